This is an optimization exercise on Yosys and OpenROAD, whose aim is a short achievable clock period and few clock cycles per item, not a production implementation. RTL that was checked went through simulation tests only; none was proved equivalent to the original. Order is by start time. A run may have started before the one above it ended, and the first run may already hold edits. Not every run is shown, and edits may drop behaviour that the tests do not exercise. Only the layout flow was run in run 2; the RTL was not checked for function there. Power and IR drop assume default switching activity.

<file path="flow/design.v">
module adder(
  input     [31:0]    operand1,
  input     [31:0]    operand2,
  output    [31:0]    out_data
);
  assign  out_data = operand1 + operand2;
endmodule
module mux(
  input   [31:0]    input1,
  input   [31:0]    input2,
  input             sel,
  output  [31:0]    out_data
);
  assign  out_data = (sel == 0) ? input1 : input2;
endmodule
module alu(
  input           [3:0]     alu_opr,
  input           [31:0]    operand1,
  input           [31:0]    operand2,
  output   reg    [31:0]    result,
  output   reg    [3:0]     flag
);
  localparam      ADD     = 4'b0000;
  localparam      SUB     = 4'b0001;
  localparam      AND     = 4'b0010;
  localparam      OR      = 4'b0011;
  localparam      XOR     = 4'b0100;
  localparam      SLL     = 4'b0101;
  localparam      SLT     = 4'b0110;
  localparam      SLTU    = 4'b0111;
  localparam      SRL     = 4'b1000;
  localparam      SRA     = 4'b1001;
  localparam      SUBU    = 4'b1010;
  reg           c_out;
  reg   [31:0]  temp;
  always @(*) begin
    c_out = 1'b0;
    temp  = 32'd0;
    case(alu_opr)
      ADD: begin
        result = operand1 + operand2;
      end
      SUB: begin
        {c_out, result} = {1'b0, operand1} + ~{1'b0, operand2} + 1'b1;
      end
      AND: begin
        result = operand1 & operand2; 
      end
      OR: begin
        result = operand1 | operand2; 
      end
      XOR: begin
        result = operand1 ^ operand2; 
      end
      SLL: begin
        result = operand1 << operand2[4:0]; 
      end
      SLT: begin
        if($signed(operand1) < $signed(operand2))begin
          result = 32'd1; 
        end
        else begin
          result = 32'd0; 
        end        
      end
      SLTU: begin
        if (operand1 < operand2) begin
          result = 32'd1; 
        end
        else begin
          result = 32'd0; 
        end    
      end
      SRL: begin
        result = operand1 >> operand2[4:0]; 
      end
      SRA: begin
        result = $signed(operand1) >>> operand2[4:0]; 
      end
      SUBU: begin
        result = operand1 - operand2;
      end
      default: begin
        result = operand1;
      end
    endcase
    flag = {result==32'b0, result[31], result[31]^result[30:0] == 31'b0, 1'b1};   
  end
endmodule
module alu_control(
  input       [2:0] alu_op,
  input       [3:0] func,
  output reg  [3:0] alu_operation
);
  localparam      R_TYPE       = 3'b000;
  localparam      I_TYPE_L     = 3'b100;
  localparam      I_TYPE_A     = 3'b001;
  localparam      S_TYPE       = 3'b010;
  localparam      SB_TYPE      = 3'b011;
  always @(*) begin
    alu_operation = 4'b0000;
    case(alu_op)
      R_TYPE: begin
        case(func)
          4'b0000: begin  
            alu_operation = 4'b0000;
          end
          4'b1000: begin  
            alu_operation = 4'b0001;
          end
          4'b0001: begin  
            alu_operation = 4'b0101;
          end
          4'b0010: begin  
            alu_operation = 4'b0110;
          end
          4'b0011: begin  
            alu_operation = 4'b0111;
          end
          4'b0100: begin  
            alu_operation = 4'b0100;
          end
          4'b0101: begin  
            alu_operation = 4'b1000;
          end
          4'b1101: begin  
            alu_operation = 4'b1001;
          end
          4'b0110: begin  
            alu_operation = 4'b0011;
          end
          4'b0111: begin   
            alu_operation = 4'b0010;
          end
        endcase
      end
      I_TYPE_L: begin
        case(func[2:0])
          3'b000: begin  
            alu_operation = 4'b0000;
          end
          3'b001: begin  
            alu_operation = 4'b0000;
          end
          3'b010: begin  
            alu_operation = 4'b0000;
          end
          3'b100: begin  
            alu_operation = 4'b0000;
          end
          3'b101: begin  
            alu_operation = 4'b0000;
          end
        endcase
      end
      I_TYPE_A: begin
        case(func[2:0])
          3'b000: begin  
            alu_operation = 4'b0000;
          end
          3'b010: begin  
            alu_operation = 4'b0110;
          end
          3'b011: begin  
            alu_operation = 4'b0111;
          end
          3'b100: begin  
            alu_operation = 4'b0100;
          end
          3'b110: begin  
            alu_operation = 4'b0011;
          end
          3'b111: begin  
            alu_operation = 4'b0010;
          end
          3'b001: begin  
            alu_operation = 4'b0101;
          end
          3'b101: begin
            if(func[3]) begin  
              alu_operation = 4'b1001;
            end
            else begin         
              alu_operation = 4'b1000;
            end
          end
        endcase
      end
      S_TYPE: begin
        case(func[2:0])
          3'b000: begin  
            alu_operation = 4'b0000;
          end
          3'b001: begin  
            alu_operation = 4'b0000;
          end
          3'b010: begin  
            alu_operation = 4'b0000;
          end
        endcase
      end
      SB_TYPE: begin
        case(func[2:0])
          3'b000: begin  
            alu_operation = 4'b0001;
          end
          3'b001: begin  
            alu_operation = 4'b0001;
          end
          3'b100: begin  
            alu_operation = 4'b0001;
          end
          3'b101: begin  
            alu_operation = 4'b0001;
          end
          3'b110: begin  
            alu_operation = 4'b1010;
          end
          3'b111: begin  
            alu_operation = 4'b1010;
          end
        endcase
      end
    endcase
  end
endmodule
module controller(
  input              [6:0]      opcode,
  output      reg               mem_to_reg,
  output      reg               mem_write,
  output      reg               mem_read,
  output      reg               alu_src,
  output      reg    [2:0]      alu_op,
  output      reg               reg_write,
  output      reg               branch
);
  localparam      R_TYPE       = 5'b01100;
  localparam      I_TYPE_L     = 5'b00000;
  localparam      I_TYPE_A     = 5'b00100;
  localparam      S_TYPE       = 5'b01000;
  localparam      SB_TYPE      = 5'b11000;
  always @(*) begin
    case(opcode[6:2])
      R_TYPE: begin
        mem_to_reg =  1'b0;
        mem_write  =  1'b0;
        mem_read   =  1'b0;
        alu_src    =  1'b0;
        alu_op     =  3'b000;
        reg_write  =  1'b1;
        branch     =  1'b0;
      end 
      I_TYPE_L: begin
        mem_to_reg =  1'b1;
        mem_write  =  1'b0;
        mem_read   =  1'b1;
        alu_src    =  1'b1;
        alu_op     =  3'b100;
        reg_write  =  1'b1;
        branch     =  1'b0;
      end
      I_TYPE_A: begin
        mem_to_reg =  1'b0;
        mem_write  =  1'b0;
        mem_read   =  1'b0;
        alu_src    =  1'b1;
        alu_op     =  3'b001;
        reg_write  =  1'b1;
        branch     =  1'b0;
      end
      S_TYPE: begin
        mem_to_reg =  1'b0;
        mem_write  =  1'b1;
        mem_read   =  1'b0;
        alu_src    =  1'b1;
        alu_op     =  3'b010;
        reg_write  =  1'b0;
        branch     =  1'b0;
      end
      SB_TYPE: begin
        mem_to_reg =  1'b0;
        mem_write  =  1'b0;
        mem_read   =  1'b0;
        alu_src    =  1'b0;
        alu_op     =  3'b011;
        reg_write  =  1'b0;
        branch     =  1'b1;
      end
      default: begin
        mem_to_reg =  1'b0;
        mem_write  =  1'b0;
        mem_read   =  1'b0;
        alu_src    =  1'b0;
        alu_op     =  3'b000;
        reg_write  =  1'b0;
        branch     =  1'b0;
      end
    endcase
  end
endmodule
module immediate_generator(
  input           [31:0]    instruction,
  output   reg    [31:0]    immediate   
);
  localparam      I_TYPE_L     = 5'b00000;
  localparam      I_TYPE_A     = 5'b00100;
  localparam      S_TYPE       = 5'b01000;
  localparam      SB_TYPE      = 5'b11000;
  always @(*) begin
    case(instruction[6:2]) 
      I_TYPE_L: begin
        immediate = {{20{instruction[31]}}, instruction[31:20]};
      end
      I_TYPE_A: begin
        immediate = {{20{instruction[31]}}, instruction[31:20]};
      end
      S_TYPE: begin
        immediate = {{20{instruction[31]}}, instruction[31:25], instruction[11:7]};
      end
      SB_TYPE: begin
        immediate = {{20{instruction[31]}}, instruction[7], instruction[30:25], instruction[11:8], 1'b0};
      end
      default: begin
        immediate = 32'b0;
      end
    endcase
  end
endmodule 
module program_counter(
  input                    clk,
  input                    rst,
  input                    mem_out_ready,
  input           [31:0]   next_pc,
  output    reg   [31:0]   pc 
);
  always @(posedge clk) begin
    if (rst) begin
      pc <= 32'b0;
    end
    else if (~mem_out_ready) begin
      pc <= pc;
    end
    else begin
      pc <= next_pc;
    end 
  end
endmodule
module register_array(
  input                 clk,
  input                 rst,
  input         [4:0]   rs1_sel,
  input         [4:0]   rs2_sel,
  input         [31:0]  wr_data,
  input         [4:0]   rd_sel,
  input                 wr_en,
  output  reg   [31:0]  rs1_data,
  output  reg   [31:0]  rs2_data
);
  reg   [31:0]    reg_array   [31:0];
  integer         count;  
  always @(posedge clk) begin
    if(rst) begin
      for(count=0; count<32; count = count +1) begin
        reg_array[count] 	<= 	32'b0;
      end 
    end
    else if(wr_en && rd_sel != 5'd0) begin
        reg_array[rd_sel] <= wr_data;
    end
    else begin
        reg_array[rd_sel] <= reg_array[rd_sel];
    end   
	end
  always @(*) begin
    rs1_data  = reg_array[rs1_sel];
    rs2_data  = reg_array[rs2_sel];
  end
endmodule
module width_sel(
    input               [2:0]     func,
    input               [31:0]    inp_word,
    output      reg     [31:0]    out_word
  );
  localparam      BYTE         = 3'b000;
  localparam      HALFWORD     = 3'b001;
  localparam      WORD         = 3'b010;
  localparam      BYTE_U       = 3'b100;
  localparam      HALFWORD_U   = 3'b101;
  reg signed [31:0] singed_word;
  reg signed [31:0] singed_byte;
  reg signed [31:0] singed_halfword;
  always @(*) begin
    singed_word = inp_word;
    singed_byte = (singed_word << 24) >>> 24;
    singed_halfword = (singed_word << 16) >>> 16;
    case(func)
      BYTE: begin
        out_word = singed_byte;
      end
      HALFWORD: begin
        out_word = singed_halfword;
      end
      WORD: begin
        out_word = inp_word;
      end
      BYTE_U: begin
        out_word = {24'b0, inp_word[7:0]};
      end
      HALFWORD_U: begin
        out_word = {16'b0, inp_word[15:0]};
      end
      default: begin
        out_word = inp_word;
      end
    endcase
  end 
endmodule
module branch_sel(
  input             branch,
  input   [3:0]     flag,
  input   [2:0]     func,
  input   [31:0]    operand1,
  input   [31:0]    operand2,
  output  reg       en_branch
);
  localparam      BEQ     = 3'b000;
  localparam      BNE     = 3'b001;
  localparam      BLT     = 3'b100;
  localparam      BGE     = 3'b101;
  localparam      BLTU    = 3'b110;
  localparam      BGEU    = 3'b111;
  always @(*) begin
    en_branch = 1'b0;
    if (branch) begin
      case(func)
        BEQ:  en_branch = flag[3];
        BNE:  en_branch = ~flag[3];
        BLT:  en_branch = ($signed(operand1) <  $signed(operand2));
        BGE:  en_branch = ($signed(operand1) >= $signed(operand2));
        BLTU: en_branch = (operand1 <  operand2);
        BGEU: en_branch = (operand1 >= operand2);
        default: en_branch = 1'b0;
      endcase
    end
  end
endmodule
module top_cpu#(
  parameter ADDR_WIDTH       = 32,
  parameter DATA_WIDTH       = 32
)(
  input                   clk,
  input                   rst,
  output [ADDR_WIDTH-1:0] imem_addr,
  input  [DATA_WIDTH-1:0] imem_rdata,
  output [ADDR_WIDTH-1:0] dmem_addr,
  output                  dmem_re,
  output                  dmem_we,
  output [DATA_WIDTH-1:0] dmem_wdata,
  input  [DATA_WIDTH-1:0] dmem_rdata,
  output                  retire_valid,
  output [ADDR_WIDTH-1:0] retire_pc,
  output                  retire_rd_we,
  output [4:0]            retire_rd,
  output [DATA_WIDTH-1:0] retire_rd_wdata
);
  wire [ADDR_WIDTH-1:0] next_address;
  wire [ADDR_WIDTH-1:0] pc;
  wire [ADDR_WIDTH-1:0] next_pc;
  wire                  out_ready;
  wire                  en_branch;
  wire [ADDR_WIDTH-1:0] branch_address;
  wire [DATA_WIDTH-1:0] immediate;
  wire [DATA_WIDTH-1:0] instruction;
  wire [3:0]            flag; 
  wire [3:0]            alu_operation;
  wire [DATA_WIDTH-1:0] alu_operand2;
  wire [DATA_WIDTH-1:0] alu_result;
  wire                  mem_to_reg;
  wire                  mem_write;
  wire                  mem_read;
  wire                  alu_src;             
  wire [2:0]            alu_op;        
  wire                  reg_write;
  wire                  branch;
  wire [DATA_WIDTH-1:0] read_data1;
  wire [DATA_WIDTH-1:0] read_data2;
  wire [DATA_WIDTH-1:0] WriteData;
  wire [DATA_WIDTH-1:0] StoreData;
  wire [DATA_WIDTH-1:0] write_data;
  wire [DATA_WIDTH-1:0] mem_read_data;
  wire [DATA_WIDTH-1:0] mem_read_data_width;
  wire [DATA_WIDTH-1:0] write_data_width;
  adder pc_adder(
    .operand1         (pc), 
    .operand2         (32'd4), 
    .out_data         (next_address)
    );
  assign imem_addr   = pc;
  assign instruction = imem_rdata;
  immediate_generator immediate_gen(
    .instruction      (instruction), 
    .immediate        (immediate)
    );
  controller controller(
    .opcode           (instruction[6:0]), 
    .mem_to_reg       (mem_to_reg), 
    .mem_write        (mem_write), 
    .mem_read         (mem_read), 
    .alu_src          (alu_src), 
    .alu_op           (alu_op), 
    .reg_write        (reg_write), 
    .branch           (branch)
  );
  alu_control alu_control(
    .alu_op           (alu_op), 
    .func             ({instruction[30], instruction[14:12]}), 
    .alu_operation    (alu_operation)
  );
  mux alu_mux(
    .input1           (read_data2), 
    .input2           (immediate), 
    .sel              (alu_src), 
    .out_data         (alu_operand2)
    );
  alu alu(
    .alu_opr          (alu_operation),
    .operand1         (read_data1), 
    .operand2         (alu_operand2), 
    .result           (alu_result), 
    .flag             (flag)
  );
  mux reg_mux(
    .input1           (alu_result), 
    .input2           (mem_read_data_width), 
    .sel              (mem_to_reg), 
    .out_data         (write_data)
    );
  register_array register_array(
    .clk              (clk), 
    .rst              (rst),
    .rs1_sel          (instruction[19:15]), 
    .rs2_sel          (instruction[24:20]),
    .wr_data          (write_data), 
    .rd_sel           (instruction[11:7]), 
    .wr_en            (reg_write), 
    .rs1_data         (read_data1), 
    .rs2_data         (read_data2)
  );
  branch_sel branch_sel(
    .branch           (branch),
    .flag             (flag),
    .func             (instruction[14:12]),
    .operand1         (read_data1),
    .operand2         (read_data2),
    .en_branch        (en_branch)
  ); 
  adder branch_adder(
    .operand1         (pc), 
    .operand2         (immediate), 
    .out_data         (branch_address)
    );
  mux pc_mux(
    .input1           (next_address), 
    .input2           (branch_address), 
    .sel              (en_branch), 
    .out_data         (next_pc)
    );
  program_counter PC(
    .clk              (clk), 
    .rst              (rst),
    .mem_out_ready    (1'b1), 
    .next_pc          (next_pc), 
    .pc               (pc)
  );
  width_sel mem_store_width_sel(
    .func             (instruction[14:12]), 
    .inp_word         (read_data2), 
    .out_word         (write_data_width)
  );
  assign dmem_addr     = alu_result;
  assign dmem_re       = mem_read;
  assign dmem_we       = mem_write;
  assign dmem_wdata    = write_data_width;
  assign mem_read_data = dmem_rdata;
  assign retire_valid    = ~rst;
  assign retire_pc       = pc;
  assign retire_rd_we    = reg_write & (instruction[11:7] != 5'd0);
  assign retire_rd       = instruction[11:7];
  assign retire_rd_wdata = write_data;
  width_sel mem_load_width_sel(
    .func             (instruction[14:12]), 
    .inp_word         (mem_read_data), 
    .out_word         (mem_read_data_width)
  );
endmodule
</file>
<file path="flow/constraint.sdc">
create_clock -name core_clock -period 12.0 [get_ports {clk}]
set_input_delay 2.4000 -clock core_clock [delete_from_list [all_inputs] [get_ports {clk}]]
set_output_delay 2.4000 -clock core_clock [all_outputs]
set_load 0.01 [all_outputs]
</file>
<file path="flow/config.mk">
export PLATFORM = sky130hd
export DESIGN_NAME = top_cpu
export DESIGN_NICKNAME = top_cpu
export VERILOG_FILES = /design/flow/design.v
export SDC_FILE = /design/flow/constraint.sdc
export NUM_CORES = 4
export LEC_CHECK = 0
export CAP_MARGIN = 20
export CORE_MARGIN = 2
export CORE_UTILIZATION = 40
export SETUP_SLACK_MARGIN = 4
export SLEW_MARGIN = 20
</file>
<file path="flow/run.sh">
#!/bin/bash
# synth_recipe.tcl (not shown) runs the flow's synth.tcl, then flattens the netlist and writes it again
# the make line also repeats each setting of config.mk as NAME=value (left out here)
make -C /OpenROAD-flow-scripts/flow DESIGN_CONFIG=/design/flow/config.mk WORK_HOME=/design/flow/orfs CLKGATE_MAP_FILE= SYNTH_SCRIPT=/design/flow/synth_recipe.tcl finish
</file>
==> reports/metrics.yaml, run 1 <==
critical_path:
  reg2reg_to: "PC.pc[26]"
  crit_path_top_delay_cell: "or4_4"
  cp.arrival_ns: 8.05
  critPathKind: "in -> out"
  critPathLaunchType: "input port"
  r2r_cells: 40
  worstPathMaxFanout: 11
  cp_num_buf_inv: 9
  max_stage_delay_ns: 0.54
  cp.required_ns: 9.60
  endpoint_kind: "output pin"
  critical_path.top_delay_family: "compound AO/OA/AOI/OAI gates"
  r2r_setup_slack_ns: 3.99
  cp_num_cells: 26
  r2r_start: "register_array.reg_array[0][8]"
clock_tree:
  cts_max_path_buffers: 3
  clk_latency_ns: 0.76
  clk_pin_slew_worst_paths_ns: 0.06
  cts_max_level: 3
  cts_tree: "done"
  clock-sinks: 1056
  clockRootBuffer: "clkbuf_16"
  cts_buffers: 110
floorplanning:
  num_rows: 150
  initial_core_util_pct: 40.3
  die-area_sq_mm: 0.172
  die_w_microns: 414
  die_h_microns: 414
  core_area_sq_mm: 0.167
  ios: 235
routing:
  drtIter0Drc: 8716
  drc: 0
  via_per_inst: 6.58
  ant_nets: 0
  routedWlPerCell_microns: 34.6
  vias: 59700
  first_pass_iters: 6
  wl_mm: 314
power:
  switching_share_pct: 37.0
  ir_worst_vdd_mv: 0.120
  p_int_mw: 8.14
  power_density_mw_per_mm2: 151
  power_leakage_nw: 33.2
  clkPwrFrac_pct: 26.9
  pwr-share-comb_pct: 40.3
  p_seq_share_pct: 32.8
  power.total_mw: 12.9
  p_sw_mw: 4.78
sta:
  max_freq_ghz: 0.0957
  period_minus_slack_ns: 10.45
  finalSetupTns_ns: 0
  setup_viol: 0
  worst_pin_slew_ns: 1.17
  rsz0062_at_grt: "yes"
  period_share_pct: 87.1
  relSlewSlack_pct: 21.6
  worst_slack_ns: 1.55
  timing_hold_violations_final: 0
  skew_ns: 0.0694
  final_max_slew_viol_count: 0
yosys:
  synthArstFlopShare_pct: 0
  avgSynthCellArea_sq_um: 10.9
  synth_flop_cell: "edfxtp_1"
  synth.most_common_cell: "nor2_1"
  syn_area_sq_mm: 0.0674
  synth_top_area_cell: "edfxtp_1"
  ys_ff_latch: 1056
  synth_warnings: 8
  synth_edf_count: 1024
  yosys-top-cells-area: "edfxtp_1 46%, mux4_2 11%, mux2i_1 8.8%"
  yosysSeqAreaShare_pct: 46.6
  yosys-top-cells-count: "1226 x nor2_1, 1024 x edfxtp_1, 591 x mux2i_1"
  yosysTopAreaCellShare_pct: 45.6
  synth_cells: 6178
  synth_cell_types: 107
flow_run:
  drv_cap: 0
placed_design:
  place_congestion: 1.04
  place_ws_ns: 0.217
  dpl.hpwl_mm: 195
  portBuffers: 232
min_path:
  worstHoldPathType: "reg -> reg"
  hold_depth: 2
  hold_end: "PC.pc[0]"
  min_from: "PC.pc[0]"
finish:
  area_growth_pct: 27.3
  layout.nets: 6994
  drive_above_1_share_pct: 29.1
global_routing:
  grt_pass1_wl_mm: 433
  first_global_vias: 58000
  grt_use_total_pct: 35.2
  antenna_found_initial: 12
  grt_max_degree: 57
  gr-total-overflow: 0
outcome:
  status: "complete, no violations"
## how the worst max path moves through the flow
| stage | start | to | slack, ns |
|---|---|---|---|
| 5_1_grt | imem_rdata[21] | retire_rd_wdata[29] | 1.47 |
| 2_1_floorplan | imem_rdata[21] | retire_rd_wdata[31] | 1.91 |
| 3_5_place_dp | imem_rdata[15] | retire_rd_wdata[28] | 0.22 |
| 6_report | imem_rdata[19] | retire_rd_wdata[29] | 1.55 |
| 4_1_cts | imem_rdata[20] | retire_rd_wdata[30] | 1.68 |
| 3_3_place_gp | imem_rdata[15] | retire_rd_wdata[28] | 0.28 |
## layout by cell type (no fill, tap or decap), types with 34 or more instances in the layout
cell,Yosys,routed
nand2_2,0,72
a22oi_1,222,197
nand4_1,46,46
buf_6,18,230
ha_1,153,129
mux4_2,341,341
inv_1,157,111
a211oi_1,61,48
edfxtp_1,1024,1024
mux2i_1,591,547
clkdlybuf4s50_1,0,133
buf_16,0,34
buf_12,2,57
clkbuf_16,0,118
nand2_1,383,309
a21oi_2,0,48
nor3_1,78,65
nand3_1,150,140
nor2_1,1226,1197
a21o_1,51,46
o21ai_0,135,96
a21oi_1,293,225
buf_4,54,502
## cell families (layout without fill, tap and decap cells)
group / after synthesis / after routing / synth area share, %
simple gates: 2091 / 2094 / 13.2
compound gates: 1123 / 1124 / 11.2
flops: 1056 / 1056 / 46.6
mux: 958 / 958 / 20.6
buf+inv: 756 / 1411 / 4.98
fa+ha+maj: 155 / 155 / 2.89
xor+xnor: 38 / 38 / 0.494
other cells: 1 / 38 / 0.00557
## layout make-up
| cell class | instances | area [sq um] |
|---|---|---|
| fillers | 14500 | 81500 |
| multi-input cells | 4401 | 36200 |
| flip-flops and latches | 1056 | 31400 |
| repair buffers | 1044 | 11100 |
| clock buffers | 127 | 2860 |
| well taps | 2204 | 2760 |
| clock inverters | 79 | 756 |
| inverters | 161 | 673 |
| diodes | 6 | 15.0 |
## repair_timing
item                                    in CTS  in global routing
gates cloned                                39                  7
resized for setup                          996                225
pin swaps                                  127                119
endpoints found under the setup margin     871                171
hold buffers                                 0                  0
setup buffers                              316                 79
## layer usage
layer  global-route usage, %  wire length [microns]  up-vias
li1                        -                      -    24400
met3                    9.75                  38700     1203
met4                    24.1                  26900       14
met5                       0                     92        -
met1                    42.1                 108000    29800
met2                    55.2                 141000     4393
## flip-flops by register name, indices dropped and copies added, names as in the netlist
signal / flops
register_array.reg_array: 1024
PC.pc: 32
## worst reg2reg max path: cells and delay by family, from the launching register on
family / cells / cell delay [ns]
flops: 1 / 0.42
mux: 5 / 1.96
buf+inv: 18 / 2.07
fa+ha+maj: 1 / 0.30
xor+xnor: 1 / 0.17
compound gates: 9 / 2.18
simple gates: 6 / 0.84
## power groups by stage
stage,clock (mW),combinational [mW],sequential (mW)
5_1_grt,3.63,5.36,4.25
2_1_floorplan,0,2.25,4.28
3_5_place_dp,0,3.95,4.31
3_3_place_gp,0,3.94,4.30
4_1_cts,3.49,4.77,4.23
6_report,3.48,5.20,4.24
## metrics by stage
step	utilization (%)	instance area (sq um)	hold WS [ns]	cells
after floorplan	-	68800	0.504	6209
after global placement	44.2	73900	0.502	8423
after detailed placement	44.2	73900	0.518	8423
after CTS	50.3	84100	0.526	8984
after global routing	51.3	85700	0.557	9077
final	51.3	85700	0.527	9078
Testbench counts, summed over its fixed seeds: cycles 24,000, instrs 24,000.
==> inputs of run 2 (changes only) <==
==> flow/design.v (replaced) <==
module top_cpu#(
  parameter ADDR_WIDTH       = 32,
  parameter DATA_WIDTH       = 32
)(
  input                   clk,
  input                   rst,
  output [ADDR_WIDTH-1:0] imem_addr,
  input  [DATA_WIDTH-1:0] imem_rdata,
  output [ADDR_WIDTH-1:0] dmem_addr,
  output                  dmem_re,
  output                  dmem_we,
  output [DATA_WIDTH-1:0] dmem_wdata,
  input  [DATA_WIDTH-1:0] dmem_rdata,
  output                  retire_valid,
  output [ADDR_WIDTH-1:0] retire_pc,
  output                  retire_rd_we,
  output [4:0]            retire_rd,
  output [DATA_WIDTH-1:0] retire_rd_wdata
);
  localparam BI = 5;
  localparam BN = 1 << BI;
  reg  [31:0] pc_f;
  reg         bht_v   [0:BN-1];
  reg  [9-BI:0] bht_tag [0:BN-1];
  reg  [1:0]  bht_ctr [0:BN-1];
  reg         v_e;
  reg  [31:0] pc_e;
  reg  [31:0] a_e, b_e, s_e;           
  reg         fa_m_e, fb_m_e, fs_m_e;  
  reg  [4:0]  rd_e;
  reg         wr_e;                    
  reg         ld_e, st_e, br_e;        
  reg  [2:0]  f3_e;
  reg         sel_add_e, sel_slt_e, sel_sltu_e, sel_xor_e, sel_or_e, sel_and_e;
  reg         sel_sll_e, sel_srl_e, sel_sra_e;
  reg         sub_e;
  reg         bq_eq_e, bq_lt_e, bq_ltu_e, bq_inv_e;    
  reg         pred_e;
  reg         hit_e;
  reg  [1:0]  ctr_e;
  reg  [31:0] alt_e;                   
  reg         v_m;
  reg  [31:0] pc_m;
  reg  [31:0] res_m;
  reg  [4:0]  rd_m;
  reg         wr_m;
  reg         ld_m;
  reg  [2:0]  f3_m;
  reg  [31:0] daddr_q, dwdata_q;
  reg         dre_q, dwe_q;
  reg         bu_v, bu_t, bu_hit;      
  reg  [1:0]  bu_ctr;
  reg         v_w;
  reg  [31:0] pc_w;
  reg  [4:0]  rd_w;
  reg         wr_w;
  reg  [31:0] rwd_w;
  reg  [31:0] rf [1:31];
  wire [31:0] ld_x = (f3_m == 3'b000) ? {{24{dmem_rdata[7]}}, dmem_rdata[7:0]} :
                     (f3_m == 3'b001) ? {{16{dmem_rdata[15]}}, dmem_rdata[15:0]} :
                     (f3_m == 3'b100) ? {24'd0, dmem_rdata[7:0]} :
                     (f3_m == 3'b101) ? {16'd0, dmem_rdata[15:0]} : dmem_rdata;
  wire [31:0] wd_x = ld_m ? ld_x : res_m;
  wire [31:0] ir    = imem_rdata;
  wire [6:0]  opc_f = ir[6:0];
  wire [4:0]  rd_f  = ir[11:7];
  wire [2:0]  f3_f  = ir[14:12];
  wire [4:0]  rs1_f = ir[19:15];
  wire [4:0]  rs2_f = ir[24:20];
  wire        f7_f  = ir[30];
  wire is_r_f  = (opc_f[6:2] == 5'b01100);
  wire is_i_f  = (opc_f[6:2] == 5'b00100);
  wire is_ld_f = (opc_f[6:2] == 5'b00000);
  wire is_st_f = (opc_f[6:2] == 5'b01000);
  wire is_br_f = (opc_f[6:2] == 5'b11000);
  wire wr_f      = (is_r_f | is_i_f | is_ld_f) & (rd_f != 5'd0);
  wire use_rs2_f = is_r_f | is_st_f | is_br_f;
  wire use_imm_f = is_i_f | is_ld_f | is_st_f;
  wire [31:0] imm_i_f = {{20{ir[31]}}, ir[31:20]};
  wire [31:0] imm_s_f = {{20{ir[31]}}, ir[31:25], ir[11:7]};
  wire [31:0] imm_b_f = {{20{ir[31]}}, ir[7], ir[30:25], ir[11:8], 1'b0};
  wire [31:0] imm_f   = is_st_f ? imm_s_f : imm_i_f;
  wire [13:0] tlo_f   = {1'b0, pc_f[12:0]} + {1'b0, imm_b_f[12:0]};
  wire [18:0] hinc_f  = pc_f[31:13] + 19'd1;
  wire [18:0] hdec_f  = pc_f[31:13] - 19'd1;
  wire [18:0] thi_f   = (ir[31] == tlo_f[13]) ? pc_f[31:13] : (tlo_f[13] ? hinc_f : hdec_f);
  wire [31:0] tgt_f   = {thi_f, tlo_f[12:0]};
  wire [31:0] pcp4_f  = pc_f + 32'd4;
  wire [BI-1:0] fi    = pc_f[BI+1:2];
  wire          hit_f = bht_v[fi] & (bht_tag[fi] == pc_f[11:BI+2]);
  wire [1:0]    ctr_f = bht_ctr[fi];
  wire          pred_f = is_br_f & (hit_f ? ctr_f[1] : (ir[31] | f3_f == 3'b001));
  wire [31:0] rf1_f = (rs1_f == 5'd0) ? 32'd0 : rf[rs1_f];
  wire [31:0] rf2_f = (rs2_f == 5'd0) ? 32'd0 : rf[rs2_f];
  wire        m1_f  = wr_m & (rd_m == rs1_f);
  wire        m2_f  = wr_m & (rd_m == rs2_f);
  wire [31:0] r1_f  = m1_f ? wd_x : rf1_f;
  wire [31:0] r2_f  = m2_f ? wd_x : rf2_f;
  wire [31:0] b_f   = ({32{use_imm_f}} & imm_f) |
                      ({32{~use_imm_f & m2_f}} & wd_x) |
                      ({32{~use_imm_f & ~m2_f}} & rf2_f);
  wire stall_f = ld_e & wr_e & ((rs1_f == rd_e) | (use_rs2_f & (rs2_f == rd_e)));
  wire alu_any = is_r_f | is_i_f;
  wire f_add  = (alu_any & f3_f == 3'b000 & ~(is_r_f & f7_f)) | is_ld_f | is_st_f;
  wire f_sub  = is_r_f & f3_f == 3'b000 & f7_f;
  wire f_sll  = alu_any & f3_f == 3'b001;
  wire f_slt  = alu_any & f3_f == 3'b010;
  wire f_sltu = alu_any & f3_f == 3'b011;
  wire f_xor  = alu_any & f3_f == 3'b100;
  wire f_srl  = alu_any & f3_f == 3'b101 & ~f7_f;
  wire f_sra  = alu_any & f3_f == 3'b101 & f7_f;
  wire f_or   = alu_any & f3_f == 3'b110;
  wire f_and  = alu_any & f3_f == 3'b111;
  wire [31:0] a_x = fa_m_e ? res_m : a_e;
  wire [31:0] b_x = fb_m_e ? res_m : b_e;
  wire [31:0] s_x = fs_m_e ? res_m : s_e;
  wire [31:0] sum_x  = a_x + (sub_e ? ~b_x : b_x) + {31'd0, sub_e};
  wire        eq_ab  = (a_e == b_e);
  wire        lt_ab  = ($signed(a_e) < $signed(b_e));
  wire        ltu_ab = (a_e < b_e);
  wire        eq_mb  = (res_m == b_e);
  wire        lt_mb  = ($signed(res_m) < $signed(b_e));
  wire        ltu_mb = (res_m < b_e);
  wire        eq_am  = (a_e == res_m);
  wire        lt_am  = ($signed(a_e) < $signed(res_m));
  wire        ltu_am = (a_e < res_m);
  wire        eq_x   = fa_m_e ? (fb_m_e | eq_mb) : (fb_m_e ? eq_am : eq_ab);
  wire        lt_x   = fa_m_e ? (~fb_m_e & lt_mb) : (fb_m_e ? lt_am : lt_ab);
  wire        ltu_x  = fa_m_e ? (~fb_m_e & ltu_mb) : (fb_m_e ? ltu_am : ltu_ab);
  wire [31:0] sll_x  = a_x << b_x[4:0];
  wire [31:0] srl_x  = a_x >> b_x[4:0];
  wire [31:0] sra_x  = $signed(a_x) >>> b_x[4:0];
  wire [31:0] res_x =
      ({32{sel_add_e}}  & sum_x) |
      ({32{sel_slt_e}}  & {31'd0, lt_x}) |
      ({32{sel_sltu_e}} & {31'd0, ltu_x}) |
      ({32{sel_xor_e}}  & (a_x ^ b_x)) |
      ({32{sel_or_e}}   & (a_x | b_x)) |
      ({32{sel_and_e}}  & (a_x & b_x)) |
      ({32{sel_sll_e}}  & sll_x) |
      ({32{sel_srl_e}}  & srl_x) |
      ({32{sel_sra_e}}  & sra_x);
  wire [31:0] sd_x = (f3_e[1:0] == 2'b00) ? {{24{s_x[7]}}, s_x[7:0]} :
                     (f3_e[1:0] == 2'b01) ? {{16{s_x[15]}}, s_x[15:0]} : s_x;
  wire cmp_x = (bq_eq_e & eq_x) | (bq_lt_e & lt_x) | (bq_ltu_e & ltu_x);
  wire mis_e = br_e & (cmp_x ^ bq_inv_e);
  wire go_f = ~stall_f & ~mis_e;           
  always @(posedge clk) begin
    if (rst)            pc_f <= 32'd0;
    else if (mis_e)     pc_f <= alt_e;
    else if (stall_f)   pc_f <= pc_f;
    else if (pred_f)    pc_f <= tgt_f;
    else                pc_f <= pcp4_f;
    v_e  <= ~rst & go_f;
    wr_e <= ~rst & go_f & wr_f;
    ld_e <= ~rst & go_f & is_ld_f;
    st_e <= ~rst & go_f & is_st_f;
    br_e <= ~rst & go_f & is_br_f;
    pc_e <= pc_f;
    rd_e <= rd_f;
    f3_e <= f3_f;
    a_e  <= r1_f;
    b_e  <= b_f;
    s_e  <= r2_f;
    fa_m_e <= wr_e & (rd_e == rs1_f);
    fb_m_e <= ~use_imm_f & wr_e & (rd_e == rs2_f);
    fs_m_e <= wr_e & (rd_e == rs2_f);
    sel_add_e  <= f_add | f_sub;
    sub_e      <= f_sub;
    sel_slt_e  <= f_slt;
    sel_sltu_e <= f_sltu;
    sel_xor_e  <= f_xor;
    sel_or_e   <= f_or;
    sel_and_e  <= f_and;
    sel_sll_e  <= f_sll;
    sel_srl_e  <= f_srl;
    sel_sra_e  <= f_sra;
    bq_eq_e  <= (f3_f[2:1] == 2'b00);
    bq_lt_e  <= (f3_f[2:1] == 2'b10);
    bq_ltu_e <= (f3_f[2:1] == 2'b11);
    bq_inv_e <= f3_f[0] ^ pred_f;
    pred_e   <= pred_f;
    hit_e    <= hit_f;
    ctr_e    <= ctr_f;
    alt_e    <= pred_f ? pcp4_f : tgt_f;
    v_m  <= ~rst & v_e;
    wr_m <= ~rst & wr_e;
    ld_m <= ~rst & ld_e;
    pc_m <= pc_e;
    rd_m <= rd_e;
    f3_m <= f3_e;
    res_m <= res_x;
    dre_q <= ~rst & ld_e;
    dwe_q <= ~rst & st_e;
    if (ld_e | st_e) daddr_q  <= sum_x;
    if (st_e)        dwdata_q <= sd_x;
    bu_v   <= ~rst & br_e;
    bu_t   <= mis_e ^ pred_e;
    bu_hit <= hit_e;
    bu_ctr <= ctr_e;
    v_w  <= ~rst & v_m;
    wr_w <= ~rst & wr_m;
    pc_w <= pc_m;
    rd_w <= rd_m;
    if (wr_m) rwd_w <= wd_x;
  end
  wire [BI-1:0] ui = pc_m[BI+1:2];
  integer bj;
  always @(posedge clk) begin
    if (rst) begin
      for (bj = 0; bj < BN; bj = bj + 1) bht_v[bj] <= 1'b0;
    end else if (bu_v) begin
      bht_v[ui]   <= 1'b1;
      bht_tag[ui] <= pc_m[11:BI+2];
      if (!bu_hit)
        bht_ctr[ui] <= bu_t ? 2'b10 : 2'b01;
      else if (bu_t)
        bht_ctr[ui] <= (bu_ctr == 2'b11) ? 2'b11 : bu_ctr + 2'b01;
      else
        bht_ctr[ui] <= (bu_ctr == 2'b00) ? 2'b00 : bu_ctr - 2'b01;
    end
  end
  genvar gi;
  generate
    for (gi = 1; gi < 32; gi = gi + 1) begin : g_rf
      always @(posedge clk) begin
        if (rst)
          rf[gi] <= 32'd0;
        else if (wr_m && rd_m == gi)
          rf[gi] <= wd_x;
      end
    end
  endgenerate
  assign imem_addr       = pc_f;
  assign dmem_addr       = daddr_q;
  assign dmem_re         = dre_q;
  assign dmem_we         = dwe_q;
  assign dmem_wdata      = dwdata_q;
  assign retire_valid    = v_w;
  assign retire_pc       = pc_w;
  assign retire_rd_we    = wr_w;
  assign retire_rd       = rd_w;
  assign retire_rd_wdata = rwd_w;
endmodule
==> flow/flow/run.sh (new file) <==
#!/bin/bash
# The standard layout, with timing repair aimed well below the clock period:
# SETUP_SLACK_MARGIN asks repair_timing for that much slack at the design's
# 12 ns clock, so the achieved period is pushed toward 12 - margin.
set -euo pipefail
bash standard.sh SETUP_SLACK_MARGIN=8.5 finish > standard_make.log 2>&1
==> flow/standard.sh (new file) <==
#!/bin/bash
# synth_recipe.tcl (not shown) runs the flow's synth.tcl, then flattens the netlist and writes it again
# the make line also repeats each setting of config.mk as NAME=value (left out here)
make -C /OpenROAD-flow-scripts/flow DESIGN_CONFIG=/design/flow/config.mk WORK_HOME=/design/flow/orfs CLKGATE_MAP_FILE= SYNTH_SCRIPT=/design/flow/synth_recipe.tcl "${@:-finish}"
--- a/flow/config.mk
+++ b/flow/config.mk
@@ -9,4 +9,6 @@
 export CORE_MARGIN = 2
-export CORE_UTILIZATION = 40
-export SETUP_SLACK_MARGIN = 4
+export CORE_UTILIZATION = 60
+export CTS_CLUSTER_DIAMETER = 80
+export CTS_CLUSTER_SIZE = 30
+export PLACE_DENSITY = 0.7
 export SLEW_MARGIN = 20
removed: flow/run.sh
==> reports/metrics.yaml, run 2 <==
outcome:
  status: "aborted with a tool error"
  lastStage: "global routing"
  error_line: "[ERROR GRT-0232] Routing congestion too high. Check the congestion heatmap in the GUI."
clock_tree:
  clockRootBuffer: "clkbuf_16"
  hold_buffers: 0
  cts_buffers: 84
  cts_max_path_buffers: 3
  clock-sinks: 1694
  cts_max_level: 3
yosys:
  yosys-top-cells-area: "dfxtp_1 34%, edfxtp_1 12%, a21oi_1 7.0%"
  syn_area_sq_mm: 0.0815
  synth_cells: 9520
  synth_top_area_cell: "dfxtp_1"
  synth.most_common_cell: "nand2_1"
  avgSynthCellArea_sq_um: 8.56
  yosys-top-cells-count: "1388 x nand2_1, 1374 x dfxtp_1, 1196 x nor2_1"
  yosysTopAreaCellShare_pct: 33.8
  synth_cell_types: 82
  synth_warnings: 34
  yosysSeqAreaShare_pct: 45.5
  synthArstFlopShare_pct: 0
  synth_flop_cell: "dfxtp_1"
  synth_edf_count: 320
  ys_ff_latch: 1694
placed_design:
  dp_cells: 10900
  dpl.hpwl_mm: 226
  place_congestion: 1.03
  portBuffers: 232
global_routing:
  grt_use_total_pct: 65.6
  grt_max_degree: 108
  gr-total-overflow: 3
floorplanning:
  ios: 235
  initial_core_util_pct: 60.3
  num_rows: 135
  die_h_microns: 373
  die_w_microns: 373
==> run 2: logic make-up after synthesis <==
group / share of synthesized area [%]
xor gates and xnor gates: 1.39
buffers and inverters: 4.83
and+or+nand+nor: 16.9
muxes: 4.51
adders and majority gates: 3.47
AOI/OAI and AO/OA: 23.4
DFF: 45.5
==> run 2: repair_timing <==
item,4_1_cts
cloned,98
pin swaps,463
endpoints found under the setup margin,1479
gates resized for setup,2103
setup buffers,589
==> run 2: worst max-delay path by stage <==
stage                        startpoint        to  slack [ns]
after floorplan           imem_rdata[8]  pc_f[31]        5.62
after detailed placement  imem_rdata[8]  pc_f[31]        4.20
after CTS                 imem_rdata[8]  pc_f[31]        6.08
after global placement    imem_rdata[8]  pc_f[31]        4.25
==> run 2: through the flow <==
step	utilization [%]	cell area, sq um	power [mW]	setup WS [ns]
floorplan	-	85900	6.61	5.62
global placement	64.7	87400	6.91	4.25
detailed placement	64.7	87400	6.92	4.20
CTS	76.2	103000	10.8	6.08
==> run 2: per-layer routing <==
layer  GRT overflow  track usage [%]
met2              0             79.6
met3              0             48.1
met5              0             31.8
met4              0             51.8
met1              3             73.4
==> run 2: power groups by stage <==
stage | registers [mW] | logic (mW) | clock network [mW]
2_1_floorplan | 5.99 | 0.620 | 0
3_3_place_gp | 6.02 | 0.881 | 0
3_5_place_dp | 6.03 | 0.892 | 0
4_1_cts | 5.88 | 1.22 | 3.66
==> inputs of run 3 (changes only) <==
--- a/flow/design.v
+++ b/flow/design.v
@@ -1 +1,42 @@
+module adder(
+  input  [12:0] operand1,
+  input  [12:0] operand2,
+  output [13:0] out_data
+);
+  assign out_data = {1'b0, operand1} + {1'b0, operand2};
+endmodule
+module program_counter(
+  input  [31:0] pc,
+  output [31:0] pcp4,
+  output [18:0] hinc,
+  output [18:0] hdec
+);
+  assign pcp4 = pc + 32'd4;
+  assign hinc = pc[31:13] + 19'd1;
+  assign hdec = pc[31:13] - 19'd1;
+endmodule
+module register_array(
+  input      [991:0] regs,
+  input      [4:0]   sel,
+  output     [31:0]  q
+);
+  wire [1023:0] all = {regs, 32'd0};
+  wire [511:0] l1; wire [255:0] l2; wire [127:0] l3; wire [63:0] l4;
+  genvar i;
+  generate
+    for (i = 0; i < 16; i = i + 1) begin : g1
+      assign l1[i*32 +: 32] = sel[0] ? all[(2*i+1)*32 +: 32] : all[(2*i)*32 +: 32];
+    end
+    for (i = 0; i < 8; i = i + 1) begin : g2
+      assign l2[i*32 +: 32] = sel[1] ? l1[(2*i+1)*32 +: 32] : l1[(2*i)*32 +: 32];
+    end
+    for (i = 0; i < 4; i = i + 1) begin : g3
+      assign l3[i*32 +: 32] = sel[2] ? l2[(2*i+1)*32 +: 32] : l2[(2*i)*32 +: 32];
+    end
+    for (i = 0; i < 2; i = i + 1) begin : g4
+      assign l4[i*32 +: 32] = sel[3] ? l3[(2*i+1)*32 +: 32] : l3[(2*i)*32 +: 32];
+    end
+  endgenerate
+  assign q = sel[4] ? l4[63:32] : l4[31:0];
+endmodule
 module top_cpu#(
@@ -82,8 +123,9 @@
   wire [31:0] imm_f   = is_st_f ? imm_s_f : imm_i_f;
-  wire [13:0] tlo_f   = {1'b0, pc_f[12:0]} + {1'b0, imm_b_f[12:0]};
-  wire [18:0] hinc_f  = pc_f[31:13] + 19'd1;
-  wire [18:0] hdec_f  = pc_f[31:13] - 19'd1;
+  wire [13:0] tlo_f;
+  wire [18:0] hinc_f, hdec_f;
+  wire [31:0] pcp4_f;
+  adder           u_tlo (.operand1(pc_f[12:0]), .operand2(imm_b_f[12:0]), .out_data(tlo_f));
+  program_counter u_pcx (.pc(pc_f), .pcp4(pcp4_f), .hinc(hinc_f), .hdec(hdec_f));
   wire [18:0] thi_f   = (ir[31] == tlo_f[13]) ? pc_f[31:13] : (tlo_f[13] ? hinc_f : hdec_f);
   wire [31:0] tgt_f   = {thi_f, tlo_f[12:0]};
-  wire [31:0] pcp4_f  = pc_f + 32'd4;
   wire [BI-1:0] fi    = pc_f[BI+1:2];
@@ -92,4 +134,6 @@
   wire          pred_f = is_br_f & (hit_f ? ctr_f[1] : (ir[31] | f3_f == 3'b001));
-  wire [31:0] rf1_f = (rs1_f == 5'd0) ? 32'd0 : rf[rs1_f];
-  wire [31:0] rf2_f = (rs2_f == 5'd0) ? 32'd0 : rf[rs2_f];
+  wire [991:0] rf_flat;
+  wire [31:0]  rf1_f, rf2_f;
+  register_array u_rd1 (.regs(rf_flat), .sel(rs1_f), .q(rf1_f));
+  register_array u_rd2 (.regs(rf_flat), .sel(rs2_f), .q(rf2_f));
   wire        m1_f  = wr_m & (rd_m == rs1_f);
@@ -102,2 +146,3 @@
   wire stall_f = ld_e & wr_e & ((rs1_f == rd_e) | (use_rs2_f & (rs2_f == rd_e)));
+  reg  rp_f;                               
   wire alu_any = is_r_f | is_i_f;
@@ -146,3 +191,3 @@
   wire mis_e = br_e & (cmp_x ^ bq_inv_e);
-  wire go_f = ~stall_f & ~mis_e;           
+  wire go_f = ~stall_f & ~mis_e & ~rp_f;   
   always @(posedge clk) begin
@@ -150,5 +195,6 @@
     else if (mis_e)     pc_f <= alt_e;
-    else if (stall_f)   pc_f <= pc_f;
+    else if (rp_f)      pc_f <= pc_e;
     else if (pred_f)    pc_f <= tgt_f;
     else                pc_f <= pcp4_f;
+    rp_f <= ~rst & stall_f;
     v_e  <= ~rst & go_f;
@@ -225,2 +271,3 @@
     for (gi = 1; gi < 32; gi = gi + 1) begin : g_rf
+      assign rf_flat[(gi-1)*32 +: 32] = rf[gi];
       always @(posedge clk) begin
--- a/flow/config.mk
+++ b/flow/config.mk
@@ -9,6 +9,7 @@
 export CORE_MARGIN = 2
-export CORE_UTILIZATION = 60
+export CORE_UTILIZATION = 40
 export CTS_CLUSTER_DIAMETER = 80
 export CTS_CLUSTER_SIZE = 30
-export PLACE_DENSITY = 0.7
 export SLEW_MARGIN = 20
+export SYNTH_HIERARCHICAL = 1
+export SYNTH_MINIMUM_KEEP_SIZE = 0
==> reports/metrics.yaml, run 3 <==
global_routing:
  antenna_found_initial: 14
  grt_use_total_pct: 30.3
  met2_usage_pct: 46.8
  grt_max_degree: 224
  grt_use_met1_pct: 38.0
  top_usage_layer: "met2"
  first_global_vias: 73400
  grt_util_met3_pct: 5.90
  gr-total-overflow: 0
  grt_pass1_wl_mm: 502
yosys:
  yosys-top-cells-area: "dfxtp_1 31%, mux4_2 12%, edfxtp_1 11%"
  avgSynthCellArea_sq_um: 9.50
  yosysTopAreaCellShare_pct: 31.4
  yosys-top-cells-count: "1371 x dfxtp_1, 1321 x nand2_1, 1143 x nor2_1"
  synth_edf_count: 320
  synthArstFlopShare_pct: 0
  syn_area_sq_mm: 0.0875
  ys_ff_latch: 1691
  synth_cells: 9215
  synth_warnings: 8
  yosysSeqAreaShare_pct: 42.3
  synth_top_area_cell: "dfxtp_1"
  synth.most_common_cell: "dfxtp_1"
  synth_cell_types: 94
  synth_flop_cell: "dfxtp_1"
sta:
  final_max_slew_viol_count: 0
  max_freq_ghz: 0.246
  period_minus_slack_ns: 4.06
  finalSetupTns_ns: 0
  timing_hold_violations_final: 0
  relSlewSlack_pct: 17.2
  holdWs_ns: 0.331
  worst_pin_slew_ns: 1.24
  rsz0062_at_grt: "yes"
  setup_viol: 0
  skew_ns: 0.0734
  period_share_pct: 33.8
  worst_slack_ns: 7.94
critical_path:
  r2r_start: "fa_m_e"
  cp.arrival_ns: 4.81
  crit_path_top_delay_cell: "mux2_4"
  startpoint: "imem_rdata[25]"
  critical_path.endpoint: "pc_f[21]"
  path_cells: "buf_2 -> ha_4 -> a211oi_4 -> o21ai_1 -> o21a_1 -> a21oi_4 -> o21ai_4 -> buf_8 -> buf_16 -> nor2b_2 -> a211oi_1 -> a21oi_1 -> nor2_1 -> mux2_4 -> o32ai_2"
  endpoint_kind: "flip-flop"
  cp.required_ns: 12.75
  critPathKind: "in -> reg"
  reg2reg_to: "res_m[26]"
  r2r_setup_slack_ns: 8.13
  r2r_cells: 16
  max_stage_delay_ns: 0.31
  critPathLaunchType: "input port"
  worstPathMaxFanout: 7
finish:
  drive_above_1_share_pct: 25.4
  layout.nets: 9616
  nFillCells: 19200
  reg_top3: "rf x992, bht_tag x160, bht_ctr x64"
  fin_cells: 12300
  final_common_cell: "nand2_1"
  fin_util_pct: 49.6
  largest_reg_flops: 992
  final_cell_area_sq_mm: 0.108
  final_cell_mix: "1306 x nand2_1, 1261 x dfxtp_1, 1038 x nor2_1"
  regMostFlops: "rf"
  area_growth_pct: 23.2
min_path:
  hold_depth: 0
  worstHoldPathType: "reg -> reg"
routing:
  via_per_inst: 6.22
  drtIter0Drc: 9625
  wl_mm: 355
  drc: 0
  ant_nets: 0
  routedWlPerCell_microns: 28.9
  first_pass_iters: 7
  vias: 76400
flow_run:
  drv_cap: 0
power:
  power.total_mw: 11.8
  ir_worst_vdd_mv: 0.126
  power_density_mw_per_mm2: 109
  power_leakage_nw: 39.0
floorplanning:
  initial_core_util_pct: 40.3
  die_h_microns: 472
  num_rows: 171
  die-area_sq_mm: 0.223
  ios: 235
  core_area_sq_mm: 0.217
  die_w_microns: 472
clock_tree:
  clk_pin_slew_worst_paths_ns: 0.11
  clockRootBuffer: "clkbuf_16"
  cts_tree: "done"
  clock-sinks: 1691
  clk_latency_ns: 0.84
  cts_max_path_buffers: 3
  cts_max_level: 3
  cts_buffers: 99
placed_design:
  place_congestion: 0.981
  dpl.hpwl_mm: 196
  portBuffers: 232
  postPlaceCellArea_sq_mm: 0.0926
  dp_cells: 11700
  place_ws_ns: 5.51
outcome:
  status: "complete, no violations"
==> run 3: how the worst min path moves through the flow <==
| stage | start | to | slack, ns |
|---|---|---|---|
| floorplan | ctr_e[0] | bu_ctr[0] | 0.31 |
| global placement | ctr_e[1] | bu_ctr[1] | 0.31 |
| detailed placement | f3_e[2] | f3_m[2] | 0.31 |
| CTS | f3_e[2] | f3_m[2] | 0.33 |
| global route | f3_e[2] | f3_m[2] | 0.33 |
| finish | f3_e[2] | f3_m[2] | 0.33 |
==> run 3: cell type report <==
class	instances	area [sq um]	share of cell area [%]
diodes	6	15.0	0.0139
flip-flops and latches	1691	37300	34.6
inverters	225	888	0.824
clock buffers	107	2550	2.36
repair buffers	846	11000	10.2
well taps	2854	3570	3.31
clock inverters	81	1230	1.14
multi-input cells	6478	51200	47.5
==> run 3: worst max-delay path: cells and delay by family <==
kind                       cells  cell delay (ns)
AOI/OAI and AO/OA              8             1.25
buffers and inverters          3             0.45
muxes                          1             0.31
and+or+nand+nor                2             0.20
adders and majority gates      1             0.18
==> run 3: repair_timing <==
item,CTS,global route
hold buffers,0,0
cloned,115,16
setup buffers,206,100
endpoints found under the setup margin,1479,1057
pin swaps,164,152
gates resized for setup,1764,353
==> run 3: modules after synthesis (local to each module, per instance) <==
module	times used	flops+latches	area (sq um)
program_counter	1	0	1200
top_cpu	1	1691	69400
register_array	2	0	8130
adder	1	0	687
==> run 3: report_power, final <==
part | total [mW] | internal [mW] | switching [mW]
clock | 4.23 | 1.84 | 2.39
combinational | 1.67 | 0.677 | 0.991
sequential | 5.89 | 5.82 | 0.0719
total | 11.8 | 8.34 | 3.45
==> run 3: kinds of logic after synthesis <==
| logic type | count (synthesis) | synth area share [%] |
|---|---|---|
| AND/OR/NAND/NOR | 2882 | 13.5 |
| AO/OA/AOI/OAI | 2174 | 15.7 |
| flip-flops | 1691 | 42.3 |
| buffers and inverters | 1055 | 5.05 |
| multiplexers | 1049 | 18.8 |
| adder cells (fa/ha/maj) | 209 | 3.00 |
| XOR/XNOR | 154 | 1.55 |
| other | 1 | 0.00428 |
==> run 3: per-layer routing <==
metal | wire length [microns] | up-vias | part of all wire [%]
met5 | 21 | - | 0.0059
met4 | 30100 | 4 | 8.5
met3 | 34900 | 1168 | 9.8
met2 | 156000 | 4475 | 44
met1 | 134000 | 37500 | 38
li1 | - | 33300 | -
Testbench counts for the RTL of run 3, summed over its fixed seeds: cycles 24,956, instrs 24,000.
==> inputs of run 4 (changes only) <==
--- a/flow/design.v
+++ b/flow/design.v
@@ -1,5 +1,5 @@
 module adder(
-  input  [12:0] operand1,
-  input  [12:0] operand2,
-  output [13:0] out_data
+  input  [8:0]  operand1,
+  input  [8:0]  operand2,
+  output [9:0]  out_data
 );
@@ -7,2 +7,51 @@
 endmodule
+module mux(
+  input   [31:0]    input1,
+  input   [31:0]    input2,
+  input             sel,
+  output  [31:0]    out_data
+);
+  assign  out_data = ({32{sel}} & input1) | input2;
+endmodule
+module alu(
+  input  [31:0] operand1,
+  input  [31:0] operand2,
+  input         cin,
+  output [31:0] sum
+);
+  wire [31:0] p0 = operand1 ^ operand2;
+  wire [31:0] g0 = (operand1 & operand2) | {31'd0, p0[0] & cin};
+  wire [31:0] g1, p1, g2, p2, g3, p3, g4, p4, g5, p5;
+  width_sel l1 (.g(g0), .p(p0), .gs({g0[30:0], 1'b0}),  .ps({p0[30:0], 1'b1}),  .go(g1), .po(p1));
+  width_sel l2 (.g(g1), .p(p1), .gs({g1[29:0], 2'b0}),  .ps({p1[29:0], 2'b11}), .go(g2), .po(p2));
+  width_sel l3 (.g(g2), .p(p2), .gs({g2[27:0], 4'b0}),  .ps({p2[27:0], 4'hf}),  .go(g3), .po(p3));
+  width_sel l4 (.g(g3), .p(p3), .gs({g3[23:0], 8'b0}),  .ps({p3[23:0], 8'hff}), .go(g4), .po(p4));
+  width_sel l5 (.g(g4), .p(p4), .gs({g4[15:0], 16'b0}), .ps({p4[15:0], 16'hffff}), .go(g5), .po(p5));
+  assign sum = p0 ^ {g5[30:0], cin};
+endmodule
+module alu_control(
+  input   [31:0]    pc,
+  input   [12:0]    offset,
+  output  [31:0]    target
+);
+  assign  target = pc + {{19{offset[12]}}, offset};
+endmodule
+module controller(
+  input         sel_add, sel_slt, sel_sltu, sel_xor, sel_or, sel_and,
+  input         sel_sll, sel_srl, sel_sra,
+  input  [31:0] sum, x_xor, x_or, x_and, x_sll, x_srl, x_sra,
+  input         lt, ltu,
+  output [31:0] result
+);
+  assign result =
+      ({32{sel_add}}  & sum) |
+      ({32{sel_slt}}  & {31'd0, lt}) |
+      ({32{sel_sltu}} & {31'd0, ltu}) |
+      ({32{sel_xor}}  & x_xor) |
+      ({32{sel_or}}   & x_or) |
+      ({32{sel_and}}  & x_and) |
+      ({32{sel_sll}}  & x_sll) |
+      ({32{sel_srl}}  & x_srl) |
+      ({32{sel_sra}}  & x_sra);
+endmodule
 module program_counter(
@@ -10,8 +59,8 @@
   output [31:0] pcp4,
-  output [18:0] hinc,
-  output [18:0] hdec
+  output [22:0] hinc,
+  output [22:0] hdec
 );
   assign pcp4 = pc + 32'd4;
-  assign hinc = pc[31:13] + 19'd1;
-  assign hdec = pc[31:13] - 19'd1;
+  assign hinc = pc[31:9] + 23'd1;
+  assign hdec = pc[31:9] - 23'd1;
 endmodule
@@ -41,2 +90,21 @@
 endmodule
+module width_sel(
+  input  [31:0] g,
+  input  [31:0] p,
+  input  [31:0] gs,
+  input  [31:0] ps,
+  output [31:0] go,
+  output [31:0] po
+);
+  assign go = g | (p & gs);
+  assign po = p & ps;
+endmodule
+module branch_sel(
+  input   [22:0]    if_carry,
+  input   [22:0]    if_no_carry,
+  input             carry,
+  output  [22:0]    hi
+);
+  assign  hi = carry ? if_carry : if_no_carry;
+endmodule
 module top_cpu#(
@@ -81,3 +149,4 @@
   reg  [1:0]  ctr_e;
-  reg  [31:0] alt_e;                   
+  reg  [31:0] pcp4_e;
+  reg  [12:0] offb_e;                  
   reg         v_m;
@@ -123,9 +192,13 @@
   wire [31:0] imm_f   = is_st_f ? imm_s_f : imm_i_f;
-  wire [13:0] tlo_f;
-  wire [18:0] hinc_f, hdec_f;
+  wire [9:0]  tlo_f;
+  wire [22:0] hinc_f, hdec_f;
   wire [31:0] pcp4_f;
-  adder           u_tlo (.operand1(pc_f[12:0]), .operand2(imm_b_f[12:0]), .out_data(tlo_f));
+  adder           u_tlo (.operand1(pc_f[8:0]), .operand2(imm_b_f[8:0]), .out_data(tlo_f));
   program_counter u_pcx (.pc(pc_f), .pcp4(pcp4_f), .hinc(hinc_f), .hdec(hdec_f));
-  wire [18:0] thi_f   = (ir[31] == tlo_f[13]) ? pc_f[31:13] : (tlo_f[13] ? hinc_f : hdec_f);
-  wire [31:0] tgt_f   = {thi_f, tlo_f[12:0]};
+  wire        near_f = (ir[7] == ir[31]) & (ir[30] == ir[31]) & (ir[29] == ir[31]);
+  wire [22:0] thi_f;
+  branch_sel u_thi (.if_carry(ir[31] ? pc_f[31:9] : hinc_f),
+                    .if_no_carry(ir[31] ? hdec_f : pc_f[31:9]),
+                    .carry(tlo_f[9]), .hi(thi_f));
+  wire [31:0] tgt_f   = {thi_f, tlo_f[8:0]};
   wire [BI-1:0] fi    = pc_f[BI+1:2];
@@ -133,3 +206,3 @@
   wire [1:0]    ctr_f = bht_ctr[fi];
-  wire          pred_f = is_br_f & (hit_f ? ctr_f[1] : (ir[31] | f3_f == 3'b001));
+  wire          pred_f = is_br_f & near_f & (hit_f ? ctr_f[1] : (ir[31] | f3_f == 3'b001));
   wire [991:0] rf_flat;
@@ -140,7 +213,7 @@
   wire        m2_f  = wr_m & (rd_m == rs2_f);
-  wire [31:0] r1_f  = m1_f ? wd_x : rf1_f;
-  wire [31:0] r2_f  = m2_f ? wd_x : rf2_f;
-  wire [31:0] b_f   = ({32{use_imm_f}} & imm_f) |
-                      ({32{~use_imm_f & m2_f}} & wd_x) |
-                      ({32{~use_imm_f & ~m2_f}} & rf2_f);
+  wire [31:0] r1_f, r2_f, b_f;
+  mux u_r1 (.input1(rf1_f), .sel(~m1_f), .input2({32{m1_f}} & wd_x), .out_data(r1_f));
+  mux u_r2 (.input1(rf2_f), .sel(~m2_f), .input2({32{m2_f}} & wd_x), .out_data(r2_f));
+  mux u_b  (.input1(rf2_f), .sel(~use_imm_f & ~m2_f),
+            .input2(use_imm_f ? imm_f : ({32{m2_f}} & wd_x)), .out_data(b_f));
   wire stall_f = ld_e & wr_e & ((rs1_f == rd_e) | (use_rs2_f & (rs2_f == rd_e)));
@@ -161,3 +234,4 @@
   wire [31:0] s_x = fs_m_e ? res_m : s_e;
-  wire [31:0] sum_x  = a_x + (sub_e ? ~b_x : b_x) + {31'd0, sub_e};
+  wire [31:0] sum_x;
+  alu u_add (.operand1(a_x), .operand2(b_x ^ {32{sub_e}}), .cin(sub_e), .sum(sum_x));
   wire        eq_ab  = (a_e == b_e);
@@ -177,23 +251,23 @@
   wire [31:0] sra_x  = $signed(a_x) >>> b_x[4:0];
-  wire [31:0] res_x =
-      ({32{sel_add_e}}  & sum_x) |
-      ({32{sel_slt_e}}  & {31'd0, lt_x}) |
-      ({32{sel_sltu_e}} & {31'd0, ltu_x}) |
-      ({32{sel_xor_e}}  & (a_x ^ b_x)) |
-      ({32{sel_or_e}}   & (a_x | b_x)) |
-      ({32{sel_and_e}}  & (a_x & b_x)) |
-      ({32{sel_sll_e}}  & sll_x) |
-      ({32{sel_srl_e}}  & srl_x) |
-      ({32{sel_sra_e}}  & sra_x);
+  wire [31:0] res_x;
+  controller u_res (.sel_add(sel_add_e), .sel_slt(sel_slt_e), .sel_sltu(sel_sltu_e),
+                    .sel_xor(sel_xor_e), .sel_or(sel_or_e), .sel_and(sel_and_e),
+                    .sel_sll(sel_sll_e), .sel_srl(sel_srl_e), .sel_sra(sel_sra_e),
+                    .sum(sum_x), .x_xor(a_x ^ b_x), .x_or(a_x | b_x), .x_and(a_x & b_x),
+                    .x_sll(sll_x), .x_srl(srl_x), .x_sra(sra_x),
+                    .lt(lt_x), .ltu(ltu_x), .result(res_x));
   wire [31:0] sd_x = (f3_e[1:0] == 2'b00) ? {{24{s_x[7]}}, s_x[7:0]} :
                      (f3_e[1:0] == 2'b01) ? {{16{s_x[15]}}, s_x[15:0]} : s_x;
+  wire [31:0] tgt_x;
+  alu_control u_tgt (.pc(pc_e), .offset(offb_e), .target(tgt_x));
+  wire [31:0] alt_x = pred_e ? pcp4_e : tgt_x;
   wire cmp_x = (bq_eq_e & eq_x) | (bq_lt_e & lt_x) | (bq_ltu_e & ltu_x);
   wire mis_e = br_e & (cmp_x ^ bq_inv_e);
+  wire        tsel_f  = ~rst & ~mis_e & ~rp_f & pred_f;
+  wire [31:0] nother_f = rst ? 32'd0 : mis_e ? alt_x : rp_f ? pc_e : pcp4_f;
+  wire [31:0] npc_f;
+  mux u_npc (.input1(tgt_f), .sel(tsel_f), .input2({32{~tsel_f}} & nother_f), .out_data(npc_f));
   wire go_f = ~stall_f & ~mis_e & ~rp_f;   
   always @(posedge clk) begin
-    if (rst)            pc_f <= 32'd0;
-    else if (mis_e)     pc_f <= alt_e;
-    else if (rp_f)      pc_f <= pc_e;
-    else if (pred_f)    pc_f <= tgt_f;
-    else                pc_f <= pcp4_f;
+    pc_f <= npc_f;
     rp_f <= ~rst & stall_f;
@@ -230,3 +304,4 @@
     ctr_e    <= ctr_f;
-    alt_e    <= pred_f ? pcp4_f : tgt_f;
+    pcp4_e   <= pcp4_f;
+    offb_e   <= imm_b_f[12:0];
     v_m  <= ~rst & v_e;
@@ -240,4 +315,4 @@
     dwe_q <= ~rst & st_e;
-    if (ld_e | st_e) daddr_q  <= sum_x;
-    if (st_e)        dwdata_q <= sd_x;
+    daddr_q  <= sum_x;
+    dwdata_q <= sd_x;
     bu_v   <= ~rst & br_e;
@@ -250,3 +325,3 @@
     rd_w <= rd_m;
-    if (wr_m) rwd_w <= wd_x;
+    rwd_w <= wd_x;
   end
--- a/flow/config.mk
+++ b/flow/config.mk
@@ -10,4 +10,4 @@
 export CORE_UTILIZATION = 40
-export CTS_CLUSTER_DIAMETER = 80
-export CTS_CLUSTER_SIZE = 30
+export CTS_CLUSTER_DIAMETER = 60
+export CTS_CLUSTER_SIZE = 20
 export SLEW_MARGIN = 20
==> reports/metrics.yaml, run 4 <==
outcome:
  status: "complete, no violations"
yosys:
  syn_area_sq_mm: 0.0903
  synth_warnings: 8
  synth_cells: 9741
  avgSynthCellArea_sq_um: 9.27
placed_design:
  portBuffers: 232
  place_congestion: 0.965
  dpl.hpwl_mm: 209
  place_ws_ns: 5.37
  dp_cells: 12300
  postPlaceCellArea_sq_mm: 0.0950
finish:
  drive_above_1_share_pct: 24.7
  final_common_cell: "dfxtp_1"
  nFillCells: 20200
  final_cell_mix: "1281 x dfxtp_1, 1273 x nand2_1, 1034 x nor2_1"
  fin_cells: 13000
  reg_top3: "rf x992, bht_tag x160, bht_ctr x64"
  final_cell_area_sq_mm: 0.111
  area_growth_pct: 22.8
  layout.nets: 10200
  regMostFlops: "rf"
  largest_reg_flops: 992
critical_path:
  cp.required_ns: 12.78
  crit_path_top_delay_cell: "or4_4"
  path_common_cell: "buf_12"
  critPathLaunchType: "flip-flop"
  cp.arrival_ns: 4.84
  endpoint_kind: "flip-flop"
  cp_num_buf_inv: 5
  max_stage_delay_ns: 0.58
  worstPathMaxFanout: 8
  critical_path.top_delay_family: "compound AO/OA/AOI/OAI gates"
  path_cells: "buf_12 -> buf_16 -> buf_12 -> mux4_2 -> a22o_1 -> a221oi_4 -> nand3_2 -> xor2_2 -> or4_4 -> o311a_4 -> buf_12 -> buf_8 -> o31a_1 -> a221oi_2 -> a21o_1"
  critPathKind: "reg -> reg"
floorplanning:
  initial_core_util_pct: 40.2
  core_area_sq_mm: 0.225
  die_h_microns: 479
  num_rows: 174
  die_w_microns: 479
  die-area_sq_mm: 0.230
  ios: 235
sta:
  timing_hold_violations_final: 0
  relSlewSlack_pct: 21.5
  finalSetupTns_ns: 0
  period_minus_slack_ns: 4.06
  worst_slack_ns: 7.94
  period_share_pct: 33.8
  rsz0062_at_grt: "yes"
  worst_pin_slew_ns: 1.18
  final_max_slew_viol_count: 0
  skew_ns: 0.0486
  max_freq_ghz: 0.246
  setup_viol: 0
clock_tree:
  cts_tree: "done"
  clk_pin_slew_worst_paths_ns: 0.08
  cts_buffers: 145
  clock-sinks: 1698
  cts_max_path_buffers: 3
  clockRootBuffer: "clkbuf_16"
  cts_max_level: 4
  clk_latency_ns: 0.86
global_routing:
  gr-total-overflow: 0
  grt_max_degree: 107
  first_global_vias: 76400
  grt_pass1_wl_mm: 526
  antenna_found_initial: 21
  grt_use_total_pct: 30.7
min_path:
  worstHoldPathType: "reg -> reg"
power:
  p_int_mw: 9.13
  p_seq_share_pct: 46.0
  ir_worst_vdd_mv: 0.179
  pwr-share-comb_pct: 14.1
  power_density_mw_per_mm2: 115
  p_sw_mw: 3.63
  power_leakage_nw: 42.3
  clkPwrFrac_pct: 40.0
  power.total_mw: 12.8
  switching_share_pct: 28.5
flow_run:
  drv_cap: 0
routing:
  dr_wl_met2_mm: 163
  top_layer_used: "met5"
  wl_mm: 372
  met1_length_mm: 142
  first_pass_iters: 8
  routedWlPerCell_microns: 28.6
  via_per_inst: 6.19
  drtIter0Drc: 10700
  drc: 0
  ant_nets: 0
  vias: 80600
  met3WireLength_mm: 39.5
run 4: power groups by stage:
stage | combinational, mW | sequential [mW] | clock [mW]
finish | 1.80 | 5.87 | 5.10
global route | 1.86 | 5.87 | 5.38
CTS | 1.63 | 5.87 | 5.16
detailed placement | 1.30 | 6.01 | 0
global placement | 1.30 | 6.01 | 0
floorplan | 0.873 | 5.98 | 0
run 4: worst reg2reg max path, cell delays in order (launching register included):
cell	delay, ns
dfxtp_4	0.40
buf_12	0.14
buf_16	0.15
buf_12	0.12
mux4_2	0.50
a22o_1	0.26
a221oi_4	0.28
nand3_2	0.16
xor2_2	0.19
or4_4	0.58
o311a_4	0.22
buf_12	0.16
buf_8	0.12
o31a_1	0.24
a221oi_2	0.33
a21o_1	0.15
run 4: per-stage QoR:
stage / utilization, % / hold WS [ns]
finish: 49.4 / 0.325
global route: 49.3 / 0.332
CTS: 47.9 / 0.327
detailed placement: 42.3 / 0.312
global placement: 42.3 / 0.310
floorplan: - / 0.310
run 4: final cells by class:
cell class                      instances  area [sq um]  share of cell area, %
Clock buffer                          174          3890                   3.51
Timing Repair Buffer                  799         10700                   9.63
Antenna cell                           16          40.0                 0.0361
Multi-Input combinational cell       6948         53300                   48.1
Sequential cell                      1698         36600                   33.0
Inverter                              283          1340                   1.21
Timing Repair inverter                 12           109                 0.0982
Tap cell                             2992          3740                   3.38
Clock inverter                         94          1130                   1.02
run 4: path summary, 6_finish.rpt:
kind	from	to	slack, ns	depth (start not counted)
hold reg to reg	pc_m[26]	pc_w[26]	0.33	0
setup / recovery	pc_f[2]	pc_f[6]	7.94	15
hold / removal	pc_m[26]	pc_w[26]	0.33	0
setup reg to reg	pc_f[2]	pc_f[6]	7.94	15
run 4: timing repair:
action	4_1_cts	5_1_grt
endpoints found under the setup margin	1292	923
hold buffers	0	0
cloned	102	31
pin swaps	113	175
hold endpoints to repair	0	0
gates resized for setup	1702	373
buffers inserted	183	106
run 4: per-layer routing:
| metal | up-vias | GRT usage [%] |
|---|---|---|
| met5 | - | 0 |
| met4 | 8 | 19.6 |
| met3 | 1229 | 6.49 |
| met2 | 4906 | 47.2 |
| met1 | 39300 | 39.3 |
| li1 | 35100 | - |
Testbench counts for the RTL of run 4, summed over its fixed seeds: cycles 24,956, instrs 24,000.
==> inputs of run 5 (changes only) <==
--- a/flow/design.v
+++ b/flow/design.v
@@ -56,2 +56,43 @@
 endmodule
+module branch_check(
+  input  br, fa, fb, t_eq, t_lt, t_ltu, inv,
+  input  eq_ab, lt_ab, ltu_ab, eq_mb, lt_mb, ltu_mb, eq_am, lt_am, ltu_am,
+  output eq, lt, ltu, mis
+);
+  assign eq  = fa ? (fb | eq_mb) : (fb ? eq_am : eq_ab);
+  assign lt  = fa ? (~fb & lt_mb) : (fb ? lt_am : lt_ab);
+  assign ltu = fa ? (~fb & ltu_mb) : (fb ? ltu_am : ltu_ab);
+  assign mis = br & (((t_eq & eq) | (t_lt & lt) | (t_ltu & ltu)) ^ inv);
+endmodule
+module immediate_generator(
+  input  [31:0] a,
+  input  [31:0] b,
+  output        eq,
+  output        lt
+);
+  wire [31:0] g0 = a & ~b;
+  wire [31:0] e0 = ~(a ^ b);
+  wire [15:0] g1, e1, g2, e2, g3, e3, g4, e4, g5, e5;
+  cmp_step s1 (.g(g0), .e(e0), .go(g1), .eo(e1));
+  cmp_step s2 (.g({16'd0, g1}), .e({16'd0, e1}), .go(g2), .eo(e2));
+  cmp_step s3 (.g({24'd0, g2[7:0]}), .e({24'd0, e2[7:0]}), .go(g3), .eo(e3));
+  cmp_step s4 (.g({28'd0, g3[3:0]}), .e({28'd0, e3[3:0]}), .go(g4), .eo(e4));
+  cmp_step s5 (.g({30'd0, g4[1:0]}), .e({30'd0, e4[1:0]}), .go(g5), .eo(e5));
+  assign eq = e5[0];
+  assign lt = ~g5[0] & ~e5[0];
+endmodule
+module cmp_step(
+  input  [31:0] g,
+  input  [31:0] e,
+  output [15:0] go,
+  output [15:0] eo
+);
+  genvar i;
+  generate
+    for (i = 0; i < 16; i = i + 1) begin : g_pair
+      assign go[i] = g[2*i+1] | (e[2*i+1] & g[2*i]);
+      assign eo[i] = e[2*i+1] & e[2*i];
+    end
+  endgenerate
+endmodule
 module program_counter(
@@ -236,14 +277,11 @@
   alu u_add (.operand1(a_x), .operand2(b_x ^ {32{sub_e}}), .cin(sub_e), .sum(sum_x));
-  wire        eq_ab  = (a_e == b_e);
-  wire        lt_ab  = ($signed(a_e) < $signed(b_e));
-  wire        ltu_ab = (a_e < b_e);
-  wire        eq_mb  = (res_m == b_e);
-  wire        lt_mb  = ($signed(res_m) < $signed(b_e));
-  wire        ltu_mb = (res_m < b_e);
-  wire        eq_am  = (a_e == res_m);
-  wire        lt_am  = ($signed(a_e) < $signed(res_m));
-  wire        ltu_am = (a_e < res_m);
-  wire        eq_x   = fa_m_e ? (fb_m_e | eq_mb) : (fb_m_e ? eq_am : eq_ab);
-  wire        lt_x   = fa_m_e ? (~fb_m_e & lt_mb) : (fb_m_e ? lt_am : lt_ab);
-  wire        ltu_x  = fa_m_e ? (~fb_m_e & ltu_mb) : (fb_m_e ? ltu_am : ltu_ab);
+  wire        eq_ab, lt_ab, ltu_ab, eq_mb, lt_mb, ltu_mb, eq_am, lt_am, ltu_am;
+  wire        eq_x, lt_x, ltu_x, mis_e;
+  wire [31:0] sgn = 32'h8000_0000;
+  immediate_generator u_cab  (.a(a_e),         .b(b_e),         .eq(eq_ab), .lt(ltu_ab));
+  immediate_generator u_sab  (.a(a_e ^ sgn),   .b(b_e ^ sgn),   .eq(),      .lt(lt_ab));
+  immediate_generator u_cmb  (.a(res_m),       .b(b_e),         .eq(eq_mb), .lt(ltu_mb));
+  immediate_generator u_smb  (.a(res_m ^ sgn), .b(b_e ^ sgn),   .eq(),      .lt(lt_mb));
+  immediate_generator u_cam  (.a(a_e),         .b(res_m),       .eq(eq_am), .lt(ltu_am));
+  immediate_generator u_sam  (.a(a_e ^ sgn),   .b(res_m ^ sgn), .eq(),      .lt(lt_am));
   wire [31:0] sll_x  = a_x << b_x[4:0];
@@ -263,8 +301,13 @@
   wire [31:0] alt_x = pred_e ? pcp4_e : tgt_x;
-  wire cmp_x = (bq_eq_e & eq_x) | (bq_lt_e & lt_x) | (bq_ltu_e & ltu_x);
-  wire mis_e = br_e & (cmp_x ^ bq_inv_e);
-  wire        tsel_f  = ~rst & ~mis_e & ~rp_f & pred_f;
-  wire [31:0] nother_f = rst ? 32'd0 : mis_e ? alt_x : rp_f ? pc_e : pcp4_f;
-  wire [31:0] npc_f;
-  mux u_npc (.input1(tgt_f), .sel(tsel_f), .input2({32{~tsel_f}} & nother_f), .out_data(npc_f));
+  branch_check u_br (.br(br_e), .fa(fa_m_e), .fb(fb_m_e),
+                     .t_eq(bq_eq_e), .t_lt(bq_lt_e), .t_ltu(bq_ltu_e), .inv(bq_inv_e),
+                     .eq_ab(eq_ab), .lt_ab(lt_ab), .ltu_ab(ltu_ab),
+                     .eq_mb(eq_mb), .lt_mb(lt_mb), .ltu_mb(ltu_mb),
+                     .eq_am(eq_am), .lt_am(lt_am), .ltu_am(ltu_am),
+                     .eq(eq_x), .lt(lt_x), .ltu(ltu_x), .mis(mis_e));
+  wire        tsel_f  = ~rst & ~rp_f & pred_f;
+  wire [31:0] nother_f = rst ? 32'd0 : rp_f ? pc_e : pcp4_f;
+  wire [31:0] npc0_f, npc_f;
+  mux u_npc (.input1(tgt_f), .sel(tsel_f), .input2({32{~tsel_f}} & nother_f), .out_data(npc0_f));
+  mux u_mis (.input1(alt_x), .sel(mis_e & ~rst), .input2({32{~mis_e | rst}} & npc0_f), .out_data(npc_f));
   wire go_f = ~stall_f & ~mis_e & ~rp_f;   
==> reports/metrics.yaml, run 5 <==
finish:
  largest_reg_flops: 992
  multi_input_area_sq_mm: 0.0571
  drive_above_1_share_pct: 24.1
  reg_top3: "rf x992, bht_tag x160, bht_ctr x64"
  nFillCells: 20900
  area_growth_pct: 22.7
  final-seq-area_sq_mm: 0.0367
  regMostFlops: "rf"
  layout.nets: 10800
  final_common_cell: "dfxtp_1"
  final_cell_mix: "1261 x dfxtp_1, 1221 x nand2_1, 997 x nor2_1"
  fin_cells: 13600
power:
  ir_worst_vdd_mv: 0.125
  power_density_mw_per_mm2: 112
  power_leakage_nw: 45.8
floorplanning:
  core_area_sq_mm: 0.233
  initial_core_util_pct: 40.3
  die_w_microns: 489
  ios: 235
  num_rows: 177
  die-area_sq_mm: 0.239
  die_h_microns: 489
clock_tree:
  clock-sinks: 1698
  clk_latency_ns: 0.86
  cts_max_path_buffers: 3
  clockRootBuffer: "clkbuf_16"
  cts_buffers: 147
  cts_tree: "done"
  clk_pin_slew_worst_paths_ns: 0.07
  cts_max_level: 4
  hold_buffers: 0
critical_path:
  worstPathMaxFanout: 2
  critPathLaunchType: "flip-flop"
  critPathKind: "reg -> out"
  cp.arrival_ns: 1.46
  endpoint_kind: "output pin"
  r2r_setup_slack_ns: 8.27
  cp.required_ns: 9.60
flow_run:
  drv_cap: 0
placed_design:
  dpl.hpwl_mm: 222
  portBuffers: 232
  dp_cells: 12900
  place_congestion: 0.911
routing:
  vias: 83200
  ant_nets: 0
  wl_mm: 384
  routedWlPerCell_microns: 28.2
  drtIter0Drc: 10100
  first_pass_iters: 9
  drc: 0
  via_per_inst: 6.11
sta:
  finalSetupTns_ns: 0
  setup_viol: 0
  period_share_pct: 32.1
  skew_ns: 0.0443
  worst_pin_slew_ns: 1.28
  period_minus_slack_ns: 3.86
  timing_hold_violations_final: 0
  max_freq_ghz: 0.259
  relSlewSlack_pct: 14.7
  rsz0062_at_grt: "yes"
  final_max_slew_viol_count: 0
yosys:
  synth_warnings: 8
  syn_area_sq_mm: 0.0940
  synth_cells: 10200
  avgSynthCellArea_sq_um: 9.22
min_path:
  worstHoldPathType: "reg -> reg"
global_routing:
  grt_use_total_pct: 30.1
  antenna_found_initial: 25
  grt_pass1_wl_mm: 535
  grt_max_degree: 108
  gr-total-overflow: 0
  first_global_vias: 79700
outcome:
  status: "complete, no violations"
[run 5: changes by cell type in the layout (fill, tap and decap cells not counted), sizes merged, moves of 27 or more]
cell | previous run | this run
a21o | 330 | 538
and2 | 233 | 420
inv | 319 | 443
mux2i | 339 | 460
ha | 236 | 332
a21oi | 920 | 868
nor2 | 1131 | 1088
a221oi | 39 | 3
nand2 | 1294 | 1260
a211oi | 334 | 367
a22oi | 75 | 107
o31a | 33 | 2
mux4 | 440 | 412
nor3 | 55 | 28
[run 5: metrics by stage]
stage / total power, mW / cell area (sq um) / hold slack [ns] / utilization (%) / worst slack, ns
after floorplan: 6.93 / 96100 / 0.310 / - / 7.73
after global placement: 7.40 / 98800 / 0.310 / 42.4 / 5.37
after detailed placement: 7.42 / 98900 / 0.312 / 42.4 / 5.37
after CTS: 12.8 / 111000 / 0.318 / 47.7 / 8.10
after global routing: 13.3 / 115000 / 0.329 / 49.5 / 8.11
final: 12.9 / 115000 / 0.324 / 49.5 / 8.14
[run 5: final timing paths]
path                        to  cells past startpoint     from
hold reg to reg        pc_w[1]                      0  pc_m[1]
setup / recovery  imem_addr[2]                      2  pc_f[2]
hold / removal         pc_w[1]                      0  pc_m[1]
setup reg to reg      pc_f[22]                     16  pc_f[2]
[run 5: cell type report]
type	instances	share of cell area [%]
diodes	15	0.0326
well taps	3132	3.40
clock buffers	170	3.43
flip-flops and latches	1698	31.8
inverters	386	1.59
repair inverters	24	0.182
repair buffers	795	9.01
clock inverters	95	1.00
multi-input cells	7302	49.5
[run 5: critical path, cell delays in order, from the launching register on]
cell and delay [ns]:
dfxtp_4 0.36, buf_16 0.14, buf_6 0.12
[run 5: routing by layer]
layer / share of wire (%) / vias up / track usage (%) / routed length, microns
met5: 0.037 / - / 0 / 142
met4: 6.7 / 8 / 18.2 / 25900
met3: 10 / 1218 / 6.35 / 39600
met2: 45 / 4915 / 47.9 / 173000
met1: 38 / 40600 / 37.2 / 146000
li1: - / 36500 / - / -
[run 5: where the power goes]
part | internal (mW) | switching (mW)
combinational | 0.772 | 1.10
sequential | 5.79 | 0.0844
clock | 2.63 | 2.56
[run 5: repair_timing]
action                     in CTS  in global routing
gates cloned                   85                 45
pin swaps                      74                122
buffers inserted              169                142
setup endpoints to repair    1452               1078
resized for setup            1704                428
Testbench counts for the RTL of run 5, summed over its fixed seeds: cycles 24,956, instrs 24,000.
==> inputs of run 6 (changes only) <==
--- a/flow/design.v
+++ b/flow/design.v
@@ -260,3 +260,2 @@
   wire stall_f = ld_e & wr_e & ((rs1_f == rd_e) | (use_rs2_f & (rs2_f == rd_e)));
-  reg  rp_f;                               
   wire alu_any = is_r_f | is_i_f;
@@ -307,4 +306,4 @@
                      .eq(eq_x), .lt(lt_x), .ltu(ltu_x), .mis(mis_e));
-  wire        tsel_f  = ~rst & ~rp_f & pred_f;
-  wire [31:0] nother_f = rst ? 32'd0 : rp_f ? pc_e : pcp4_f;
+  wire        tsel_f  = ~rst & ~stall_f & pred_f;
+  wire [31:0] nother_f = rst ? 32'd0 : stall_f ? pc_f : pcp4_f;
   wire [31:0] npc0_f, npc_f;
@@ -312,6 +311,5 @@
   mux u_mis (.input1(alt_x), .sel(mis_e & ~rst), .input2({32{~mis_e | rst}} & npc0_f), .out_data(npc_f));
-  wire go_f = ~stall_f & ~mis_e & ~rp_f;   
+  wire go_f = ~stall_f & ~mis_e;           
   always @(posedge clk) begin
     pc_f <= npc_f;
-    rp_f <= ~rst & stall_f;
     v_e  <= ~rst & go_f;
==> reports/metrics.yaml, run 6 <==
floorplanning:
  core_area_sq_mm: 0.233
  ios: 235
  die_h_microns: 489
  die-area_sq_mm: 0.239
  initial_core_util_pct: 40.3
  num_rows: 177
  die_w_microns: 489
routing:
  met1_length_mm: 147
  top_layer_used: "met5"
  drtIter0Drc: 9853
  routedWlPerCell_microns: 27.9
  met3WireLength_mm: 36.7
  vias: 82500
  dr_wl_met2_mm: 171
  first_pass_iters: 9
  ant_nets: 0
  wl_mm: 378
  drc: 0
  via_per_inst: 6.08
clock_tree:
  cts_tree: "done"
  clk_latency_ns: 0.87
  clockRootBuffer: "clkbuf_16"
  clock-sinks: 1697
  hold_buffers: 0
  cts_buffers: 147
  cts_max_path_buffers: 3
  clk_pin_slew_worst_paths_ns: 0.07
  cts_max_level: 4
min_path:
  worstHoldPathType: "reg -> reg"
yosys:
  synth_warnings: 8
  syn_area_sq_mm: 0.0940
  synth_cells: 10200
  avgSynthCellArea_sq_um: 9.23
critical_path:
  endpoint_kind: "flip-flop"
  max_stage_delay_ns: 0.29
  critPathLaunchType: "input port"
  path_common_cell: "a21o_1"
  critPathKind: "in -> reg"
  cp.arrival_ns: 4.71
  crit_path_top_delay_cell: "nor4_1"
  cp.required_ns: 12.75
  path_cells: "buf_12 -> buf_16 -> xor2_2 -> nor4_1 -> and3_2 -> a41o_4 -> nand2_8 -> nor2b_4 -> and4_4 -> clkbuf_16 -> a21o_1 -> and2_1 -> a21o_1"
  worstPathMaxFanout: 7
finish:
  fin_cells: 13600
  drive_above_1_share_pct: 22.9
  regMostFlops: "rf"
  area_growth_pct: 21.4
  final_cell_mix: "1317 x dfxtp_1, 1232 x nand2_1, 1005 x nor2_1"
  layout.nets: 10700
  final_cell_area_sq_mm: 0.114
  largest_reg_flops: 992
  fin_util_pct: 49.0
  reg_top3: "rf x992, bht_tag x160, bht_ctr x64"
  final_common_cell: "dfxtp_1"
sta:
  period_share_pct: 33.0
  final_max_slew_viol_count: 0
  setup_viol: 0
  relSlewSlack_pct: 23.5
  max_freq_ghz: 0.252
  period_minus_slack_ns: 3.97
  finalSetupTns_ns: 0
  skew_ns: 0.0485
  timing_hold_violations_final: 0
  worst_pin_slew_ns: 1.14
  rsz0062_at_grt: "yes"
placed_design:
  postPlaceCellArea_sq_mm: 0.0988
  dpl.hpwl_mm: 218
  place_congestion: 0.968
  portBuffers: 232
  dp_cells: 12900
global_routing:
  grt_max_degree: 165
  grt_use_total_pct: 30.0
  antenna_found_initial: 13
  first_global_vias: 78800
  grt_pass1_wl_mm: 532
  gr-total-overflow: 0
flow_run:
  drv_cap: 0
power:
  power_leakage_nw: 45.7
  power_density_mw_per_mm2: 114
  ir_worst_vdd_mv: 0.144
outcome:
  status: "complete, no violations"
-- run 6: timing repair --
action / in CTS / in global routing
endpoints found under the setup margin: 1328 / 1294
pin swaps: 90 / 85
gates resized for setup: 1580 / 318
setup buffers: 178 / 94
gates cloned: 97 / 23
-- run 6: area by class of cell --
cell class	instances	area (sq um)
Multi-Input combinational cell	7300	56600
Sequential cell	1697	36500
Clock buffer	163	3850
Fill cell	21100	119000
Clock inverter	106	1440
Inverter	387	1640
Tap cell	3132	3920
Timing Repair Buffer	767	10100
Antenna cell	4	10.0
Timing Repair inverter	6	52.6
-- run 6: critical path, delay by kind of cell --
| family | cells | cell delay, ns |
|---|---|---|
| xor+xnor | 1 | 0.17 |
| simple gates | 6 | 1.27 |
| compound gates | 3 | 0.47 |
| buf+inv | 3 | 0.40 |
-- run 6: metal layers --
layer / vias to the layer above / GRT usage (%)
li1: 36400 / -
met1: 40200 / 38.0
met2: 4630 / 47.7
met3: 1209 / 6.27
met4: 6 / 16.6
met5: - / 0
-- run 6: where the power goes --
| part | internal, mW | switching, mW | leakage [nW] |
|---|---|---|---|
| Combinational | 0.743 | 1.08 | 29.0 |
| Sequential | 5.79 | 0.0765 | 14.2 |
| Clock | 2.67 | 2.62 | 2.56 |
| Total | 9.21 | 3.77 | 45.7 |
-- run 6: worst paths after layout --
path,to,slack (ns),cells past startpoint,start
max,pc_f[20],8.03,13,imem_rdata[19]
min,pc_w[18],0.33,0,pc_m[18]
max reg2reg,pc_f[20],8.11,16,pc_f[3]
min reg2reg,pc_w[18],0.33,0,pc_m[18]
-- run 6: per-stage QoR --
step	power [mW]	hold slack (ns)	worst slack, ns
6_report	13.0	0.326	8.03
5_1_grt	13.3	0.331	8.02
4_1_cts	12.9	0.326	8.07
3_5_place_dp	7.41	0.312	5.52
3_3_place_gp	7.39	0.312	5.51
2_1_floorplan	6.93	0.310	7.75
Testbench counts for the RTL of run 6, summed over its fixed seeds: cycles 24,810, instrs 24,000.
==> inputs of run 7 (changes only) <==
--- a/flow/design.v
+++ b/flow/design.v
@@ -306,7 +306,7 @@
                      .eq(eq_x), .lt(lt_x), .ltu(ltu_x), .mis(mis_e));
-  wire        tsel_f  = ~rst & ~stall_f & pred_f;
-  wire [31:0] nother_f = rst ? 32'd0 : stall_f ? pc_f : pcp4_f;
-  wire [31:0] npc0_f, npc_f;
-  mux u_npc (.input1(tgt_f), .sel(tsel_f), .input2({32{~tsel_f}} & nother_f), .out_data(npc0_f));
-  mux u_mis (.input1(alt_x), .sel(mis_e & ~rst), .input2({32{~mis_e | rst}} & npc0_f), .out_data(npc_f));
+  wire        tsel_f  = ~rst & ~mis_e & ~stall_f & pred_f;
+  wire [31:0] nother_f = rst ? 32'd0 : mis_e ? alt_x : stall_f ? pc_f :
+                         pred_f ? 32'd0 : pcp4_f;
+  wire [31:0] npc_f;
+  mux u_npc (.input1(tgt_f), .sel(tsel_f), .input2(nother_f), .out_data(npc_f));
   wire go_f = ~stall_f & ~mis_e;           
==> reports/metrics.yaml, run 7 <==
routing:
  routedWlPerCell_microns: 27.6
  wl_mm: 375
  met1_length_mm: 146
  dr_wl_met2_mm: 170
  vias: 83100
  drc: 0
  via_per_inst: 6.11
  top_layer_used: "met5"
  met3WireLength_mm: 36.8
  first_pass_iters: 10
  ant_nets: 0
  drtIter0Drc: 9865
min_path:
  worstHoldPathType: "reg -> reg"
  hold_depth: 0
  hold_end: "f3_m[2]"
  min_from: "f3_e[2]"
critical_path:
  reg2reg_to: "pc_f[29]"
  max_stage_delay_ns: 0.51
  cp.arrival_ns: 4.66
  path_common_cell: "buf_16"
  r2r_cells: 21
  critPathLaunchType: "input port"
  endpoint_kind: "flip-flop"
  path_cells: "buf_16 -> buf_16 -> buf_12 -> buf_16 -> buf_12 -> buf_16 -> mux4_2 -> a22o_4 -> o21ai_4 -> o31ai_4 -> a21o_1"
  critPathKind: "in -> reg"
  r2r_setup_slack_ns: 8.14
  crit_path_top_delay_cell: "mux4_2"
  cp.required_ns: 12.75
  cp_num_buf_inv: 6
  r2r_start: "b_e[29]"
  critical_path.top_delay_family: "compound AO/OA/AOI/OAI gates"
  worstPathMaxFanout: 6
sta:
  relSlewSlack_pct: 25.6
  finalSetupTns_ns: 0
  skew_ns: 0.0621
  worst_pin_slew_ns: 1.11
  max_freq_ghz: 0.256
  setup_viol: 0
  period_share_pct: 32.6
  final_max_slew_viol_count: 0
  period_minus_slack_ns: 3.91
  timing_hold_violations_final: 0
  rsz0062_at_grt: "yes"
finish:
  largest_reg_flops: 992
  final_cell_area_sq_mm: 0.115
  drive_above_1_share_pct: 25.3
  layout.nets: 10800
  area_growth_pct: 23.2
  nFillCells: 20900
  final_common_cell: "nand2_1"
  final_cell_mix: "1232 x nand2_1, 1231 x dfxtp_1, 1050 x nor2_1"
  regMostFlops: "rf"
  reg_top3: "rf x992, bht_tag x160, bht_ctr x64"
outcome:
  status: "complete, no violations"
floorplanning:
  num_rows: 177
  ios: 235
  core_area_sq_mm: 0.233
  die_h_microns: 488
  die-area_sq_mm: 0.238
  initial_core_util_pct: 40.2
  die_w_microns: 488
clock_tree:
  cts_max_level: 4
  cts_tree: "done"
  clk_latency_ns: 0.88
  clock-sinks: 1697
  cts_buffers: 147
  clk_pin_slew_worst_paths_ns: 0.07
  hold_buffers: 0
  clockRootBuffer: "clkbuf_16"
  cts_max_path_buffers: 3
global_routing:
  grt_pass1_wl_mm: 525
  grt_use_total_pct: 29.5
  gr-total-overflow: 0
  first_global_vias: 78700
  grt_max_degree: 126
  antenna_found_initial: 17
power:
  power.total_mw: 13.0
  power_leakage_nw: 45.4
  power_density_mw_per_mm2: 113
  ir_worst_vdd_mv: 0.155
yosys:
  syn_area_sq_mm: 0.0935
  synth_warnings: 8
  synth_cells: 10200
  avgSynthCellArea_sq_um: 9.14
placed_design:
  place_congestion: 0.980
  dpl.hpwl_mm: 216
  postPlaceCellArea_sq_mm: 0.0982
  portBuffers: 232
flow_run:
  drv_cap: 0
## run 7: area by class of cell
class	instances	area (sq um)	area share, %
well taps	3043	3810	3.30
repair buffers	815	10300	8.96
flip-flops and latches	1697	36800	32.0
multi-input cells	7352	57100	49.6
inverters	383	1800	1.56
repair inverters	17	149	0.129
clock buffers	170	3920	3.40
diodes	11	27.5	0.0239
clock inverters	98	1260	1.10
## run 7: metrics by stage
stage	hold slack, ns	worst slack [ns]	utilization [%]	std cells
6_report	0.326	8.09	49.6	13600
5_1_grt	0.332	8.07	49.6	13600
4_1_cts	0.326	8.10	47.9	13400
3_5_place_dp	0.312	5.36	42.2	12900
3_3_place_gp	0.311	5.35	42.2	12900
2_1_floorplan	0.310	8.01	-	10300
## run 7: worst register-to-register path, cell delays in order, from the launching register on
cell      delay (ns)
dfxtp_4         0.41
inv_2           0.06
ha_4            0.26
and2_1          0.13
and2_4          0.15
and2_4          0.15
and2_4          0.18
and2_4          0.15
nor2_2          0.03
mux2i_2         0.22
o21ai_4         0.15
a221oi_4        0.37
mux2i_4         0.31
buf_6           0.13
buf_8           0.12
buf_6           0.12
buf_16          0.15
a21oi_1         0.11
and3_1          0.17
a21oi_1         0.11
o21ai_1         0.08
a21o_1          0.15
## run 7: what timing repair did
item,CTS,global route
endpoints found under the setup margin,1258,1057
pin swaps,165,155
setup buffers,203,129
gates resized for setup,1930,435
cloned,83,32
## run 7: how the worst max path moves through the flow
stage	from	endpoint	slack, ns	depth (start not counted)
6_report	imem_rdata[20]	s_e[18]	8.09	11
4_1_cts	pc_f[2]	imem_addr[2]	8.10	2
3_3_place_gp	imem_rdata[20]	s_e[24]	5.35	8
3_5_place_dp	imem_rdata[20]	s_e[24]	5.36	8
2_1_floorplan	imem_rdata[20]	b_e[13]	8.01	8
5_1_grt	res_m[30]	pc_f[29]	8.07	22
## run 7: power by group
group	internal (mW)	switching, mW	total (mW)
combinational	0.807	1.11	1.92
clock	2.69	2.56	5.25
sequential	5.79	0.0841	5.87
## run 7: layer usage
layer  global-route usage [%]  vias to the layer above
li1                         -                    36700
met4                     16.7                        6
met5                        0                        -
met1                     37.9                    40700
met2                     46.9                     4628
met3                     5.09                     1023
Testbench counts for the RTL of run 7, summed over its fixed seeds: cycles 24,810, instrs 24,000.
==> inputs of run 8 (changes only) <==
--- a/flow/config.mk
+++ b/flow/config.mk
@@ -9,3 +9,3 @@
 export CORE_MARGIN = 2
-export CORE_UTILIZATION = 40
+export CORE_UTILIZATION = 50
 export CTS_CLUSTER_DIAMETER = 60
==> reports/metrics.yaml, run 8 <==
floorplanning:
  die_w_microns: 436
  ios: 235
  initial_core_util_pct: 50.4
  num_rows: 158
  core_area_sq_mm: 0.186
  die_h_microns: 436
  die-area_sq_mm: 0.191
clock_tree:
  cts_max_level: 4
  cts_tree: "done"
  clk_pin_slew_worst_paths_ns: 0.08
  clk_latency_ns: 0.85
  hold_buffers: 0
  cts_max_path_buffers: 3
  clock-sinks: 1697
  cts_buffers: 144
  clockRootBuffer: "clkbuf_16"
critical_path:
  critPathLaunchType: "flip-flop"
  critPathKind: "reg -> reg"
  cp.required_ns: 12.73
  endpoint_kind: "flip-flop"
  worstPathMaxFanout: 8
  cp.arrival_ns: 4.64
global_routing:
  antenna_found_initial: 17
  grt_use_total_pct: 37.8
  grt_pass1_wl_mm: 536
  grt_max_degree: 113
  first_global_vias: 79400
  gr-total-overflow: 0
finish:
  layout.nets: 10900
  fin_cells: 13100
  multi_input_area_sq_mm: 0.0570
  regMostFlops: "rf"
  area_growth_pct: 23.2
  final-seq-area_sq_mm: 0.0368
  final_common_cell: "dfxtp_1"
  reg_top3: "rf x992, bht_tag x160, bht_ctr x64"
  largest_reg_flops: 992
  nFillCells: 15200
  final_cell_mix: "1249 x dfxtp_1, 1230 x nand2_1, 1047 x nor2_1"
  drive_above_1_share_pct: 25.4
sta:
  worst_pin_slew_ns: 1.22
  relSlewSlack_pct: 18.7
  period_minus_slack_ns: 3.91
  timing_hold_violations_final: 0
  setup_viol: 0
  rsz0062_at_grt: "yes"
  finalSetupTns_ns: 0
  period_share_pct: 32.6
  max_freq_ghz: 0.256
  final_max_slew_viol_count: 0
  worst_slack_ns: 8.09
  skew_ns: 0.0411
routing:
  drc: 0
  via_per_inst: 6.45
  routedWlPerCell_microns: 29.5
  wl_mm: 386
  ant_nets: 0
  vias: 84400
  first_pass_iters: 9
  drtIter0Drc: 11000
outcome:
  status: "complete, no violations"
yosys:
  synth_warnings: 8
  syn_area_sq_mm: 0.0935
  avgSynthCellArea_sq_um: 9.14
  synth_cells: 10200
placed_design:
  place_ws_ns: 5.29
  dp_cells: 12300
  portBuffers: 232
  dpl.hpwl_mm: 216
  place_congestion: 0.984
power:
  power_density_mw_per_mm2: 112
  ir_worst_vdd_mv: 0.118
  power_leakage_nw: 45.8
min_path:
  worstHoldPathType: "reg -> reg"
flow_run:
  drv_cap: 0
run 8: changes by cell type in the layout (fill, tap and decap cells not counted), moves of 13 or more:
cell	before	now
and2_4	108	84
a21oi_2	22	35
inv_2	63	39
buf_2	41	57
dfxtp_1	1231	1249
buf_16	76	89
buf_4	336	380
ha_1	240	262
inv_1	295	315
dfxtp_2	110	93
ha_4	92	67
a21oi_1	932	912
run 8: layout make-up:
type	instances	area share, %
diodes	10	0.0217
clock buffers	180	3.43
clock inverters	88	0.887
inverters	383	1.58
multi-input cells	7350	49.5
flip-flops and latches	1697	32.0
well taps	2480	2.69
repair buffers	891	9.87
repair inverters	11	0.0858
run 8: what timing repair did:
action | in CTS | in global routing
gates resized for setup | 1803 | 507
gates cloned | 98 | 35
endpoints found under the setup margin | 1374 | 1065
pin swaps | 153 | 170
setup buffers | 214 | 171
run 8: stage by stage:
stage | total power [mW] | hold slack [ns] | area, sq um | utilization, %
floorplan | 6.95 | 0.310 | 95500 | -
global placement | 7.41 | 0.310 | 97400 | 52.5
detailed placement | 7.43 | 0.312 | 97600 | 52.6
CTS | 12.7 | 0.318 | 111000 | 59.6
global route | 13.2 | 0.327 | 115000 | 62.1
finish | 12.9 | 0.326 | 115000 | 62.1
run 8: layer usage:
| layer | track usage [%] | share of wire [%] |
|---|---|---|
| met2 | 58.1 | 44 |
| met4 | 22.3 | 7.0 |
| met5 | 0 | 0.012 |
| met3 | 8.37 | 11 |
| met1 | 48.8 | 38 |
run 8: worst paths after layout:
| check | from | endpoint | slack, ns | cells past startpoint |
|---|---|---|---|---|
| worst max-delay path | a_e[29] | pc_f[4] | 8.09 | 17 |
| worst min register to register | pc_m[20] | pc_w[20] | 0.33 | 0 |
| worst max register to register | a_e[29] | pc_f[4] | 8.09 | 17 |
| worst min-delay path | pc_m[20] | pc_w[20] | 0.33 | 0 |
run 8: worst max-delay path, stage by stage, from the launching register on:
cell and delay, ns:
dfxtp_4 0.47, ha_4 0.24, and2_4 0.13, and2_4 0.13, and2_4 0.16, and2_4 0.21
and2_4 0.15, or3b_1 0.38, o311a_4 0.16, a221oi_4 0.31, mux2i_4 0.39, buf_12 0.19
buf_16 0.17, nor3_4 0.05, buf_6 0.16, and2_4 0.18, buf_12 0.15, a21o_1 0.15
run 8: power by group:
part           leakage (nW)  internal (mW)  total (mW)  switching (mW)
logic                  29.2          0.816        1.96            1.14
clock network          2.39           2.60        5.09            2.49
registers              14.2           5.79        5.86          0.0796
==> inputs of run 9 (changes only) <==
--- a/flow/design.v
+++ b/flow/design.v
@@ -260,2 +260,3 @@
   wire stall_f = ld_e & wr_e & ((rs1_f == rd_e) | (use_rs2_f & (rs2_f == rd_e)));
+  reg  rp_f;                               
   wire alu_any = is_r_f | is_i_f;
@@ -306,4 +307,4 @@
                      .eq(eq_x), .lt(lt_x), .ltu(ltu_x), .mis(mis_e));
-  wire        tsel_f  = ~rst & ~mis_e & ~stall_f & pred_f;
-  wire [31:0] nother_f = rst ? 32'd0 : mis_e ? alt_x : stall_f ? pc_f :
+  wire        tsel_f  = ~rst & ~mis_e & ~rp_f & pred_f;
+  wire [31:0] nother_f = rst ? 32'd0 : mis_e ? alt_x : rp_f ? pc_e :
                          pred_f ? 32'd0 : pcp4_f;
@@ -311,5 +312,6 @@
   mux u_npc (.input1(tgt_f), .sel(tsel_f), .input2(nother_f), .out_data(npc_f));
-  wire go_f = ~stall_f & ~mis_e;           
+  wire go_f = ~stall_f & ~mis_e & ~rp_f;   
   always @(posedge clk) begin
     pc_f <= npc_f;
+    rp_f <= ~rst & stall_f;
     v_e  <= ~rst & go_f;
--- a/flow/flow/run.sh
+++ b/flow/flow/run.sh
@@ -5,2 +5,2 @@
 set -euo pipefail
-bash standard.sh SETUP_SLACK_MARGIN=8.5 finish > standard_make.log 2>&1
+bash standard.sh SETUP_SLACK_MARGIN=9 finish > standard_make.log 2>&1
--- a/flow/config.mk
+++ b/flow/config.mk
@@ -9,3 +9,3 @@
 export CORE_MARGIN = 2
-export CORE_UTILIZATION = 50
+export CORE_UTILIZATION = 40
 export CTS_CLUSTER_DIAMETER = 60
==> reports/metrics.yaml, run 9 <==
finish:
  regMostFlops: "rf"
  final_cell_area_sq_mm: 0.131
  final_cell_mix: "1241 x dfxtp_1, 891 x nor2_1, 850 x nand2_1"
  area_growth_pct: 40.1
  drive_above_1_share_pct: 41.1
  fin_util_pct: 56.4
  largest_reg_flops: 992
  reg_top3: "rf x992, bht_tag x160, bht_ctr x64"
  layout.nets: 11300
  final_common_cell: "dfxtp_1"
yosys:
  syn_area_sq_mm: 0.0936
  synth_warnings: 8
  avgSynthCellArea_sq_um: 9.13
  synth_cells: 10200
critical_path:
  endpoint_kind: "flip-flop"
  worstPathMaxFanout: 6
  critPathKind: "in -> reg"
  cp.required_ns: 12.69
  r2r_setup_slack_ns: 8.30
  cp.arrival_ns: 4.63
  critPathLaunchType: "input port"
clock_tree:
  clockRootBuffer: "clkbuf_16"
  clock-sinks: 1698
  hold_buffers: 0
  cts_buffers: 151
  cts_tree: "done"
  cts_max_path_buffers: 3
  clk_latency_ns: 0.88
  cts_max_level: 4
  clk_pin_slew_worst_paths_ns: 0.07
routing:
  drc: 0
  via_per_inst: 6.43
  first_pass_iters: 10
  drtIter0Drc: 12700
  vias: 90500
  routedWlPerCell_microns: 30.9
  wl_mm: 435
  ant_nets: 0
floorplanning:
  initial_core_util_pct: 40.2
  die_h_microns: 488
  core_area_sq_mm: 0.233
  die-area_sq_mm: 0.238
  num_rows: 177
  ios: 235
  die_w_microns: 488
global_routing:
  antenna_found_initial: 22
  grt_use_total_pct: 34.5
  gr-total-overflow: 0
  grt_pass1_wl_mm: 601
  first_global_vias: 85500
  grt_max_degree: 184
power:
  power.total_mw: 13.7
  ir_worst_vdd_mv: 0.161
  power_leakage_nw: 54.8
  power_density_mw_per_mm2: 104
flow_run:
  drv_cap: 0
outcome:
  status: "complete, no violations"
placed_design:
  dpl.hpwl_mm: 225
  portBuffers: 232
  place_congestion: 0.945
  postPlaceCellArea_sq_mm: 0.100
sta:
  rsz0062_at_grt: "yes"
  max_freq_ghz: 0.254
  skew_ns: 0.0910
  setup_viol: 0
  period_minus_slack_ns: 3.94
  final_max_slew_viol_count: 0
  timing_hold_violations_final: 0
  period_share_pct: 32.8
  worst_pin_slew_ns: 1.28
  relSlewSlack_pct: 14.3
  finalSetupTns_ns: 0
min_path:
  worstHoldPathType: "reg -> reg"
[run 9: changes by cell type in the layout (fill, tap and decap cells not counted), moves of 63 or more]
cell / delta
nor2_4: +151
nand2_1: -380
a21oi_2: +386
nor2_1: -156
nand2_4: +319
buf_4: +108
a211oi_2: +280
a211oi_1: -282
nand2_2: +63
buf_12: +112
buf_6: +79
a21oi_1: -432
[run 9: what timing repair did]
item,4_1_cts,5_1_grt
setup buffers,429,250
resized for setup,3123,1239
pin swaps,473,464
endpoints found under the hold margin,0,0
cloned,213,21
setup endpoints to repair,1702,1408
[run 9: area by class of cell]
type                    instances  area, sq um
repair buffers               1210        16000
repair inverters               48          993
inverters                     384         1880
diodes                         19         47.5
multi-input cells            7396        66000
clock buffers                 165         3970
fillers                     19000       101000
clock inverters               117         1530
well taps                    3043         3810
flip-flops and latches       1698        36900
[run 9: power by group]
part | total, mW | internal, mW | switching (mW)
Sequential | 5.88 | 5.79 | 0.0859
Combinational | 2.36 | 1.00 | 1.35
Clock | 5.46 | 2.78 | 2.68
[run 9: final timing paths]
check,endpoint,depth (start not counted),startpoint
max,b_e[26],10,imem_rdata[20]
min,pc_w[21],0,pc_m[21]
max reg2reg,pc_f[30],17,res_m[10]
min reg2reg,pc_w[21],0,pc_m[21]
[run 9: stage by stage]
step	setup WS, ns	hold slack (ns)	std cells
after floorplan	8.01	0.310	10300
after global placement	5.78	0.310	12900
after detailed placement	5.80	0.312	12900
after CTS	8.07	0.318	13800
after global routing	8.07	0.319	14100
final	8.06	0.317	14100
[run 9: routing by layer]
layer	global-route usage, %	vias to the layer above	routed length [microns]
met5	0	-	497
met4	22.4	12	34600
met3	11.4	1853	55400
met2	50.4	6287	182000
met1	43.4	44600	162000
li1	-	37800	-
[run 9: critical path, cell delays in order]
cell     delay [ns]
buf_16         0.11
buf_12         0.10
buf_16         0.17
buf_16         0.21
buf_12         0.13
mux4_2         0.51
a22o_4         0.29
o21ai_4        0.27
o31ai_4        0.18
a21o_1         0.22
Testbench counts for the RTL of run 9, summed over its fixed seeds: cycles 24,956, instrs 24,000.
==> inputs of run 10 (changes only) <==
--- a/flow/flow/run.sh
+++ b/flow/flow/run.sh
@@ -5,2 +5,2 @@
 set -euo pipefail
-bash standard.sh SETUP_SLACK_MARGIN=9 finish > standard_make.log 2>&1
+bash standard.sh SETUP_SLACK_MARGIN=8.5 finish > standard_make.log 2>&1
==> reports/metrics.yaml, run 10 <==
outcome:
  status: "complete, no violations"
finish:
  drive_above_1_share_pct: 25.9
  layout.nets: 10900
  reg_top3: "rf x992, bht_tag x160, bht_ctr x64"
  regMostFlops: "rf"
  nFillCells: 20900
  final_cell_mix: "1254 x dfxtp_1, 1233 x nand2_1, 1066 x nor2_1"
  final_common_cell: "dfxtp_1"
  largest_reg_flops: 992
  area_growth_pct: 24.7
power:
  ir_worst_vdd_mv: 0.181
  pwr-share-comb_pct: 15.2
  switching_share_pct: 28.7
  power_leakage_nw: 45.7
  p_seq_share_pct: 44.7
  clkPwrFrac_pct: 40.1
  p_sw_mw: 3.77
  power_density_mw_per_mm2: 113
  p_int_mw: 9.37
critical_path:
  critPathKind: "in -> reg"
  cp.required_ns: 12.72
  r2r_setup_slack_ns: 8.40
  startpoint: "imem_rdata[20]"
  worstPathMaxFanout: 7
  endpoint_kind: "flip-flop"
  cp.arrival_ns: 4.59
  r2r_start: "res_m[7]"
  critPathLaunchType: "input port"
sta:
  final_max_slew_viol_count: 0
  holdWs_ns: 0.329
  skew_ns: 0.0536
  worst_pin_slew_ns: 1.17
  setup_viol: 0
  rsz0062_at_grt: "yes"
  period_share_pct: 32.3
  period_minus_slack_ns: 3.87
  timing_hold_violations_final: 0
  worst_slack_ns: 8.13
  max_freq_ghz: 0.258
  relSlewSlack_pct: 22.0
  finalSetupTns_ns: 0
global_routing:
  grt_use_met1_pct: 37.3
  top_usage_layer: "met2"
  grt_use_total_pct: 30.6
  antenna_found_initial: 23
  met2_usage_pct: 48.8
  gr-total-overflow: 0
  grt_util_met3_pct: 6.14
  grt_max_degree: 196
  grt_pass1_wl_mm: 540
  first_global_vias: 80200
clock_tree:
  cts_max_level: 4
  cts_tree: "done"
  clock-sinks: 1698
  clockRootBuffer: "clkbuf_16"
  clk_pin_slew_worst_paths_ns: 0.07
  hold_buffers: 0
  cts_buffers: 146
  clk_latency_ns: 0.87
  cts_max_path_buffers: 3
placed_design:
  dpl.hpwl_mm: 218
  place_congestion: 0.929
  place_ws_ns: 5.59
  portBuffers: 232
yosys:
  synth_cells: 10200
  avgSynthCellArea_sq_um: 9.13
  syn_area_sq_mm: 0.0936
  synth_warnings: 8
routing:
  vias: 83900
  first_pass_iters: 10
  wl_mm: 387
  via_per_inst: 6.14
  routedWlPerCell_microns: 28.3
  drtIter0Drc: 10100
  ant_nets: 0
  drc: 0
floorplanning:
  die-area_sq_mm: 0.238
  initial_core_util_pct: 40.2
  core_area_sq_mm: 0.233
  ios: 235
  die_h_microns: 488
  die_w_microns: 488
  num_rows: 177
min_path:
  min_from: "pc_m[18]"
  worstHoldPathType: "reg -> reg"
flow_run:
  drv_cap: 0
run 10: power by group through the flow:
stage | registers, mW | clock network [mW] | logic [mW]
final | 5.87 | 5.27 | 1.99
after global routing | 5.88 | 5.52 | 2.07
after CTS | 5.87 | 5.31 | 1.80
after detailed placement | 6.03 | 0 | 1.42
after global placement | 6.03 | 0 | 1.40
after floorplan | 5.99 | 0 | 0.972
run 10: metrics by stage:
stage	utilization (%)	instance area, sq um	total power [mW]	instances
floorplan	-	95400	6.96	10300
detailed placement	42.3	98400	7.44	12900
CTS	48.5	113000	13.0	13500
global placement	42.3	98300	7.43	12900
finish	50.2	117000	13.1	13700
global route	50.1	117000	13.5	13700
run 10: layout make-up:
type	instances	area [sq um]	share of cell area, %
multi-input combinational	7359	57600	49.4
sequential	1698	36900	31.6
timing repair buffer	877	11300	9.70
clock buffer	170	3980	3.41
tap	3043	3810	3.26
inverter	384	1640	1.40
clock inverter	98	1250	1.07
timing repair inverter	10	87.6	0.0751
antenna	35	87.6	0.0751
run 10: critical path, cell delays in order:
cell and delay [ns]:
buf_16 0.14, buf_12 0.13, buf_12 0.13, buf_16 0.16, buf_12 0.15, mux4_2 0.51
a22o_1 0.26, o21ai_4 0.28, o31ai_4 0.18, a21o_2 0.22
run 10: metal layers:
layer  up-vias  wire (microns)
met2      4872          175000
met3      1285           38000
met4         8           30000
met5         -              39
li1      36800               -
met1     41000          144000
run 10: repair_timing:
action,4_1_cts,5_1_grt
pin swaps,138,171
endpoints found under the setup margin,1281,935
setup buffers,248,116
resized for setup,1976,440
cloned,102,29
run 10: final timing paths:
path | to | depth (start not counted)
setup / recovery | b_e[30] | 10
hold / removal | pc_w[18] | 0
setup reg to reg | pc_f[16] | 19
hold reg to reg | pc_w[18] | 0

static timing again, ports no longer ideal:
How much do the figures lean on ideal ports? The routed layouts below were timed once more, with nothing changed but the port constraints.
Step 1, drivers: a clkbuf_16 drives clk and a buf_2 each remaining input, both assumed.
Step 2 times the ports against the registers' clock, not the clock port: input delays grow and output delays shrink by t, the midpoint of the rising clock arrivals with the driver on.
Slacks: ideal ports / drivers / drivers and shift; pairs: ideal ports / drivers.
| run | t, ns | setup slack, ns | worst setup path at the end | slew at the worst register clock pin (ns) | worst slew at a driven data input, ns |
|---|---|---|---|---|---|
| run 1 | 0.813 | 1.554 / 1.149 / 1.149 | input to output | 0.07 / 0.07 | 0.56 |
| run 3 | 0.891 | 7.943 / 7.445 / 6.554 | input to register | 0.12 / 0.12 | 0.87 |
| run 4 | 0.928 | 7.940 / 7.879 / 6.951 | input to register | 0.09 / 0.09 | 0.49 |
| run 5 | 0.928 | 8.144 / 7.981 / 7.053 | input to register | 0.09 / 0.09 | 0.41 |
| run 6 | 0.938 | 8.035 / 7.748 / 6.810 | input to register | 0.09 / 0.09 | 0.43 |
| run 7 | 0.947 | 8.090 / 7.863 / 6.916 | input to register | 0.09 / 0.09 | 0.54 |
| run 8 | 0.915 | 8.094 / 7.855 / 6.940 | input to register | 0.09 / 0.09 | 0.57 |
| run 9 | 0.933 | 8.064 / 7.772 / 6.839 | input to register | 0.09 / 0.09 | 0.51 |
| run 10 | 0.939 | 8.128 / 7.830 / 6.891 | input to register | 0.09 / 0.09 | 0.46 |
After both steps setup and hold are still met in every run listed. For run 3, which loses most, drivers alone change the setup slack by -0.498 ns; drivers and shift together by -1.389 ns.
